What follows belongs to an exercise in optimizing a design on an open flow for small area; a production flow would make more cautious choices. At most, simulation tests tie the RTL to the original design; equivalence was not proved. The runs stand in the order in which they began. Some may have run side by side, so a run need not build on the results above it, and the first need not be the original design. Not every run is shown, and edits may drop behaviour that the tests do not exercise. Only the layout flow was run in run 1; the RTL was not checked for function there. The flow treats the clock pin as an ideal source. Dropping or thinning the clock tree relies on that and would not hold on a real chip. Power is estimated from default activity; no workload was simulated.

==> design/flow/design.v <==
`timescale 1ns / 1ps
module seven_seg( output a, b, c, d, e, f, g, input d3, d2, d1, d0 );
    assign a = ~d2 & ~d0 | ~d3 & d1 | ~d3 & d2 & d0 | d3 & ~d2;
    assign b = ~d2 | ~d1 & ~d0 | ~d3 & d1 & d0;
    assign c = ~d1 | ~d3 & d0 | ~d3 & d2;
    assign d = ~d2 & ~d0 | ~d2 & d1 | d1 & ~d0 | d2 & ~d1 & d0;
    assign e = ~d2 & ~d0 | d1 & ~d0;
    assign f = ~d1 & ~d0 | d2 & ~d1 | d2 & ~d0 | d3 & ~d2;
    assign g = ~d2 & d1 | d2 & ~d1 | d2 & ~d0 | d3 & ~d2;
endmodule
`timescale 1ns / 1ps
module seg_multiplexer( digit, clk, enable, A, B, C, D, select );
    output  reg [3:0]digit;
    input   clk;
    input   enable;
    input   [3:0]A;
    input   [3:0]B;
    input   [3:0]C;
    input   [3:0]D;
    input   [3:0]select;
    always @( posedge clk )
    if( enable )
    begin
        case( select )
            4'h1:  digit <= A;
            4'h2:  digit <= B;
            4'h4:  digit <= C;
            4'h8:  digit <= D;
        endcase
    end
    else
    begin
        digit <= 4'hF;
    end
endmodule
`timescale 1ns / 1ps
module timer #(parameter size = 24)( tmr_count, flag, wrap, clk, ce, rst, tmr_period, tmr_compare );
    output  reg [size-1:0]tmr_count;
    output  flag;
    output  wrap;
    input   clk, ce, rst;
    input   [size-1:0]tmr_period;
    input   [size-1:0]tmr_compare;
    reg     [size-1:0]tmr_load;
    reg     [size-1:0]tmr_cmp;
    always@( posedge clk or negedge rst )
    begin
        if( rst == 0 )
        begin
            tmr_count <= 0;
            tmr_load  <= 0;
            tmr_cmp   <= 0;
        end
        else if( ce )
        begin
            if( wrap )
            begin
                tmr_count <= 0;
                tmr_load  <= tmr_period;
                tmr_cmp   <= tmr_compare;
            end
            else
            begin
                tmr_count <= tmr_count + 1;
            end
        end
    end
    assign flag = tmr_cmp > tmr_count;
    assign wrap = tmr_count == tmr_load;
endmodule
`timescale 1ns / 1ps
module rotate #(parameter size = 4)(
    output  reg[size-1:0] out,
    input   clk,
    input   rst,
    input   en,
    input   direction,
    input   [size-1:0] load
    );
    always @( posedge clk or negedge rst )
    begin
        if( rst == 0 )
            out <= load;
        else if( en )
        begin
            if( direction )
                out <= {out[size-2:0],out[size-1]};
            else
                out <= {out[0],out[size-1:1]};
        end
    end
endmodule
`timescale 1ns / 1ps
module divide10( quotient, remainder, ready, clk, rst, start, value );
    output  reg [9:0]   quotient;
    output      [3:0]   remainder;
    output              ready;
    input               clk, rst, start;
    input   [13:0]      value;
    reg     [13:0]  dividend;
    reg     [13:0]  divisor;
    reg             run;
    wire            fit;
    assign ready = divisor[0];
    assign fit   = dividend >= divisor;
    assign remainder = dividend[3:0];
    always @( posedge clk or negedge rst ) begin
        if( ~rst ) begin
            quotient <= 0;
            dividend <= 0;
            divisor <= 0;
            run <= 0;
        end
        else if( run ) begin
            if( ~ready ) begin
                quotient <= {quotient[8:0], fit};
                divisor <= divisor >> 1;
                if( fit ) begin
                    dividend <= dividend - divisor;
                end
            end
            else begin
                run <= 0;
            end
        end
        else if( start ) begin
            quotient <= 0;
            dividend <= value;
            divisor <= 14'h2800;
            run <= 1;
        end
    end
endmodule
`timescale 1ns / 1ps
module bcd4digit( ready, A, B, C, D, clk, rst, value, start );
    parameter   S_IDLE      = 2'b00,
                S_LOAD_V    = 2'b01,
                S_DIVIDE    = 2'b11,
                S_LOAD_Q    = 2'b10;
    output          ready;
    output  [3:0]   A;
    output  [3:0]   B;
    output  [3:0]   C;
    output  [3:0]   D;
    input           clk;
    input           rst;
    input   [13:0]  value;
    input           start;
    reg     [1:0]   state;
    reg     [3:0]   digits [0:3];
    reg     [1:0]   dig_sel;
    reg             start_div;
    wire    [9:0]   quotient;
    wire    [3:0]   remainder;
    wire            div_ready;
    wire    [13:0]  div_value;
    wire            done;
    assign ready = state == S_IDLE;
    assign A = digits[0];
    assign B = digits[1];
    assign C = digits[2];
    assign D = digits[3];
    assign div_value = ~state[1] ? value : {4'h0, quotient};
    divide10 M1(quotient, remainder, div_ready, clk, rst, start_div, div_value);
    assign done = quotient == 10'h0 && div_ready;
    always @( posedge clk or negedge rst ) begin
        if( ~rst ) begin
            state <= S_IDLE;
            digits[0] <= 4'hF;
            digits[1] <= 4'hF;
            digits[2] <= 4'hF;
            digits[3] <= 4'hF;
            dig_sel <= 0;
            start_div <= 0;
        end
        else begin
            case( state )
                S_IDLE:
                    if( start ) begin
                        state <= S_LOAD_V;
                        start_div <= 1;
                    end
                S_LOAD_V:
                    if( 1 ) begin
                        state <= S_DIVIDE;
                        start_div <= 0;
                    end
                S_LOAD_Q:
                    if( 1 ) begin
                        state <= S_DIVIDE;
                        start_div <= 0;
                    end
                S_DIVIDE:
                    if( div_ready ) begin
                        digits[dig_sel] <= remainder;
                        dig_sel <= dig_sel + 1;
                        if( done ) begin
                            state <= S_IDLE;
                            dig_sel <= 0;
                        end
                        else begin
                            state <= S_LOAD_Q;
                            start_div <= 1;
                        end
                    end
            endcase
        end
    end
endmodule
`timescale 1ns / 1ps
module display_driver( 
    a_l, b_l, c_l, d_l, e_l, f_l, g_l, dp_l, dig1, dig2, dig3, dig4, led,
    clk, rst, en
    );
    output  a_l, b_l, c_l, d_l, e_l, f_l, g_l, dp_l, dig1, dig2, dig3, dig4;
    output  [3:0] led;
    input   clk, rst, en;
    wire    dp = 1'b0;
    wire    a, b, c, d, e, f, g;
    wire    d1, d2, d3, d4;
    not(a_l, a);
    not(b_l, b);
    not(c_l, c);
    not(d_l, d);
    not(e_l, e);
    not(f_l, f);
    not(g_l, g);
    not(dp_l, dp);
    not(dig1, d1);
    not(dig2, d2);
    not(dig3, d3);
    not(dig4, d4);
    wire [3:0] digit;
    seven_seg M1(a, b, c, d, e, f, g, digit[3], digit[2], digit[1], digit[0]);
    wire [3:0] A;
    wire [3:0] B;
    wire [3:0] C;
    wire [3:0] D;
    seg_multiplexer M2(digit, clk, en, A, B, C, D, {d1,d2,d3,d4});
    wire [13:0] value;
    not(led[3], value[3]);
    not(led[2], value[2]);
    not(led[1], value[1]);
    not(led[0], value[0]);
    wire plse, plse_rise;
    wire [15:0] nc1;
    timer #(16) M3(nc1, plse, plse_rise, clk, 1'b1, rst, 16'h7CF, 16'h3E8);
    rotate M4({d1,d2,d3,d4}, clk, rst, en & plse_rise, 1'b1, 4'b1);
    wire rdy, incr, incr_rise, tick, nc3;
    bcd4digit M5(rdy, A, B, C, D, clk, rst, value, incr);
    wire [19:0] nc2;
    timer #(20) M6(nc2, incr, incr_rise, clk, 1'b1, rst, 20'd99, 20'd1);
    timer #(14) M7(value, tick, nc3, clk, incr_rise, rst, 14'd9999, 14'd1);
endmodule
==> design/flow/run.sh <==
#!/bin/bash
# synth_recipe.tcl (not shown) runs the flow's synth.tcl, then flattens the netlist and writes it again
# the make line also repeats each setting of config.mk as NAME=value (left out here)
make -C /OpenROAD-flow-scripts/flow DESIGN_CONFIG=/design/flow/config.mk WORK_HOME=/design/flow/orfs CLKGATE_MAP_FILE= SYNTH_SCRIPT=/design/flow/synth_recipe.tcl finish
==> design/flow/config.mk <==
export PLATFORM = sky130hd
export DESIGN_NAME = display_driver
export DESIGN_NICKNAME = display_driver
export VERILOG_FILES = /design/flow/design.v
export SDC_FILE = /design/flow/constraint.sdc
export NUM_CORES = 4
export LEC_CHECK = 0
export CAP_MARGIN = 20
export CORE_MARGIN = 2
export CORE_UTILIZATION = 40
export SLEW_MARGIN = 20
==> design/flow/constraint.sdc <==
create_clock -name core_clock -period 10.0 [get_ports {clk}]
set_input_delay 2.0000 -clock core_clock [delete_from_list [all_inputs] [get_ports {clk}]]
set_output_delay 2.0000 -clock core_clock [all_outputs]
set_load 0.01 [all_outputs]
==> run summary, run 1 <==
- Outcome: no timing/DRC/antenna violations
- Post-detailed-routing wire length: ~14000 um
- Chip height: approximately 130 um
- Unrepaired setup endpoints after global routing: no
- IO Count: 19
- Largest net degree at the start of global routing: between 70 and 80
- Slew @ Worst Pin: ~1.1 ns
- R2R Setup Slk: 6.68 ns
- Hold_buf cts: 0
- Cell seen most often among critical-path stages: inv_1
- DRC: 0
- Post-cts resize count: 0
- CTS Buf Count: 17
- Row cnt: 46
- Setup Viol. Count Final: 0
- TritonRoute pass-1 iters: 4
- Global route overflow: 0
- Yosys top cell area share: 0.3829
- Max clock buf depth: 2
- Share of layout cells above drive strength 1: 0.1264
- Cell count after synthesis: about 670
- Final worst path period need: between 4 and 5 ns
- Pre-CTS setup slack: 6.384 ns
- Syn avg cell area: 9.812 um^2
- First-pass GRT wire length: approximately 24000 um
- Final setup TNS: 0 ns
- Worst Hold Class: flop to flop
- CTS root buffer: clkbuf_16
- Area grow syn2layout: 14.74%
- H-tree levels: 4
- CP peak stage delay: ~0.57 ns
- WL met3: a little under 400 um
- Crit start category: flop
- Met1 WL: 6419 um
- Synth unique cells: 74
- Die X-Extent: about 130 um
- Setup WS post-layout: 5.951 ns
- DP Wirelength: 9407 um
- Ys Warns: 9
- Sequential share of the synthesized area: 0.4635
- Dpl cell area: just under 7000 um^2
- Max Cap Violations: 0
- 1st-iter DRT viols: about 290
- # port buffers: 17
- Crit-path cells: inv_1 > ha_1 > inv_1 > a211oi_1 > clkdlybuf4s50_1
- Synth async-reset ratio: 0.9669
- Drt wl/cell: between 10 and 15 um
- Metal2 WL: approximately 6600 um
- Clock insertion delay at the later pin of the skew report: approximately 0.42 ns
- FF-to-FF End: M5.M1.dividend[8]
- Final GP Congestion: a little over 0.8
- WHS: 0.4776 ns
- Post-synth top area cell: dfrtp_1
- Critical path class: flop to output pin
- CP max-delay cell: clkdlybuf4s50_1
- Via Count: approximately 4900
- Crit path to: g_l
- Ys flop type: dfrtp_1
- CP Max Fanout: 7
- Hold Fails Final Rpt: 0
- Worst Setup SP: M2.digit[1]
- Count of pins over their slew limit: 0
- Final #Nets: about 720
- Core area: roughly 16000 um^2
- Highest routing layer actually used: met4
- Req. time, crit path: 8.00 ns
- RR Startpoint: M5.M1.divisor[0]
- Routed vias/inst: roughly 5.3
- Fmax: 0.2470 GHz
- Vias in the first global route: roughly 5000
- Skew final: roughly 0.008 ns
- CTS tree: built
- FF+latch count, synth: approximately 120
- Die area: around 17000 um^2
- Clock sinks: between 100 and 150
- Synth area leaders: dfrtp_1 38%, dfstp_2 6.8%, ha_1 5.4%
- Most common cell in the netlist: dfrtp_1
- ANT cells: 0
- CTS clk-pin slew, worst paths: approximately 0.06 ns
- CP Data Arrival Time: between 2 and 2.5 ns
- GRT Overall Usage: 0.1694
- Reg2Reg Depth: 8
- Fin crit share: 0.4049
- Critical path endpoint category: output pin
- Max_slew headroom: 0.2829
- Finished Cell Area: about 7500 um^2
- List of most frequent post-synthesis cells: 100 x dfrtp_1, 73 x nand2_1, 55 x nor2_1
- Mapped Nets: approximately 700
- Final antenna-violating net count: 0
- Setup bufs post-CTS: 0
- Number of synthesized flops with an enable pin: 0
- Starting density of the core: 0.4099
- Initial antenna violation count: 0
- Cell Area, Synth: approximately 6500 um^2
[sequential cells by signal, summed over array words and instances, names as in the netlist, 2 cells and up]
signal / count
M6.tmr_count: 20
M5.M1.dividend: 14
M5.digits: 16
M2.digit: 4
M5.M1.divisor: 14
M4.out: 4
M5.dig_sel: 2
M5.state: 2
M3.tmr_count: 16
M7.tmr_count: 14
M5.M1.quotient: 10
[cells in the final DEF, fill, tap and decap left out, drive strengths merged, types with 5 or more instances in the layout]
cell           synthesis  final
dfstp                 17     17
mux2i                 11     11
clkbuf                12     20
mux2                  15     15
inv                   42     43
a22o                   9      9
a21oi                 26     26
nor3                   9      9
o211ai                10     10
and4                   7      7
nand3                 20     20
dfrtp                100    100
o21ai                 43     43
ha                    28     28
nor4                  13     13
nand4                 10     10
nand2                 73     73
and2                   8      8
clkdlybuf4s50          0     16
and3                   9      9
nand2b                10     10
nor2b                  7      7
nor2                  55     55
a31oi                  5      5
a21o                   6      6
clkinv                 0      6
xor2                  17     17
a211oi                 9      9
xnor2                 29     29
[logic make-up (layout without fill, tap and decap cells)]
family	Yosys count	in the layout	synth area share
AOI/OAI and AO/OA	142	142	0.1507
xor gates and xnor gates	46	46	0.06165
adders and majority gates	29	29	0.05667
buffers and inverters	63	93	0.03944
DFF	121	121	0.4635
muxes	26	26	0.04270
other	1	1	0.0005738
and+or+nand+nor	238	238	0.1848
[per-stage QoR]
step,cells,utilization
after detailed placement,880,0.4320
final,912,0.4703
after global placement,880,0.4320
after floorplan,666,-
after CTS,912,0.4703
after global routing,912,0.4703
[worst max-delay path: cells and delay by family (launching register included)]
family | cells | cell delay (ns)
buffers and inverters | 3 | 0.72
adders and majority gates | 1 | 0.29
AOI/OAI and AO/OA | 1 | 0.19
DFF | 1 | 0.43
[worst min path at each step]
stage	from	endpoint	slack, ns	depth (start not counted)
after global placement	M6.tmr_count[19]	M6.tmr_count[19]	0.46	1
after global routing	M5.digits[3][1]	M5.digits[3][1]	0.50	2
after floorplan	M6.tmr_count[19]	M6.tmr_count[19]	0.44	1
after detailed placement	M6.tmr_count[19]	M6.tmr_count[19]	0.47	1
final	M6.tmr_count[19]	M6.tmr_count[19]	0.48	1
after CTS	M6.tmr_count[19]	M6.tmr_count[19]	0.48	1
[cell type report]
type	instances	area, um^2
Sequential cell	121	3029
Tap cell	216	270.3
Fill cell	1543	8444
Clock buffer	20	436.7
Clock inverter	12	173.9
Inverter	42	157.7
Timing Repair Buffer	19	182.7
Multi-Input combinational cell	482	3248
[metal layers]
layer	GRT usage	vias up
met5	0	-
met1	0.2208	2384
met2	0.2760	73
met3	0.04268	14
li1	-	2396
met4	0.05737	0
Power of run 1 is not shown: the default activity estimate is doubtful for this run.
==> run 2, diff against run 1 <==
==> design/flow/design.v (replaced) <==
module seven_seg( output a, b, c, d, e, f, g, input d3, d2, d1, d0 );
    wire e9 = d3 & d2 & d1 & ~d0;
    wire x3 = d3, x2 = d2 & ~e9, x1 = d1 & ~e9, x0 = d0 | e9;
    assign a = ~x2 & ~x0 | ~x3 & x1 | ~x3 & x2 & x0 | x3 & ~x2;
    assign b = ~x2 | ~x1 & ~x0 | ~x3 & x1 & x0;
    assign c = ~x1 | ~x3 & x0 | ~x3 & x2;
    assign d = ~x2 & ~x0 | ~x2 & x1 | x1 & ~x0 | x2 & ~x1 & x0;
    assign e = ~x2 & ~x0 | x1 & ~x0;
    assign f = ~x1 & ~x0 | x2 & ~x1 | x2 & ~x0 | x3 & ~x2;
    assign g = ~x2 & x1 | x2 & ~x1 | x2 & ~x0 | x3 & ~x2;
endmodule
module display_driver(
    a_l, b_l, c_l, d_l, e_l, f_l, g_l, dp_l, dig1, dig2, dig3, dig4, led,
    clk, rst, en
    );
    output  a_l, b_l, c_l, d_l, e_l, f_l, g_l, dp_l, dig1, dig2, dig3, dig4;
    output  [3:0] led;
    input   clk, rst, en;
    reg [6:0] p;
    reg [3:0] d0, d1, d2, d3;
    reg [3:0] cnt;
    reg [1:0] s;
    reg [3:0] digit;
    wire wrap  = p == 7'd0;
    wire first = d0 == 4'hF;
    wire z0 = d0 == 4'd0;
    wire z1 = d1 == 4'd0;
    wire z2 = d2 == 4'd0;
    wire lead1 = d1[3] & d1[2] & d1[1];
    wire lead2 = d2[3] & d2[2] & d2[1];
    wire lead3 = d3[3] & d3[2] & d3[1];
    wire all9 = d1 == 4'd9 && d2 == 4'd9 && d3 == 4'd9;
    function [3:0] inc;
        input [3:0] d;
        inc = (d == 4'd9) ? 4'd0 : d + 4'd1;
    endfunction
    always @(posedge clk or negedge rst)
        if (!rst) p <= 7'd0;
        else p <= (p == 7'd99) ? 7'd0 : p + 7'd1;
    always @(posedge clk or negedge rst)
        if (!rst) begin
            d0 <= 4'hF; d1 <= 4'hF; d2 <= 4'hF; d3 <= 4'hF;
        end else begin
            if (p == 7'd14)
                d0 <= (d0 == 4'd9 || first) ? 4'd0 : d0 + 4'd1;
            if (p == 7'd27 && z0) begin
                if (all9) begin
                    d1 <= 4'hE; d2 <= 4'hE; d3 <= 4'hE;
                end else if (!lead1)
                    d1 <= inc(d1);
                else if (cnt[1])
                    d1 <= 4'd1;
            end
            if (p == 7'd40 && z0 && z1)
                d2 <= lead2 ? 4'd1 : inc(d2);
            if (p == 7'd53 && z0 && z1 && z2)
                d3 <= lead3 ? 4'd1 : inc(d3);
        end
    always @(posedge clk or negedge rst)
        if (!rst) cnt <= 4'd0;
        else if (wrap && !first) cnt <= cnt + 4'd1;
    wire d1odd = d1[0] & ~(d1[3] & d1[2]);
    always @(posedge clk or negedge rst)
        if (!rst) s <= 2'd0;
        else if (wrap && en && (first || (d0 == 4'd9 && d1odd))) s <= s + 2'd1;
    always @(posedge clk)
        if (en)
            case (s)
                2'd0: digit <= d0;
                2'd1: digit <= d1;
                2'd2: digit <= d2;
                default: digit <= d3;
            endcase
        else
            digit <= 4'hF;
    wire a, b, c, d, e, f, g;
    seven_seg M1(a, b, c, d, e, f, g, digit[3], digit[2], digit[1], digit[0]);
    assign {a_l, b_l, c_l, d_l, e_l, f_l, g_l} = ~{a, b, c, d, e, f, g};
    assign dp_l = 1'b1;
    assign dig4 = s != 2'd0;
    assign dig3 = s != 2'd1;
    assign dig2 = s != 2'd2;
    assign dig1 = s != 2'd3;
    assign led = ~cnt;
endmodule
==> run summary, run 2 <==
- Post-synth top area cell: dfstp_2
- Hold Path Depth: 1 (unchanged)
- Sequential fraction of design power: 0.540
- Mux contribution to synthesized area: 0.04917 (+0.006476)
- Clk network pwr share: 0.410
- Yosys top cell area share: 0.1856 (-0.1973)
- FF-to-FF End: d3[0]
- GRT Overall Usage: 0.1483 (-0.02114)
- Final #Nets: 284 (-60%)
- Synth Area in Adders: 0.1160 (+0.05935)
- Pwr per Cell Area: 98.84 nW/um^2
- WHS: 0.4768 ns (-0.0008000 ns)
- Post-synthesis compound-gate area fraction: 0.1436 (-0.007033)
- DRC: 0 (unchanged)
- Comb pwr share: 0.051
- Crit-path cells: nand2b_1 > a21o_1 > a21boi_0 > clkdlybuf4s50_1
- DP Wirelength: 3217 um (-66%)
- Setup WS post-layout: 6.298 ns (+0.3473 ns)
- Setup Viol. Count Final: 0 (unchanged)
- Crit path to: d_l
- Pwr Total: roughly 250 uW
- Max Cap Violations: 0 (unchanged)
- Starting density of the core: 0.4138 (+0.003905)
- First-pass GRT wire length: 7348 um (-69%)
- Syn avg cell area: 9.095 um^2 (-7.3%)
- Synth unique cells: 54 (-27%)
- Crit start category: flop
- Fin crit share: 0.3702 (-0.03473)
- # placed instances: 325 (-63%)
- Row cnt: 27 (-41%)
- CP max-delay cell: clkdlybuf4s50_1
- Ys Warns: 1 (-8)
- Final worst path period need: 3.702 ns (-0.3473 ns)
- Largest net degree at the start of global routing: 30 (-58%)
- List of most frequent post-synthesis cells: 27 x nand2_1, 25 x inv_1, 21 x ha_1
- Worst Setup SP: digit[3]
- Most common cell after layout, fill and taps aside: nand2_1
- Post-layout util: 0.4650 (-0.005313)
- Skew final: 0.007146 ns (-0.001048 ns)
- Final antenna-violating net count: 0 (unchanged)
- IO Count: 19 (unchanged)
- Synth Area in Simple Gates: 0.2182 (+0.03347)
- CP Depth: 4 (-1)
- Core area: 5473 um^2 (-66%)
- Most frequent cells in the layout: 27 x nand2_1, 25 x inv_1, 21 x ha_1
- Family with the most delay on the worst path: buffers and inverters
- CTS tree: built
- TritonRoute pass-1 iters: 4 (unchanged)
- Worst Hold Class: flop to flop
- Most flops, register: p
- Die area: 6280 um^2 (-64%)
- FF+latch count, synth: 33 (-73%)
- # port buffers: 17 (unchanged)
- Layout fillers: 539 (-65%)
- Outcome: no timing/DRC/antenna violations
- Sequential share of the synthesized area: 0.3646 (-0.09889)
- Cell Area, Synth: 2265 um^2 (-65%)
- Vias in the first global route: 1621 (-68%)
- Sw frac: 0.2173
- Finished Cell Area: 2545 um^2 (-66%)
- Unrepaired setup endpoints after global routing: no
- Req. time, crit path: 8.00 ns (about the same)
- Share of layout cells above drive strength 1: 0.1456 (+0.01916)
- Die X-Extent: 79.25 um (-40%)
- Pre-CTS setup slack: 6.561 ns (+0.1770 ns)
- Final std cells w/o fill: 333 (-63%)
- Switch Pwr: around 55 uW
- Flip-flop count of the largest register after layout: 7 (-65%)
- Number of synthesized flops with an enable pin: 0 (unchanged)
- Leak Pwr: between 1 and 1.5 nW
- Mapped Nets: 273 (-61%)
- Dpl cell area: 2455 um^2 (-64%)
- Hold_buf cts: 0 (unchanged)
- Critical path endpoint category: output pin
- Cell count after synthesis: 249 (-63%)
- Ys flop type: dfstp_2
- CTS root buffer: clkbuf_8
- Post-detailed-routing wire length: 4387 um (-68%)
- R2R Setup Slk: 7.97 ns (+1.29 ns)
- Synth async-reset ratio: 0.8788 (-0.08815)
- Chip height: 79.25 um (-40%)
- H-tree levels: 2 (-2)
- 1st-iter DRT viols: 114 (-61%)
- Hold Fails Final Rpt: 0 (unchanged)
- Initial antenna violation count: 0 (unchanged)
- Synth area leaders: dfstp_2 19%, dfrtp_1 14%, ha_1 12%
- Reg2Reg Depth: 5 (-3)
- CP Data Arrival Time: 1.70 ns (-0.35 ns)
- Post-cts resize count: 0 (unchanged)
- Internal: about 200 uW
- Peak VDD IR: about 0.05 mV
- Clock insertion delay at the later pin of the skew report: 0.28 ns (-0.14 ns)
- Global route overflow: 0 (unchanged)
- CTS clk-pin slew, worst paths: 0.07 ns (about the same)
- Final GP Congestion: 0.8716 (+6.6%)
- Routed vias/inst: 5.282 (-1.0%)
- RR Startpoint: d1[0]
- Drt wl/cell: 13.17 um (-11%)
- Critical path class: flop to output pin
- Max clock buf depth: 2 (unchanged)
- Count of pins over their slew limit: 0 (unchanged)
- CP peak stage delay: 0.56 ns (about the same)
- CTS Buf Count: 5 (-12)
- Final setup TNS: 0 ns (unchanged)
- ANT cells: 0 (unchanged)
- Largest family of logic cells by synthesized area: simple AND/OR/NAND/NOR gates
- Setup bufs post-CTS: 0 (unchanged)
- Via Count: 1759 (-64%)
- CP Max Fanout: 5 (-2)
- Fmax: 0.2701 GHz (+9.4%)
- Buffers & Inverters on Critical Path: 1 (-2)
- Synth Area in XOR/XNOR: 0.03094 (-0.03071)
- Clock sinks: 33 (-73%)
- Most common cell in the netlist: nand2_1
- Area grow syn2layout: 12.38%
-- run 2: changes by cell type in the layout (fill, tap and decap cells not counted), moves of 17 or more --
cell / delta
clkbuf_16: -17
dfrtp_1: -87
inv_1: -17
xnor2_1: -21
nor2_1: -45
xor2_1: -17
o21ai_0: -30
nand2_1: -46
-- run 2: worst min-delay path by stage --
stage	start	end	slack (ns)
3_5_place_dp	cnt[3]	cnt[3]	0.47
5_1_grt	cnt[3]	cnt[3]	0.51
2_1_floorplan	cnt[3]	cnt[3]	0.45
4_1_cts	cnt[3]	cnt[3]	0.48
3_3_place_gp	cnt[3]	cnt[3]	0.46
6_report	cnt[3]	cnt[3]	0.48
-- run 2: power by group through the flow --
stage | combinational, mW | sequential (mW) | clock [mW]
finish | 0.0128 | 0.136 | 0.103
global placement | 0.0129 | 0.138 | 0
global route | 0.0143 | 0.136 | 0.113
CTS | 0.0131 | 0.136 | 0.106
floorplan | 0.00594 | 0.137 | 0
detailed placement | 0.0130 | 0.138 | 0
-- run 2: logic make-up after synthesis --
family                     Yosys count
other                                1
xor gates and xnor gates             8
and+or+nand+nor                     87
muxes                               10
DFF                                 33
AOI/OAI and AO/OA                   50
adders and majority gates           21
buffers and inverters               39
-- run 2: layer usage --
layer,vias up,global-route usage,share of wire,routed length [um]
met1,831,0.1938,0.49,2159
met5,-,0,0,0
met3,5,0.03750,0.039,171
met2,31,0.2458,0.46,2022
li1,892,-,-,-
met4,0,0.03621,0.0078,34
-- run 2: layout make-up --
cell class / count / area [um^2] / area share
inverters: 25 / 93.84 / 0.03687
flip-flops and latches: 33 / 825.8 / 0.3245
clock buffers: 8 / 90.09 / 0.03540
multi-input cells: 177 / 1267 / 0.4980
well taps: 72 / 90.09 / 0.03540
repair buffers: 18 / 177.7 / 0.06981
==> run 3, diff against run 2 <==
--- a/design/flow/config.mk
+++ b/design/flow/config.mk
@@ -5,6 +5,7 @@
 export SDC_FILE = /design/flow/constraint.sdc
 export NUM_CORES = 4
 export LEC_CHECK = 0
+export ABC_AREA = 1
 export CAP_MARGIN = 20
 export CORE_MARGIN = 2
 export CORE_UTILIZATION = 40
==> run summary, run 3 <==
- Req. time, crit path: 8.00 ns (about the same)
- First-pass GRT wire length: 8666 um (+18%)
- Ys flop type: dfstp_2
- Pwr per Cell Area: 90.51 nW/um^2 (-8.4%)
- CTS tree: built
- Final std cells w/o fill: 400 (+20%)
- Max clock buf depth: 2 (unchanged)
- Initial antenna violation count: 0 (unchanged)
- # placed instances: 392 (+21%)
- Clk network pwr share: 0.399 (-0.011)
- Cell count after synthesis: 302 (+21%)
- Pre-CTS setup slack: 6.484 ns (-0.07709 ns)
- Clock sinks: 33 (unchanged)
- Die area: 6569 um^2 (+4.6%)
- GRT Overall Usage: 0.1700 (+0.02177)
- 1st-iter DRT viols: 78 (-32%)
- Post-synth top area cell: dfstp_2
- Sequential share of the synthesized area: 0.3477 (-0.01691)
- Via Count: 1919 (+9.1%)
- Peak VDD IR: 0.05752 mV (+13%)
- Sequential fraction of design power: 0.551 (+0.011)
- Max Cap Violations: 0 (unchanged)
- Routed vias/inst: 4.798 (-9.2%)
- Most common cell in the netlist: nand2_1
- Setup WS post-layout: 6.176 ns (-0.1227 ns)
- Post-cts resize count: 0 (unchanged)
- FF+latch count, synth: 33 (unchanged)
- Outcome: no timing/DRC/antenna violations
- Crit start category: flop
- Most frequent cells in the layout: 52 x nand2_1, 47 x inv_1, 32 x nand3_1
- Setup bufs post-CTS: 0 (unchanged)
- HP Start: p[0]
- WHS: 0.5146 ns (+0.03785 ns)
- Area grow syn2layout: 13.91%
- CTS clk-pin slew, worst paths: 0.07 ns (about the same)
- Drt wl/cell: 12.09 um (-8.3%)
- Synth area leaders: dfstp_2 18%, dfrtp_1 14%, ha_1 11%
- DRC: 0 (unchanged)
- H-tree levels: 2 (unchanged)
- Mapped Nets: 326 (+19%)
- Fmax: 0.2615 GHz (-3.2%)
- Critical path class: flop to output pin
- Final #Nets: 348 (+23%)
- Chip height: 81.05 um (+2.3%)
- CTS root buffer: clkbuf_8
- CP Data Arrival Time: 1.82 ns (+0.12 ns)
- Worst Setup SP: digit[2]
- Worst Hold Class: flop to flop
- Die X-Extent: 81.05 um (+2.3%)
- Global route overflow: 0 (unchanged)
- Synth unique cells: 44 (-19%)
- Final setup TNS: 0 ns (unchanged)
- Final worst path period need: 3.824 ns (+0.1227 ns)
- Starting density of the core: 0.4083 (-0.005461)
- Largest net degree at the start of global routing: 30 (unchanged)
- CTS Buf Count: 5 (unchanged)
- Hold_buf cts: 0 (unchanged)
- Cell Area, Synth: 2375 um^2 (+4.9%)
- Pwr Total: 244.8 uW (-2.7%)
- Sw frac: 0.2326 (+0.01533)
- Post-detailed-routing wire length: 4834 um (+10%)
- Row cnt: 28 (+3.7%)
- Vias in the first global route: 1925 (+19%)
- Dpl cell area: 2623 um^2 (+6.8%)
- Most flops, register: p
- Unrepaired setup endpoints after global routing: no
- Setup Viol. Count Final: 0 (unchanged)
- IO Count: 19 (unchanged)
- Hold Fails Final Rpt: 0 (unchanged)
- Core area: 5816 um^2 (+6.3%)
- Flip-flop count of the largest register after layout: 7 (unchanged)
- Ys Warns: 1 (unchanged)
- Yosys top cell area share: 0.1770 (-0.008607)
- Finished Cell Area: 2705 um^2 (+6.3%)
- TritonRoute pass-1 iters: 4 (unchanged)
- Comb pwr share: 0.050 (about the same)
- Syn avg cell area: 7.864 um^2 (-14%)
- DP Wirelength: 3755 um (+17%)
- Post-layout util: 0.4651 (about the same)
- ANT cells: 0 (unchanged)
- Most common cell after layout, fill and taps aside: nand2_1
- Share of layout cells above drive strength 1: 0.1569 (+0.01133)
- Internal: 187.9 uW (-4.6%)
- Final antenna-violating net count: 0 (unchanged)
- Clock insertion delay at the later pin of the skew report: 0.28 ns (about the same)
- Switch Pwr: 56.95 uW (+4.2%)
- Final GP Congestion: 0.8426 (-3.3%)
- Count of pins over their slew limit: 0 (unchanged)
- Skew final: 0.005357 ns (-0.001789 ns)
- Number of synthesized flops with an enable pin: 0 (unchanged)
- # port buffers: 17 (unchanged)
- List of most frequent post-synthesis cells: 52 x nand2_1, 47 x inv_1, 32 x nand3_1
- Critical path endpoint category: output pin
- Leak Pwr: 1.226 nW (+23%)
- Fin crit share: 0.3824 (+0.01227)
- Synth async-reset ratio: 0.8788 (unchanged)
- CP Max Fanout: 4 (-1)
- RR Startpoint: d3[0]
run 3: power groups by stage:
stage	registers [mW]	clock network [mW]	logic [mW]
floorplan	0.137	0	0.00476
global placement	0.137	0	0.0123
detailed placement	0.137	0	0.0123
CTS	0.135	0.101	0.0124
global route	0.135	0.106	0.0140
finish	0.135	0.0976	0.0122
run 3: final cells by class:
| class | count | area (um^2) |
|---|---|---|
| clock inverters | 2 | 10.01 |
| repair buffers | 18 | 177.7 |
| well taps | 75 | 93.84 |
| multi-input cells | 215 | 1333 |
| clock buffers | 6 | 72.57 |
| flip-flops and latches | 33 | 825.8 |
| inverters | 51 | 192.7 |
| fillers | 596 | 3110 |
run 3: kinds of logic (layout without fill, tap and decap cells):
kind of cell	count (synthesis)	in the layout	synth area share
AND/OR/NAND/NOR	140	140	0.3051
buffers and inverters	54	77	0.09115
AO/OA/AOI/OAI	44	44	0.1107
flip-flops	33	33	0.3477
adder cells (fa/ha/maj)	21	21	0.1106
XOR/XNOR	9	9	0.03319
other	1	1	0.001579
run 3: path summary, 6_finish.rpt:
kind	endpoint	slack, ns	cells past startpoint
worst max-delay path	g_l	6.18	6
worst min-delay path	p[0]	0.51	1
worst max register to register	d3[1]	8.34	9
worst min register to register	p[0]	0.51	1
max in group asynchronous	d1[3]	7.58	2
min in group asynchronous	p[0]	2.10	2
run 3: worst max-delay path, stage by stage (launching register included):
cell and delay [ns]:
dfxtp_1 0.36, inv_1 0.08, nor2_1 0.23, a21oi_1 0.13, a21o_1 0.18, inv_1 0.05, clkdlybuf4s50_1 0.52
run 3: layer usage:
metal	track usage	part of all wire
met1	0.2114	0.46
met2	0.2942	0.49
met3	0.03222	0.029
met4	0.05932	0.015
met5	0	0
==> run 4, diff against run 3 <==
--- a/design/flow/config.mk
+++ b/design/flow/config.mk
@@ -5,8 +5,10 @@
 export SDC_FILE = /design/flow/constraint.sdc
 export NUM_CORES = 4
 export LEC_CHECK = 0
-export ABC_AREA = 1
 export CAP_MARGIN = 20
 export CORE_MARGIN = 2
 export CORE_UTILIZATION = 40
+export CTS_BUF_LIST = sky130_fd_sc_hd__clkbuf_4 sky130_fd_sc_hd__clkbuf_8
+export CTS_CLUSTER_DIAMETER = 200
+export CTS_CLUSTER_SIZE = 40
 export SLEW_MARGIN = 20
==> run summary, run 4 <==
- HP Start: cnt[3]
- Skew final: 0.005370 ns (+0.00001337 ns)
- Most common cell in the netlist: nand2_1
- 1st-iter DRT viols: 110 (+41%)
- Outcome: no timing/DRC/antenna violations
- Post-detailed-routing wire length: 4408 um (-8.8%)
- CTS clk-pin slew, worst paths: 0.07 ns (about the same)
- Via Count: 1764 (-8.1%)
- Die area: 6280 um^2 (-4.4%)
- Clk network pwr share: 0.421 (+0.022)
- Max clock buf depth: 2 (unchanged)
- Reg2Reg Depth: 5 (-4)
- WHS: 0.4765 ns (-0.03814 ns)
- Yosys top cell area share: 0.1856 (+0.008607)
- Post-cts resize count: 0 (unchanged)
- Layout fillers: 538 (-9.7%)
- Sequential fraction of design power: 0.529 (-0.022)
- Setup Viol. Count Final: 0 (unchanged)
- Fin crit share: 0.3700 (-0.01240)
- Area grow syn2layout: 12.71%
- # port buffers: 17 (unchanged)
- R2R Setup Slk: 7.97 ns (-0.37 ns)
- IO Count: 19 (unchanged)
- Initial antenna violation count: 0 (unchanged)
- FF-to-FF End: d3[0]
- Cell count after synthesis: 249 (-18%)
- CP Max Fanout: 5 (+1)
- Share of layout cells above drive strength 1: 0.1533 (-0.003666)
- Leak Pwr: 1.007 nW (-18%)
- Clock insertion delay at the later pin of the skew report: 0.28 ns (about the same)
- Sequential share of the synthesized area: 0.3646 (+0.01691)
- Metal2 WL: 2039 um (-14%)
- Post-synth top area cell: dfstp_2
- Met1 WL: 2173 um (-2.9%)
- Multi-input logic area: 1267 um^2 (-4.9%)
- Switch Pwr: 54.23 uW (-4.8%)
- Most flops, register: p
- Synth unique cells: 54 (+23%)
- Family with the most delay on the worst path: buffers and inverters
- Highest routing layer actually used: met4
- Drt wl/cell: 13.24 um (+9.5%)
- WL met3: 171 um (+21%)
- Register area: 825.8 um^2 (unchanged)
- Row cnt: 27 (-3.6%)
- First-pass GRT wire length: 7348 um (-15%)
- Hold Path Sink: cnt[3]
- Final worst path period need: 3.700 ns (-0.1240 ns)
- Sw frac: 0.2114 (-0.02123)
- ANT cells: 0 (unchanged)
- Die X-Extent: 79.25 um (-2.2%)
- Number of synthesized flops with an enable pin: 0 (unchanged)
- Crit-path cells: nand2b_1 > a21o_1 > a21boi_0 > clkdlybuf4s50_1
- Critical path endpoint category: output pin
- DRC: 0 (unchanged)
- Crit start category: flop
- Starting density of the core: 0.4138 (+0.005461)
- Count of pins over their slew limit: 0 (unchanged)
- Internal: 202.3 uW (+7.7%)
- Comb pwr share: 0.050 (about the same)
- Synth async-reset ratio: 0.8788 (unchanged)
- Pwr per Cell Area: 100.5 nW/um^2 (+11%)
- Largest net degree at the start of global routing: 30 (unchanged)
- Synth area leaders: dfstp_2 19%, dfrtp_1 14%, ha_1 12%
- Cell Area, Synth: 2265 um^2 (-4.6%)
- DP Wirelength: 3217 um (-14%)
- Fmax: 0.2702 GHz (+3.4%)
- CTS tree: built
- TritonRoute pass-1 iters: 6 (+2)
- Mapped Nets: 273 (-16%)
- CTS Buf Count: 5 (unchanged)
- Most common cell after layout, fill and taps aside: nand2_1
- CP peak stage delay: 0.56 ns (+0.04 ns)
- Vias in the first global route: 1621 (-16%)
- Hold_buf cts: 0 (unchanged)
- Peak VDD IR: 0.05096 mV (-11%)
- Critical path class: flop to output pin
- GRT Overall Usage: 0.1483 (-0.02177)
- Worst Hold Class: flop to flop
- CP max-delay cell: clkdlybuf4s50_1
- Req. time, crit path: 8.00 ns (about the same)
- Core area: 5473 um^2 (-5.9%)
- Ys Warns: 1 (unchanged)
- Flip-flop count of the largest register after layout: 7 (unchanged)
- Final #Nets: 284 (-18%)
- Most frequent cells in the layout: 27 x nand2_1, 25 x inv_1, 21 x ha_1
- Setup bufs post-CTS: 0 (unchanged)
- CP Data Arrival Time: 1.70 ns (-0.12 ns)
- H-tree levels: 2 (unchanged)
- Routed vias/inst: 5.297 (+10%)
- Syn avg cell area: 9.095 um^2 (+16%)
- Global route overflow: 0 (unchanged)
- FF+latch count, synth: 33 (unchanged)
- CTS root buffer: clkbuf_8
- Hold Fails Final Rpt: 0 (unchanged)
- Chip height: 79.25 um (-2.2%)
- Clock sinks: 33 (unchanged)
- Unrepaired setup endpoints after global routing: no
- Ys flop type: dfstp_2
- Hold Path Depth: 1 (unchanged)
- List of most frequent post-synthesis cells: 27 x nand2_1, 25 x inv_1, 21 x ha_1
- Buffers & Inverters on Critical Path: 1 (-2)
- RR Startpoint: d1[0]
- Final antenna-violating net count: 0 (unchanged)
- Final GP Congestion: 0.8716 (+3.4%)
- Max Cap Violations: 0 (unchanged)
- Final setup TNS: 0 ns (unchanged)
-- run 4: cell types whose count changed after synthesis, sizes merged, moves of 8 or more --
cell / before / now
mux2: 0 / 9
clkbuf: 0 / 8
o21ai: 20 / 10
nor2: 33 / 11
nand3: 35 / 11
nand2: 58 / 27
inv: 50 / 25
-- run 4: final cells by class --
cell class	instances	share of cell area
flip-flops and latches	33	0.3235
well taps	72	0.03529
repair buffers	18	0.06961
clock buffers	8	0.03824
inverters	25	0.03676
multi-input cells	177	0.4966
-- run 4: cells by family (layout without fill, tap and decap cells) --
group,after synthesis,after routing,synth area share
DFF,33,33,0.3646
AOI/OAI and AO/OA,50,50,0.1437
and+or+nand+nor,87,87,0.2182
other,1,1,0.001656
xor gates and xnor gates,8,8,0.03094
buffers and inverters,39,51,0.07569
muxes,10,10,0.04917
adders and majority gates,21,21,0.1160
-- run 4: stage by stage --
| stage | area [um^2] | worst slack (ns) | utilization | power (mW) | instances |
|---|---|---|---|---|---|
| after floorplan | 2265 | 6.947 | - | 0.1431 | 249 |
| after global placement | 2455 | 6.585 | 0.4486 | 0.1510 | 325 |
| after global routing | 2552 | 6.167 | 0.4664 | 0.2683 | 333 |
| final | 2552 | 6.300 | 0.4664 | 0.2566 | 333 |
| after CTS | 2552 | 6.294 | 0.4664 | 0.2608 | 333 |
| after detailed placement | 2455 | 6.561 | 0.4486 | 0.1511 | 325 |
-- run 4: layer usage --
layer / track usage / vias up
met5: 0 / -
met3: 0.03750 / 2
met4: 0.03621 / 0
li1: - / 895
met2: 0.2458 / 38
met1: 0.1938 / 829
-- run 4: power by group through the flow --
stage,clock network (mW),registers [mW],logic [mW]
final,0.108,0.136,0.0128
after global routing,0.118,0.136,0.0143
after CTS,0.112,0.136,0.0131
after detailed placement,0,0.138,0.0130
after global placement,0,0.138,0.0129
after floorplan,0,0.137,0.00594
-- run 4: worst max path at each step --
stage,from,depth (start not counted),slack (ns),endpoint
final,digit[3],4,6.30,d_l
after global placement,en,4,6.59,s[1]
after floorplan,digit[2],3,6.95,d_l
after CTS,digit[3],4,6.29,d_l
after global routing,digit[3],4,6.17,d_l
after detailed placement,en,4,6.56,s[1]
==> run 5, diff against run 4 <==
==> design/flow/design.v (replaced) <==
module seven_seg( output a, b, c, d, e, f, g, input d3, d2, d1, d0 );
    assign a = ~d2 & ~d0 | d3 & ~d1 | d2 & ~d1 & d0 | ~d3 & d1;
    assign b = ~d2 | ~d3 & d1 & d0 | ~d1 & ~d0;
    assign c = ~(d3 & d1 | ~d2 & d1 & ~d0);
    assign d = ~d2 & ~d0 | ~d3 & d1 & ~d0 | ~d2 & d1 | d2 & ~d1 & d0;
    assign e = ~d3 & d1 & ~d0 | ~d2 & ~d0;
    assign f = ~d3 & d2 & ~d0 | d3 & ~d1 | d2 & ~d1 | ~d1 & ~d0;
    assign g = ~(d3 & d1 | d2 & d1 & d0 | ~d3 & ~d2 & ~d1);
endmodule
module display_driver(
    a_l, b_l, c_l, d_l, e_l, f_l, g_l, dp_l, dig1, dig2, dig3, dig4, led,
    clk, rst, en
    );
    output  a_l, b_l, c_l, d_l, e_l, f_l, g_l, dp_l, dig1, dig2, dig3, dig4;
    output  [3:0] led;
    input   clk, rst, en;
    reg [6:0] p;
    reg [3:0] d0, d1, d2, d3;
    reg [3:0] cnt;
    reg [1:0] s;
    reg [3:0] digit;
    wire wrap = ~p[1] &  p[2] & ~p[4] & p[5] & ~p[6];
    wire t14  = ~p[0] & ~p[2] & ~p[4] & ~p[5] & ~p[6];
    wire t27  = ~p[0] &  p[2] & ~p[3] & p[5] & ~p[6];
    wire t40  = ~p[0] &  p[1] & ~p[2] & p[3] & p[5] & ~p[6];
    wire t53  =  p[2] & ~p[3] & ~p[4] & p[5] & ~p[6];
    wire fb   = p[0] ^ p[1] ^ p[2] ^ p[6] ^ (p[1] & ~p[2] & ~p[3] & p[4] & ~p[5]);
    always @(posedge clk or negedge rst)
        if (!rst) p <= 7'b0101100;
        else p <= {p[5:0], fb};
    wire first = d0[3] & d0[1];              
    wire z0 = d0 == 4'd0;
    wire z1 = d1 == 4'd0;
    wire z2 = d2 == 4'd0;
    wire lead1 = d1[3] & d1[2];              
    wire nine1 = d1[3] & d1[0];
    wire nine2 = d2[3] & d2[0];
    wire nine3 = d3[3] & d3[0];
    function [3:0] tog;
        input [3:0] d;
        tog = {d[2] & d[1] & d[0] | d[3] & (d[2] | d[1] | d[0]),
               d[1] & d[0] | d[3] & d[2],
               d[3] ? d[1] : d[0],
               1'b1};
    endfunction
    wire w1  = t27 & z0;
    wire wr  = w1 & nine1 & nine2 & nine3;   
    wire e0  = t14;
    wire e1  = w1 & ~wr & (cnt[1] | ~lead1);
    wire e2  = t40 & z0 & z1;
    wire e3  = t53 & z0 & z1 & z2;
    always @(posedge clk or negedge rst)
        if (!rst) begin
            d0 <= 4'hF; d1 <= 4'hE; d2 <= 4'hE; d3 <= 4'hE;
        end else begin
            d0 <= d0 ^ ({4{e0}} & tog(d0));
            d1 <= d1 ^ ({4{e1}} & tog(d1)) ^ {1'b0, wr, 1'b0, wr};
            d2 <= d2 ^ ({4{e2}} & tog(d2)) ^ {1'b0, wr, 1'b0, wr};
            d3 <= d3 ^ ({4{e3}} & tog(d3)) ^ {1'b0, wr, 1'b0, wr};
        end
    wire ci = wrap & ~first;
    always @(posedge clk or negedge rst)
        if (!rst) cnt <= 4'd0;
        else cnt <= cnt ^ {ci & cnt[2] & cnt[1] & cnt[0], ci & cnt[1] & cnt[0], ci & cnt[0], ci};
    wire rot = wrap & en & d0[3] & d0[0] & (d0[1] | d1[0]);
    always @(posedge clk or negedge rst)
        if (!rst) s <= 2'd0;
        else s <= s ^ {rot & s[0], rot};
    always @(posedge clk)
        if (en)
            case (s)
                2'd0: digit <= d0;
                2'd1: digit <= d1;
                2'd2: digit <= d2;
                default: digit <= d3;
            endcase
        else
            digit <= 4'hF;
    wire a, b, c, d, e, f, g;
    seven_seg M1(a, b, c, d, e, f, g, digit[3], digit[2], digit[1], digit[0]);
    assign {a_l, b_l, c_l, d_l, e_l, f_l, g_l} = ~{a, b, c, d, e, f, g};
    assign dp_l = 1'b1;
    assign dig4 = s != 2'd0;
    assign dig3 = s != 2'd1;
    assign dig2 = s != 2'd2;
    assign dig1 = s != 2'd3;
    assign led = ~cnt;
endmodule
--- a/design/flow/config.mk
+++ b/design/flow/config.mk
@@ -8,7 +8,4 @@
 export CAP_MARGIN = 20
 export CORE_MARGIN = 2
 export CORE_UTILIZATION = 40
-export CTS_BUF_LIST = sky130_fd_sc_hd__clkbuf_4 sky130_fd_sc_hd__clkbuf_8
-export CTS_CLUSTER_DIAMETER = 200
-export CTS_CLUSTER_SIZE = 40
 export SLEW_MARGIN = 20
==> run summary, run 5 <==
- Synth Area in XOR/XNOR: 0.04208 (+0.01114)
- First-pass GRT wire length: 6727 um (-8.5%)
- Multi-input logic area: 957.2 um^2 (-24%)
- HP Start: p[2]
- Reg2Reg Depth: 4 (-1)
- Global route overflow: 0 (unchanged)
- Hold_buf cts: 0 (unchanged)
- Crit start category: flop
- Final setup TNS: 0 ns (unchanged)
- Yosys top cell area share: 0.2244 (+0.03881)
- GRT Overall Usage: 0.1665 (+0.01826)
- Hold Fails Final Rpt: 0 (unchanged)
- Peak VDD IR: 0.05180 mV (+1.6%)
- Max Cap Violations: 0 (unchanged)
- CTS tree: built
- Register area: 825.8 um^2 (unchanged)
- CP Data Arrival Time: 1.66 ns (-0.04 ns)
- Final GP Congestion: 0.7638 (-12%)
- Slew @ Worst Pin: just over 0.5 ns
- Final #Nets: 207 (-27%)
- Fin crit share: 0.3660 (-0.004075)
- Final std cells w/o fill: 254 (-24%)
- 1st-iter DRT viols: 53 (-52%)
- Skew final: 0.008473 ns (+0.003103 ns)
- Post-cts resize count: 0 (unchanged)
- Hold Path Sink: p[3]
- Final antenna-violating net count: 0 (unchanged)
- FF-to-FF End: d3[3]
- Initial antenna violation count: 0 (unchanged)
- Clock sinks: 33 (unchanged)
- Largest family of logic cells by synthesized area: simple AND/OR/NAND/NOR gates
- Unrepaired setup endpoints after global routing: no
- Largest net degree at the start of global routing: 30 (unchanged)
- Ys flop type: dfstp_2
- Setup Viol. Count Final: 0 (unchanged)
- Mux contribution to synthesized area: 0.06079 (+0.01162)
- Max_slew headroom: 0.6578
- RR Startpoint: p[5]
- Switch Pwr: 55.99 uW (+3.2%)
- Post-detailed-routing wire length: 3816 um (-13%)
- Sequential fraction of design power: 0.526 (-0.003)
- Most common cell in the netlist: dfstp_2
- Worst Hold Class: flop to flop
- Outcome: no timing/DRC/antenna violations
- DP Wirelength: 2710 um (-16%)
- Most frequent cells in the layout: 17 x clkdlybuf4s50_1, 16 x dfstp_2, 15 x o21ai_0
- Ys Warns: 1 (unchanged)
- Leak Pwr: 0.8142 nW (-19%)
- Die X-Extent: 72.43 um (-8.6%)
- Core area: 4444 um^2 (-19%)
- Internal: 201.3 uW (-0.50%)
- Routed vias/inst: 5.606 (+5.8%)
- # placed instances: 246 (-24%)
- TritonRoute pass-1 iters: 4 (-2)
- ANT cells: 0 (unchanged)
- Die area: 5246 um^2 (-16%)
- Share of layout cells above drive strength 1: 0.1980 (+0.04476)
- Critical path class: flop to output pin
- IO Count: 19 (unchanged)
- CTS Buf Count: 5 (unchanged)
- Sw frac: 0.2176 (+0.006239)
- Syn avg cell area: 9.910 um^2 (+9.0%)
- Setup bufs post-CTS: 0 (unchanged)
- Sequential share of the synthesized area: 0.4409 (+0.07624)
- FF+latch count, synth: 33 (unchanged)
- Chip height: 72.43 um (-8.6%)
- Synth unique cells: 52 (-3.7%)
- Post-synthesis compound-gate area fraction: 0.1750 (+0.03137)
- CP Max Fanout: 7 (+2)
- Synth async-reset ratio: 0.8788 (unchanged)
- Row cnt: 24 (-11%)
- Max clock buf depth: 2 (unchanged)
- Mapped Nets: 195 (-29%)
- Final worst path period need: 3.660 ns (-0.04075 ns)
- Flip-flop count of the largest register after layout: 7 (unchanged)
- R2R Setup Slk: 7.83 ns (-0.14 ns)
- Number of synthesized flops with an enable pin: 0 (unchanged)
- Starting density of the core: 0.4215 (+0.007644)
- DRC: 0 (unchanged)
- Via Count: 1424 (-19%)
- Post-synth top area cell: dfstp_2
- Hold Path Depth: 0 (-1)
- Most common cell after layout, fill and taps aside: clkdlybuf4s50_1
- Pwr per Cell Area: 119.1 nW/um^2 (+18%)
- Comb pwr share: 0.041 (-0.009)
- Synth Area in Adders: 0.02004 (-0.09598)
- Fmax: 0.2732 GHz (+1.1%)
- CTS clk-pin slew, worst paths: 0.07 ns (about the same)
- Cell Area, Synth: 1873 um^2 (-17%)
- Clk network pwr share: 0.433 (+0.012)
- Most flops, register: p
- Layout fillers: 428 (-20%)
- Req. time, crit path: 8.00 ns (about the same)
- List of most frequent post-synthesis cells: 16 x dfstp_2, 15 x o21ai_0, 14 x nor2_1
- H-tree levels: 2 (unchanged)
- CTS root buffer: clkbuf_8
- Clock insertion delay at the later pin of the skew report: 0.29 ns (about the same)
- Cell count after synthesis: 189 (-24%)
- # port buffers: 17 (unchanged)
- Synth area leaders: dfstp_2 22%, dfrtp_1 17%, dfxtp_1 4.3%
- Count of pins over their slew limit: 0 (unchanged)
- Critical path endpoint category: output pin
- Drt wl/cell: 15.02 um (+13%)
- Synth Area in Simple Gates: 0.2111 (-0.007143)
- Area grow syn2layout: 15.36%
- Vias in the first global route: 1403 (-13%)
## run 5: logic make-up (layout without fill, tap and decap cells)
logic type	after synthesis	count (layout)
fa+ha+maj	3	3
flops	33	33
mux	6	6
simple gates	68	68
other cells	1	1
xor+xnor	9	9
compound gates	47	47
buf+inv	22	35
## run 5: stage by stage
step	worst slack [ns]	power [mW]	hold WS, ns	area [um^2]	util
after global routing	6.182	0.2680	0.4285	2161	0.4862
after floorplan	7.071	0.1410	0.3830	1873	-
after CTS	6.329	0.2616	0.4159	2161	0.4862
after global placement	6.698	0.1479	0.4072	2059	0.4634
final	6.340	0.2573	0.4127	2161	0.4862
after detailed placement	6.645	0.1484	0.4043	2059	0.4634
## run 5: worst max-delay path, cell delays in order, from the launching register on
cell and delay, ns:
dfxtp_1 0.43, o21ai_0 0.14, a211oi_1 0.24, clkdlybuf4s50_1 0.57
## run 5: area by class of cell
cell class | count | share of cell area
multi-input cells | 134 | 0.4430
clock buffers | 7 | 0.04459
repair buffers | 18 | 0.08222
well taps | 52 | 0.03011
flip-flops and latches | 33 | 0.3822
clock inverters | 1 | 0.002316
inverters | 9 | 0.01563
## run 5: how the worst max path moves through the flow
stage / start / to / slack [ns]
2_1_floorplan: digit[1] / d_l / 7.07
3_3_place_gp: digit[3] / d_l / 6.70
3_5_place_dp: digit[3] / d_l / 6.64
4_1_cts: digit[3] / d_l / 6.33
5_1_grt: digit[2] / a_l / 6.18
6_report: digit[3] / d_l / 6.34
## run 5: power groups by stage
stage	clock (mW)	sequential, mW	combinational, mW
floorplan	0	0.137	0.00398
global placement	0	0.137	0.0105
detailed placement	0	0.138	0.0108
CTS	0.116	0.135	0.0108
global route	0.121	0.135	0.0118
finish	0.111	0.135	0.0106
## run 5: layer usage
metal / up-vias / track usage / share of wire
met3: 6 / 0.04167 / 0.040
met5: - / 0 / 0
li1: 702 / - / -
met2: 30 / 0.2671 / 0.48
met1: 686 / 0.2184 / 0.47
met4: 0 / 0.06173 / 0.018
==> run 6, diff against run 5 <==
==> design/flow/design.v (replaced) <==
module seven_seg( output a, b, c, d, e, f, g, input d3, d2, d1, d0 );
    assign a = ~d2 & ~d0 | d3 & ~d1 | d2 & ~d1 & d0 | ~d3 & d1;
    assign b = ~d2 | ~d3 & d1 & d0 | ~d1 & ~d0;
    assign c = ~(d3 & d1 | ~d2 & d1 & ~d0);
    assign d = ~d2 & ~d0 | ~d3 & d1 & ~d0 | ~d2 & d1 | d2 & ~d1 & d0;
    assign e = ~d3 & d1 & ~d0 | ~d2 & ~d0;
    assign f = ~d3 & d2 & ~d0 | d3 & ~d1 | d2 & ~d1 | ~d1 & ~d0;
    assign g = ~(d3 & d1 | d2 & d1 & d0 | ~d3 & ~d2 & ~d1);
endmodule
module display_driver(
    a_l, b_l, c_l, d_l, e_l, f_l, g_l, dp_l, dig1, dig2, dig3, dig4, led,
    clk, rst, en
    );
    output  a_l, b_l, c_l, d_l, e_l, f_l, g_l, dp_l, dig1, dig2, dig3, dig4;
    output  [3:0] led;
    input   clk, rst, en;
    reg [1:0] q;
    reg [4:0] m;
    reg [3:0] r0, r1, r2, r3;
    reg [3:0] cnt;
    reg [1:0] s;
    reg [3:0] digit;
    wire q0 = ~q[1] & ~q[0];
    wire q1 = ~q[1] &  q[0];
    wire q2 =  q[1] &  q[0];
    wire q3 =  q[1] & ~q[0];
    wire wrap = q2 & m[0] & m[1] & m[4];     
    wire w0   = q0 & m[0] & m[1] & m[3];     
    wire w1   = q1 & m[0] & m[2] & m[3];     
    wire w2   = q2 & m[1] & m[2] & m[4];     
    wire w3   = q3 & m[1] & m[3] & m[4];     
    wire fb   = m[0] ^ m[2] ^ m[3] ^ m[4] ^ (m[0] & m[2] & m[3]);
    always @(posedge clk or negedge rst)
        if (!rst) begin
            q <= 2'b11;
            m <= 5'b10011;
        end else begin
            q <= {q[0], ~q[1]};
            m <= {m[3:0], fb};
        end
    function lead;                           
        input [3:0] d;
        lead = d[3] & d[2];
    endfunction
    function nine;
        input [3:0] d;
        nine = d[3] & d[0];
    endfunction
    function [3:0] tog;
        input [3:0] d;
        tog = {d[2] & d[1] & d[0] | d[3] & (d[2] | d[1] | d[0]),
               d[1] & d[0] | d[3] & d[2],
               d[3] ? d[1] : d[0],
               1'b1};
    endfunction
    wire za = r0 == 4'd0;
    wire zb = r1 == 4'd0;
    wire zc = r2 == 4'd0;
    wire carry = w0 | za & (w1 | zb & (w2 | zc & w3));
    wire wr   = w1 & za & nine(r3) & nine(r1) & nine(r2);
    wire blk  = w1 & lead(r3) & ~cnt[1];
    wire prop = ~q0 & lead(r0) & ~lead(r3);
    wire inc  = carry & ~wr & ~blk;
    always @(posedge clk or negedge rst)
        if (!rst) begin
            r0 <= 4'hE; r1 <= 4'hF; r2 <= 4'hE; r3 <= 4'hE;
        end else begin
            r0 <= (wr | prop) ? 4'hC : r3 ^ ({4{inc}} & tog(r3));
            r1 <= r0;
            r2 <= r1;
            r3 <= r2;
        end
    wire first = r1[3] & r1[1];
    wire ci = wrap & ~first;
    always @(posedge clk or negedge rst)
        if (!rst) cnt <= 4'd0;
        else cnt <= cnt ^ {ci & cnt[2] & cnt[1] & cnt[0], ci & cnt[1] & cnt[0], ci & cnt[0], ci};
    wire rot = wrap & en & r1[3] & r1[0] & (r1[1] | r0[0]);
    always @(posedge clk or negedge rst)
        if (!rst) s <= 2'd0;
        else s <= s ^ {rot & s[0], rot};
    wire [1:0] qn = {q[1], q[1] ^ q[0]};
    wire [1:0] sel = qn - 2'd1 - s;
    always @(posedge clk)
        if (en)
            case (sel)
                2'd0: digit <= r0;
                2'd1: digit <= r1;
                2'd2: digit <= r2;
                default: digit <= r3;
            endcase
        else
            digit <= 4'hF;
    wire a, b, c, d, e, f, g;
    seven_seg M1(a, b, c, d, e, f, g, digit[3], digit[2], digit[1], digit[0]);
    assign {a_l, b_l, c_l, d_l, e_l, f_l, g_l} = ~{a, b, c, d, e, f, g};
    assign dp_l = 1'b1;
    assign dig4 = s != 2'd0;
    assign dig3 = s != 2'd1;
    assign dig2 = s != 2'd2;
    assign dig1 = s != 2'd3;
    assign led = ~cnt;
endmodule
==> run summary, run 6 <==
- DP Wirelength: 2161 um (-20%)
- Slew @ Worst Pin: 0.6043 ns (+0.09496 ns)
- Final #Nets: 170 (-18%)
- Flip-flop count of the largest register after layout: 5 (-2)
- Hold_buf cts: 0 (unchanged)
- Multi-input logic area: 695.7 um^2 (-27%)
- FF-to-FF End: digit[1]
- CTS tree: built
- Cell Area, Synth: 1574 um^2 (-16%)
- Routed vias/inst: 5.135 (-8.4%)
- Syn avg cell area: 11.49 um^2 (+16%)
- Row cnt: 22 (-8.3%)
- GRT Overall Usage: 0.1555 (-0.01107)
- Post-detailed-routing wire length: 2897 um (-24%)
- Ys Warns: 1 (unchanged)
- WHS: 0.3802 ns (-0.03249 ns)
- Cell count after synthesis: 137 (-28%)
- Buffers & Inverters on Critical Path: 1 (unchanged)
- Register area: 828.3 um^2 (+0.30%)
- Max_slew headroom: 0.5942 (-0.06359)
- R2R Setup Slk: 7.42 ns (-0.41 ns)
- Sw frac: 0.2067 (-0.01096)
- Peak VDD IR: 0.06799 mV (+31%)
- Synth unique cells: 40 (-23%)
- Crit start category: flop
- Via Count: 1068 (-25%)
- Most common cell after layout, fill and taps aside: dfstp_2
- Unrepaired setup endpoints after global routing: no
- Reg2Reg Depth: 7 (+3)
- Chip height: 66.73 um (-7.9%)
- CP peak stage delay: 0.58 ns (about the same)
- Final worst path period need: 3.660 ns (+0.00003000 ns)
- 1st-iter DRT viols: 42 (-21%)
- Synth area leaders: dfstp_2 30%, dfrtp_1 17%, ha_1 6.4%
- CTS clk-pin slew, worst paths: 0.07 ns (about the same)
- Die area: 4453 um^2 (-15%)
- Global route overflow: 0 (unchanged)
- Clock sinks: 33 (unchanged)
- Setup bufs post-CTS: 0 (unchanged)
- Internal: 196.6 uW (-2.3%)
- Drt wl/cell: 13.93 um (-7.3%)
- Core area: 3716 um^2 (-16%)
- Yosys top cell area share: 0.3005 (+0.07603)
- CP max-delay cell: clkdlybuf4s50_1
- Leak Pwr: 0.7961 nW (-2.2%)
- Starting density of the core: 0.4236 (+0.002116)
- Crit path to: d_l
- CP Depth: 3 (unchanged)
- CTS Buf Count: 5 (unchanged)
- CTS root buffer: clkbuf_8
- List of most frequent post-synthesis cells: 18 x dfstp_2, 11 x dfrtp_1, 11 x nand2_1, 11 x nor2_1, 9 x inv_1
- Post-synth top area cell: dfstp_2
- Final setup TNS: 0 ns (unchanged)
- H-tree levels: 2 (unchanged)
- Pwr Total: 247.8 uW (-3.7%)
- First-pass GRT wire length: 4954 um (-26%)
- TritonRoute pass-1 iters: 4 (unchanged)
- Finished Cell Area: 1886 um^2 (-13%)
- Most common cell in the netlist: dfstp_2
- Most flops, register: m
- HP Start: r2[1]
- Switch Pwr: 51.22 uW (-8.5%)
- Final GP Congestion: 0.8152 (+6.7%)
- # port buffers: 17 (unchanged)
- Die X-Extent: 66.73 um (-7.9%)
- ANT cells: 0 (unchanged)
- Hold Fails Final Rpt: 0 (unchanged)
- Ys flop type: dfstp_2
- Most frequent cells in the layout: 18 x dfstp_2, 17 x clkdlybuf4s50_1, 11 x nand2_1, 11 x nor2_1, 11 x dfrtp_1
- Clock insertion delay at the later pin of the skew report: 0.28 ns (about the same)
- RR Startpoint: q[1]
- Pwr per Cell Area: 131.4 nW/um^2 (+10%)
- Fin crit share: 0.3660 (about the same)
- Area grow syn2layout: 19.79%
- Crit-path cells: o21ai_0 > a211oi_1 > clkdlybuf4s50_1
- Skew final: 0.007392 ns (-0.001081 ns)
- Initial antenna violation count: 0 (unchanged)
- Outcome: no timing/DRC/antenna violations
- Synth async-reset ratio: 0.8788 (unchanged)
- Mapped Nets: 148 (-24%)
- Comb pwr share: 0.050 (+0.009)
- Sequential fraction of design power: 0.549 (+0.023)
- Clk network pwr share: 0.402 (-0.031)
- Count of pins over their slew limit: 0 (unchanged)
- Layout fillers: 334 (-22%)
- Critical path endpoint category: output pin
- Max clock buf depth: 2 (unchanged)
- IO Count: 19 (unchanged)
- Fmax: 0.2732 GHz (about the same)
- Dpl cell area: 1795 um^2 (-13%)
- CP Max Fanout: 7 (unchanged)
- Post-cts resize count: 0 (unchanged)
- Req. time, crit path: 8.00 ns (about the same)
- # placed instances: 200 (-19%)
- Number of synthesized flops with an enable pin: 0 (unchanged)
- Share of layout cells above drive strength 1: 0.2188 (+0.02073)
- Setup Viol. Count Final: 0 (unchanged)
- Critical path class: flop to output pin
- DRC: 0 (unchanged)
- Max Cap Violations: 0 (unchanged)
- CP Data Arrival Time: 1.66 ns (about the same)
- Final antenna-violating net count: 0 (unchanged)
- Largest net degree at the start of global routing: 30 (unchanged)
- Sequential share of the synthesized area: 0.5262 (+0.08535)
- Worst Setup SP: digit[3]
- Vias in the first global route: 1041 (-26%)
- Worst Hold Class: flop to flop
- FF+latch count, synth: 33 (unchanged)
- Family with the most delay on the worst path: buffers and inverters
- Final std cells w/o fill: 208 (-18%)
==> run 6: cell types whose count changed after synthesis, sizes merged, moves of 3 or more <==
cell / previous run / this run
o31ai: 6 / 1
or3b: 3 / 0
clkbuf: 9 / 2
a21oi: 10 / 5
nor2: 14 / 11
ha: 3 / 8
o21ai: 15 / 5
a22oi: 3 / 0
buf: 4 / 1
nor3: 5 / 1
==> run 6: worst min-delay path by stage <==
stage                        to  depth (start not counted)
after global routing      r2[2]                          0
final                     r3[1]                          0
after floorplan           r2[2]                          0
after global placement    r2[2]                          0
after detailed placement  r3[1]                          0
after CTS                 r2[2]                          0
==> run 6: power by group through the flow <==
stage | Clock, mW | Sequential (mW) | Combinational [mW]
final | 0.0995 | 0.136 | 0.0124
after global routing | 0.111 | 0.136 | 0.0139
after CTS | 0.103 | 0.136 | 0.0127
after detailed placement | 0 | 0.138 | 0.0126
after global placement | 0 | 0.138 | 0.0123
after floorplan | 0 | 0.138 | 0.00508
==> run 6: final cells by class <==
| cell class | count | share of cell area |
|---|---|---|
| Tap cell | 48 | 0.03185 |
| Timing Repair Buffer | 18 | 0.09423 |
| Multi-Input combinational cell | 92 | 0.3689 |
| Clock buffer | 8 | 0.04778 |
| Sequential cell | 33 | 0.4393 |
| Inverter | 9 | 0.01792 |
==> run 6: metal layers <==
metal  GRT usage  up-vias  wire (um)  part of all wire
met3     0.05068        5        124             0.043
met5           0        -          0                 0
met1      0.1993      524       1403              0.48
met4     0.06888        0         44             0.015
met2      0.2388       19       1325              0.46
li1            -      520          -                 -
==> run 6: worst reg2reg max path: stages, from the launching register on <==
cell and delay (ns):
dfstp_2 0.56, inv_1 0.08, ha_1 0.28, ha_1 0.19, xor2_1 0.15, xnor2_1 0.50, mux4_2 0.58, nand2b_1 0.15
==> run 6: kinds of logic after synthesis <==
logic type	count (synthesis)	share of synthesized area
compound gates	21	0.09221
xor+xnor	9	0.05008
fa+ha+maj	8	0.06360
buf+inv	12	0.03179
flops	33	0.5262
mux	4	0.05962
other cells	1	0.002382
simple gates	49	0.1741
==> run 6: metrics by stage <==
stage               worst slack, ns    util
floorplan                     7.071       -
detailed placement            6.645  0.4832
global placement              6.707  0.4832
global route                  6.208  0.5074
finish                        6.340  0.5074
CTS                           6.322  0.5074
==> run 7, diff against run 6 <==
==> design/flow/flow/run.sh (new file) <==
#!/bin/bash
# Standard ORFS flow with smaller port buffers and a smaller clock tree.
export BUFFER_PORTS_ARGS="-buffer_cell sky130_fd_sc_hd__buf_1"
export CTS_ARGS="-sink_clustering_enable -repair_clock_nets -sink_clustering_size 40 -sink_clustering_max_diameter 500 -buf_list sky130_fd_sc_hd__clkbuf_8 -dont_use_dummy_load"
bash standard.sh > standard.log 2>&1
==> design/flow/standard.sh (new file) <==
#!/bin/bash
# synth_recipe.tcl (not shown) runs the flow's synth.tcl, then flattens the netlist and writes it again
# the make line also repeats each setting of config.mk as NAME=value (left out here)
make -C /OpenROAD-flow-scripts/flow DESIGN_CONFIG=/design/flow/config.mk WORK_HOME=/design/flow/orfs CLKGATE_MAP_FILE= SYNTH_SCRIPT=/design/flow/synth_recipe.tcl "${@:-finish}"
removed: design/flow/run.sh
==> run summary, run 7 <==
- Outcome: no timing/DRC/antenna violations
- Synth area leaders: dfstp_2 30%, dfrtp_1 17%, ha_1 6.4%
- GRT Overall Usage: 0.1533 (-0.002104)
- Unrepaired setup endpoints after global routing: no
- Mapped Nets: 148 (unchanged)
- H-tree levels: 2 (unchanged)
- Worst Hold Class: flop to flop
- Post-cts resize count: 0 (unchanged)
- Hold_buf cts: 0 (unchanged)
- CP Data Arrival Time: 1.24 ns (-0.42 ns)
- Flip-flop count of the largest register after layout: 5 (unchanged)
- Setup Viol. Count Final: 0 (unchanged)
- Finished Cell Area: 1758 um^2 (-6.8%)
- ANT cells: 0 (unchanged)
- Leak Pwr: 0.7373 nW (-7.4%)
- Sw frac: 0.2106 (+0.003956)
- Pwr per Cell Area: 131.2 nW/um^2 (-0.18%)
- Pwr Total: 230.6 uW (-6.9%)
- Global route overflow: 0 (unchanged)
- Starting density of the core: 0.4236 (unchanged)
- Most common cell in the netlist: dfstp_2
- First-pass GRT wire length: 4885 um (-1.4%)
- Via Count: 1085 (+1.6%)
- CTS tree: built
- Critical path endpoint category: output pin
- Cell count after synthesis: 137 (unchanged)
- CTS root buffer: clkbuf_8
- IO Count: 19 (unchanged)
- Setup WS post-layout: 6.755 ns (+0.4151 ns)
- DRC: 0 (unchanged)
- Yosys top cell area share: 0.3005 (unchanged)
- # port buffers: 17 (unchanged)
- FF+latch count, synth: 33 (unchanged)
- DP Wirelength: 2097 um (-3.0%)
- Most common cell after layout, fill and taps aside: dfstp_2
- Switch Pwr: 48.58 uW (-5.2%)
- Max Cap Violations: 0 (unchanged)
- CP Max Fanout: 7 (unchanged)
- Post-synth top area cell: dfstp_2
- 1st-iter DRT viols: 35 (-17%)
- Peak VDD IR: 0.07216 mV (+6.1%)
- Syn avg cell area: 11.49 um^2 (unchanged)
- Fmax: 0.3082 GHz (+13%)
- Slew @ Worst Pin: 0.5439 ns (-0.06046 ns)
- TritonRoute pass-1 iters: 4 (unchanged)
- Clock sinks: 33 (unchanged)
- Count of pins over their slew limit: 0 (unchanged)
- Ys Warns: 1 (unchanged)
- Number of synthesized flops with an enable pin: 0 (unchanged)
- Largest net degree at the start of global routing: 30 (unchanged)
- Vias in the first global route: 1028 (-1.2%)
- Row cnt: 22 (unchanged)
- Max clock buf depth: 2 (unchanged)
- Share of layout cells above drive strength 1: 0.2166 (-0.002189)
- Dpl cell area: 1689 um^2 (-5.9%)
- Skew final: 0.007492 ns (+0.0001004 ns)
- Sequential share of the synthesized area: 0.5262 (unchanged)
- Critical path class: flop to output pin
- Clk network pwr share: 0.370 (-0.032)
- Final worst path period need: 3.245 ns (-0.4151 ns)
- Max_slew headroom: 0.6348 (+0.04060)
- Die area: 4453 um^2 (unchanged)
- CTS clk-pin slew, worst paths: 0.06 ns (about the same)
- Sequential fraction of design power: 0.590 (+0.041)
- Req. time, crit path: 8.00 ns (about the same)
- Routed vias/inst: 5.293 (+3.1%)
- Chip height: 66.73 um (unchanged)
- Comb pwr share: 0.041 (-0.009)
- Clock insertion delay at the later pin of the skew report: 0.28 ns (about the same)
- Drt wl/cell: 14.19 um (+1.8%)
- Internal: 182.1 uW (-7.4%)
- Most frequent cells in the layout: 18 x dfstp_2, 17 x buf_1, 11 x nand2_1, 11 x nor2_1, 11 x dfrtp_1
- Setup bufs post-CTS: 0 (unchanged)
- Die X-Extent: 66.73 um (unchanged)
- Synth async-reset ratio: 0.8788 (unchanged)
- Final setup TNS: 0 ns (unchanged)
- Crit start category: flop
- List of most frequent post-synthesis cells: 18 x dfstp_2, 11 x dfrtp_1, 11 x nand2_1, 11 x nor2_1, 9 x inv_1
- Final GP Congestion: 0.8195 (+0.53%)
- Core area: 3716 um^2 (unchanged)
- Final antenna-violating net count: 0 (unchanged)
- Pre-CTS setup slack: 7.039 ns (+0.3945 ns)
- Synth unique cells: 40 (unchanged)
- Ys flop type: dfstp_2
- Final #Nets: 170 (unchanged)
- Area grow syn2layout: 11.69%
- Most flops, register: m
- Post-detailed-routing wire length: 2908 um (+0.38%)
- CTS Buf Count: 5 (unchanged)
- Hold Fails Final Rpt: 0 (unchanged)
- WHS: 0.3776 ns (-0.002630 ns)
- Fin crit share: 0.3245 (-0.04151)
- Initial antenna violation count: 0 (unchanged)
- Cell Area, Synth: 1574 um^2 (unchanged)
run 7: power by group through the flow:
stage	clock network, mW	logic (mW)	registers (mW)
after floorplan	0	0.00508	0.138
after global placement	0	0.00899	0.138
after detailed placement	0	0.00949	0.138
after CTS	0.0893	0.00949	0.136
after global routing	0.0947	0.0106	0.136
final	0.0853	0.00935	0.136
run 7: area by class of cell:
class	instances	area, um^2
clock buffers	5	68.82
repair buffers	18	71.32
inverters	9	33.78
fillers	347	1958
well taps	48	60.06
flip-flops and latches	33	828.3
multi-input cells	92	695.7
run 7: critical path, stage by stage, from the launching register on:
cell      delay [ns]
dfxtp_1         0.42
o21ai_0         0.13
a211oi_1        0.25
buf_1           0.17
run 7: stage by stage:
stage,instances,utilization
floorplan,137,-
global placement,200,0.4545
detailed placement,200,0.4545
CTS,205,0.4731
global route,205,0.4731
finish,205,0.4731
run 7: kinds of logic after synthesis:
family | Yosys count | share of synthesized area
and+or+nand+nor | 49 | 0.1741
DFF | 33 | 0.5262
AOI/OAI and AO/OA | 21 | 0.09221
buffers and inverters | 12 | 0.03179
xor gates and xnor gates | 9 | 0.05008
adders and majority gates | 8 | 0.06360
muxes | 4 | 0.05962
other | 1 | 0.002382
run 7: final timing paths:
kind / start / end / slack, ns / cells past startpoint
worst max-delay path: digit[3] / d_l / 6.76 / 3
worst min-delay path: r2[1] / r3[1] / 0.38 / 0
worst max register to register: q[1] / digit[1] / 7.46 / 7
worst min register to register: r2[1] / r3[1] / 0.38 / 0
max in group asynchronous: rst / r3[3] / 7.98 / 2
min in group asynchronous: rst / cnt[0] / 1.71 / 2
run 7: routing by layer:
| layer | share of wire | track usage | wire [um] |
|---|---|---|---|
| met4 | 0.0055 | 0.05357 | 16 |
| met2 | 0.44 | 0.2300 | 1273 |
| met1 | 0.48 | 0.1974 | 1408 |
| met5 | 0 | 0 | 0 |
| met3 | 0.072 | 0.06588 | 210 |
==> run 8, diff against run 7 <==
==> design/flow/flow/run.sh (replaced) <==
#!/bin/bash
# Standard ORFS flow (standard.sh) with buf_1 port buffers; after CTS
# the clock tree is collapsed into one root buffer driving every register.
export BUFFER_PORTS_ARGS="-buffer_cell sky130_fd_sc_hd__buf_1"
export CTS_ARGS="-sink_clustering_enable -repair_clock_nets -buf_list sky130_fd_sc_hd__clkbuf_4 -root_buf sky130_fd_sc_hd__clkbuf_16 -dont_use_dummy_load"
export POST_CTS_TCL="$(pwd)/flow/post_cts.tcl"
export CLK_ROOT_CELL=sky130_fd_sc_hd__clkbuf_16
bash standard.sh > standard.log 2>&1
==> design/flow/flow/collapse.tcl (new file) <==
# Collapse the clock tree built by CTS into its root buffer, which then drives
# every clock sink directly.
set block [ord::get_db_block]
set root [$block findInst clkbuf_0_clk]
set rootnet [[$root findITerm X] getNet]
foreach inst [$block getInsts] {
  if {$inst == $root} { continue }
  set m [[$inst getMaster] getName]
  if {![string match sky130_fd_sc_hd__clkbuf_* $m]} { continue }
  set a [$inst findITerm A]
  if {[$a getNet] != $rootnet} { continue }
  set onet [[$inst findITerm X] getNet]
  foreach it [$onet getITerms] {
    if {[$it getInst] == $inst} { continue }
    $it disconnect
    $it connect $rootnet
  }
  $a disconnect
  [$inst findITerm X] disconnect
  odb::dbInst_destroy $inst
  odb::dbNet_destroy $onet
}
if {[info exists ::env(CLK_ROOT_CELL)]} {
  replace_cell [$root getName] $::env(CLK_ROOT_CELL)
}
==> design/flow/flow/post_cts.tcl (new file) <==
source [file join [file dirname [info script]] collapse.tcl]
detailed_placement
check_placement -verbose
estimate_parasitics -placement
--- a/design/flow/config.mk
+++ b/design/flow/config.mk
@@ -7,5 +7,5 @@
 export LEC_CHECK = 0
 export CAP_MARGIN = 20
 export CORE_MARGIN = 2
-export CORE_UTILIZATION = 40
+export CORE_UTILIZATION = 70
 export SLEW_MARGIN = 20
==> run summary, run 8 <==
- CP Max Fanout: 7 (unchanged)
- Final antenna-violating net count: 0 (unchanged)
- WHS: 0.3899 ns (+0.01232 ns)
- TritonRoute pass-1 iters: 6 (+2)
- Yosys top cell area share: 0.3005 (unchanged)
- GRT Overall Usage: 0.3137 (+0.1603)
- RR Startpoint: q[0]
- Cell Area, Synth: 1574 um^2 (unchanged)
- HP Start: r1[2]
- Syn avg cell area: 11.49 um^2 (unchanged)
- Crit start category: flop
- Setup Viol. Count Final: 0 (unchanged)
- Hold Path Sink: r2[2]
- Pwr per Cell Area: 116.7 nW/um^2 (-11%)
- Mux contribution to synthesized area: 0.05962 (unchanged)
- Unrepaired setup endpoints after global routing: no
- Layout fillers: 132 (-62%)
- CP max-delay cell: dfxtp_1
- CP peak stage delay: 0.49 ns (+0.07 ns)
- FF+latch count, synth: 33 (unchanged)
- Count of pins over their slew limit: 0 (unchanged)
- Req. time, crit path: 8.00 ns (about the same)
- Ys flop type: dfstp_2
- Reg2Reg Depth: 7 (unchanged)
- Crit-path cells: o21ai_0 > a211oi_1 > buf_1
- List of most frequent post-synthesis cells: 18 x dfstp_2, 11 x dfrtp_1, 11 x nand2_1, 11 x nor2_1, 9 x inv_1
- Largest net degree at the start of global routing: 34 (+13%)
- Peak VDD IR: 0.1063 mV (+47%)
- Die X-Extent: 51.42 um (-23%)
- Area grow syn2layout: 7.313%
- Hold Fails Final Rpt: 0 (unchanged)
- Critical path endpoint category: output pin
- Sequential fraction of design power: 0.690 (+0.100)
- Final GP Congestion: 0.8690 (+6.0%)
- Chip height: 51.42 um (-23%)
- Slew @ Worst Pin: 0.5356 ns (-0.008273 ns)
- Synth Area in Simple Gates: 0.1741 (unchanged)
- Synth async-reset ratio: 0.8788 (unchanged)
- Pwr Total: 197.1 uW (-15%)
- Internal: 156.1 uW (-14%)
- Via Count: 1201 (+11%)
- Comb pwr share: 0.049 (+0.008)
- Outcome: no timing/DRC/antenna violations
- Synth Area in XOR/XNOR: 0.05008 (unchanged)
- Drt wl/cell: 18.26 um (+29%)
- Core area: 2170 um^2 (-42%)
- Max Cap Violations: 0 (unchanged)
- Max_slew headroom: 0.6404 (+0.005555)
- Starting density of the core: 0.7255 (+0.3019)
- Die area: 2644 um^2 (-41%)
- Routed vias/inst: 6.635 (+25%)
- Setup WS post-layout: 6.779 ns (+0.02380 ns)
- Buffers & Inverters on Critical Path: 1 (unchanged)
- Switch Pwr: 41.00 uW (-16%)
- Final #Nets: 166 (-2.4%)
- Dpl cell area: 1664 um^2 (-1.5%)
- Final setup TNS: 0 ns (unchanged)
- Leak Pwr: 0.7137 nW (-3.2%)
- Sequential share of the synthesized area: 0.5262 (unchanged)
- Share of layout cells above drive strength 1: 0.1961 (-0.02048)
- Sw frac: 0.2081 (-0.002541)
- Number of synthesized flops with an enable pin: 0 (unchanged)
- Synth unique cells: 40 (unchanged)
- Most common cell in the netlist: dfstp_2
- Largest family of logic cells by synthesized area: simple AND/OR/NAND/NOR gates
- Finished Cell Area: 1689 um^2 (-3.9%)
- ANT cells: 0 (unchanged)
- Clk network pwr share: 0.261 (-0.109)
- Global route overflow: 0 (unchanged)
- Clock sinks: 33 (unchanged)
- CP Data Arrival Time: 1.22 ns (-0.02 ns)
- Initial antenna violation count: 0 (unchanged)
- Most frequent cells in the layout: 18 x dfstp_2, 17 x buf_1, 11 x nand2_1, 11 x nor2_1, 11 x dfrtp_1
- # port buffers: 17 (unchanged)
- DP Wirelength: 2205 um (+5.2%)
- Post-synth top area cell: dfstp_2
- Most flops, register: m
- Pre-CTS setup slack: 7.052 ns (+0.01283 ns)
- Most common cell after layout, fill and taps aside: dfstp_2
- DRC: 0 (unchanged)
- CTS clk-pin slew, worst paths: 0.12 ns (+0.06 ns)
- IO Count: 19 (unchanged)
- Mapped Nets: 148 (unchanged)
- Synth Area in Adders: 0.06359 (unchanged)
- Skew final: 0.008000 ns (+0.0005072 ns)
- 1st-iter DRT viols: 68 (+94%)
- Post-detailed-routing wire length: 3305 um (+14%)
- R2R Setup Slk: 7.40 ns (-0.06 ns)
- Synth area leaders: dfstp_2 30%, dfrtp_1 17%, ha_1 6.4%
- Flip-flop count of the largest register after layout: 5 (unchanged)
- Critical path class: flop to output pin
- Fin crit share: 0.3221 (-0.002380)
- Cell count after synthesis: 137 (unchanged)
- Family with the most delay on the worst path: flip-flops
- Final worst path period need: 3.221 ns (-0.02380 ns)
- FF-to-FF End: digit[1]
- First-pass GRT wire length: 5354 um (+9.6%)
- Ys Warns: 1 (unchanged)
- Clock insertion delay at the later pin of the skew report: 0.18 ns (-0.10 ns)
- Post-synthesis compound-gate area fraction: 0.09221 (unchanged)
- Vias in the first global route: 1074 (+4.5%)
- Fmax: 0.3105 GHz (+0.74%)
- Hold Path Depth: 0 (unchanged)
- Worst Hold Class: flop to flop
- Row cnt: 17 (-23%)
-- run 8: cell types whose count changed in the layout (fill, tap and decap cells not counted), sizes merged --
cell    change
clkbuf      -4
-- run 8: kinds of logic after synthesis --
family | after synthesis
AOI/OAI and AO/OA | 21
xor gates and xnor gates | 9
adders and majority gates | 8
buffers and inverters | 12
DFF | 33
muxes | 4
other | 1
and+or+nand+nor | 49
-- run 8: per-stage QoR --
step                        util  cells
after floorplan                -    137
after global placement    0.7670    180
after detailed placement  0.7670    180
after global routing      0.7785    181
final                     0.7785    181
-- run 8: per-layer routing --
metal  GRT usage  vias up  part of all wire
met2      0.5043       98              0.46
met3     0.04678       30             0.099
met4      0.1184        0             0.064
li1            -      511                 -
met1      0.4337      562              0.37
met5           0        -                 0
-- run 8: power groups by stage --
stage	combinational [mW]	clock [mW]	sequential, mW
after detailed placement	0.00943	0	0.138
after global placement	0.00888	0	0.138
final	0.00961	0.0514	0.136
after floorplan	0.00508	0	0.138
after global routing	0.0108	0.0544	0.136
-- run 8: layout make-up --
cell class,count,area [um^2],share of cell area
multi-input combinational,92,695.7,0.4119
timing repair buffer,18,71.32,0.04222
sequential,33,828.3,0.4904
tap,28,35.03,0.02074
inverter,9,33.78,0.02000
clock buffer,1,25.02,0.01481
-- run 8: worst register-to-register path: cells and delay by family (launching register included) --
kind,cells,cell delay (ns)
DFF,1,0.59
buffers and inverters,1,0.08
xor gates and xnor gates,2,0.59
and+or+nand+nor,1,0.15
adders and majority gates,2,0.49
muxes,1,0.60
-- run 8: how the worst max path moves through the flow --
stage	from	end	slack, ns	depth (start not counted)
final	digit[3]	d_l	6.78	3
after global routing	digit[3]	f_l	6.71	4
after detailed placement	digit[2]	a_l	7.05	4
after floorplan	digit[1]	d_l	7.07	3
after global placement	digit[3]	d_l	7.11	3
==> run 9, diff against run 8 <==
==> design/flow/flow/run.sh (replaced) <==
#!/bin/bash
# The standard ORFS flow (standard.sh) with these changes:
#  - synthesis: the standard flow's synthesis script, but without Yosys's half/full-adder
#    extraction (ADDER_MAP_FILE empty) and with ABC mapping by an
#    area-oriented script (flow/abc.script); registers are mapped exactly as
#    in the standard synthesis;
#  - port buffers are buf_1 instead of clkdlybuf4s50_1;
#  - after CTS the clock tree is two clkbuf_8 fed by the clock port, each
#    driving half of the registers (flow/clock_tree.tcl).
# make's output goes to standard.log; each tool writes its own log under
# orfs/logs/.
set -e
here=$(pwd)
{ head -n 1 synth_recipe.tcl
  cat <<'EOT'
proc abc {args} {
  set i [lsearch $args -script]
  if {$i >= 0} { lset args [expr {$i + 1}] $::env(FLOW_ABC_SCRIPT) }
  yosys abc {*}$args
}
EOT
  tail -n +2 synth_recipe.tcl; } > flow_synth.tcl
export FLOW_ABC_SCRIPT="$here/flow/abc.script"
export BUFFER_PORTS_ARGS="-buffer_cell sky130_fd_sc_hd__buf_1"
export CTS_ARGS="-sink_clustering_enable -repair_clock_nets -buf_list sky130_fd_sc_hd__clkbuf_4 -dont_use_dummy_load"
export POST_CTS_TCL="$here/flow/post_cts.tcl"
export CLK_LEAF_CELL=sky130_fd_sc_hd__clkbuf_8
bash standard.sh SYNTH_SCRIPT="$here/flow_synth.tcl" ADDER_MAP_FILE= finish > standard.log 2>&1
==> design/flow/flow/abc.script (new file) <==
strash
ifraig
dc2
&get -n
&st
&dch -f
&nf -R 2000 -E 100
&put
topo
dnsize -c
==> design/flow/flow/clock_tree.tcl (new file) <==
# Rebuild the clock tree that CTS made (one root buffer feeding four leaf
# buffers) as two leaf buffers fed straight from the clock port, each
# driving the registers of two of the former leaves.
set block [ord::get_db_block]
set root [$block findInst clkbuf_0_clk]
set clknet [[$root findITerm A] getNet]
set rootnet [[$root findITerm X] getNet]
set leaves {}
foreach it [$rootnet getITerms] {
  set inst [$it getInst]
  if {$inst == $root} { continue }
  lappend leaves [list [lindex [$inst getLocation] 1] $inst]
}
set leaves [lsort -integer -index 0 $leaves]
if {[llength $leaves] != 4} { error "expected 4 leaf clock buffers, found [llength $leaves]" }
foreach {pa pb} {0 1 2 3} {
  set a [lindex $leaves $pa 1]
  set b [lindex $leaves $pb 1]
  set anet [[$a findITerm X] getNet]
  set bnet [[$b findITerm X] getNet]
  foreach it [$bnet getITerms] {
    if {[$it getInst] == $b} { continue }
    $it disconnect
    $it connect $anet
  }
  [$b findITerm A] disconnect
  [$b findITerm X] disconnect
  odb::dbInst_destroy $b
  odb::dbNet_destroy $bnet
  [$a findITerm A] disconnect
  [$a findITerm A] connect $clknet
  replace_cell [$a getName] $::env(CLK_LEAF_CELL)
}
[$root findITerm A] disconnect
[$root findITerm X] disconnect
odb::dbInst_destroy $root
odb::dbNet_destroy $rootnet
==> design/flow/flow/post_cts.tcl (replaced) <==
# Replace the clock tree that CTS built by two leaf buffers fed from the
# clock port, then re-legalise the placement.
source [file join [file dirname [info script]] clock_tree.tcl]
detailed_placement
check_placement -verbose
estimate_parasitics -placement
--- a/design/flow/config.mk
+++ b/design/flow/config.mk
@@ -7,5 +7,5 @@
 export LEC_CHECK = 0
 export CAP_MARGIN = 20
 export CORE_MARGIN = 2
-export CORE_UTILIZATION = 70
+export CORE_UTILIZATION = 40
 export SLEW_MARGIN = 20
removed: design/flow/flow/collapse.tcl
==> run summary, run 9 <==
- Share of layout cells above drive strength 1: 0.1346 (-0.06146)
- Layout fillers: 327 (+150%)
- Area grow syn2layout: 10.43%
- Fin crit share: 0.3356 (+0.01353)
- Largest net degree at the start of global routing: 30 (-12%)
- Routed vias/inst: 5.376 (-19%)
- Outcome: no timing/DRC/antenna violations
- Ys flop type: dfstp_2
- R2R Setup Slk: 7.29 ns (-0.11 ns)
- Flip-flop count of the largest register after layout: 5 (unchanged)
- Starting density of the core: 0.4212 (-0.3043)
- Setup Viol. Count Final: 0 (unchanged)
- Vias in the first global route: 1110 (+3.4%)
- Clock insertion delay at the later pin of the skew report: 0.16 ns (-0.02 ns)
- Cell count after synthesis: 137 (unchanged)
- List of most frequent post-synthesis cells: 18 x dfstp_2, 17 x nor2_1, 12 x nand2_1
- CP Data Arrival Time: 1.36 ns (+0.14 ns)
- DP Wirelength: 2079 um (-5.7%)
- Fmax: 0.2980 GHz (-4.0%)
- Final std cells w/o fill: 202 (+12%)
- Synth async-reset ratio: 0.8788 (unchanged)
- Most common cell in the netlist: dfstp_2
- Cell Area, Synth: 1428 um^2 (-9.3%)
- Hold Fails Final Rpt: 0 (unchanged)
- 1st-iter DRT viols: 61 (-10%)
- Yosys top cell area share: 0.3313 (+0.03081)
- Synth unique cells: 34 (-15%)
- Reg2Reg Depth: 10 (+3)
- Via Count: 1086 (-9.6%)
- CP Max Fanout: 8 (+1)
- Critical path class: flop to output pin
- Drt wl/cell: 14.03 um (-23%)
- Post-synth top area cell: dfstp_2
- Hold Path Depth: 0 (unchanged)
- Crit start category: flop
- Number of synthesized flops with an enable pin: 0 (unchanged)
- Final antenna-violating net count: 0 (unchanged)
- ANT cells: 0 (unchanged)
- Hold Path Sink: r2[2]
- Final #Nets: 161 (-3.0%)
- Final worst path period need: 3.356 ns (+0.1353 ns)
- Die area: 4063 um^2 (+54%)
- DRC: 0 (unchanged)
- IO Count: 19 (unchanged)
- Final GP Congestion: 0.7982 (-8.1%)
- Critical path endpoint category: output pin
- HP Start: r1[2]
- FF-to-FF End: r0[3]
- Worst Hold Class: flop to flop
- Synth area leaders: dfstp_2 33%, dfrtp_1 19%, dfxtp_1 5.6%
- CTS clk-pin slew, worst paths: 0.10 ns (-0.02 ns)
- Sequential share of the synthesized area: 0.5802 (+0.05396)
- Most frequent cells in the layout: 18 x dfstp_2, 17 x nor2_1, 17 x buf_1
- Most flops, register: m
- Max Cap Violations: 0 (unchanged)
- Clock sinks: 33 (unchanged)
- RR Startpoint: r2[2]
- Skew final: 0.009904 ns (+0.001905 ns)
- # port buffers: 17 (unchanged)
- GRT Overall Usage: 0.1592 (-0.1545)
- Most common cell after layout, fill and taps aside: dfstp_2
- Post-detailed-routing wire length: 2834 um (-14%)
- Initial antenna violation count: 0 (unchanged)
- Count of pins over their slew limit: 0 (unchanged)
- Met1 WL: 1302 um (+5.3%)
- Req. time, crit path: 8.00 ns (about the same)
- Ys Warns: 1 (unchanged)
- Metal2 WL: 1371 um (-10%)
- Core area: 3390 um^2 (+56%)
- Syn avg cell area: 10.42 um^2 (-9.3%)
- Final setup TNS: 0 ns (unchanged)
- First-pass GRT wire length: 5175 um (-3.3%)
- Highest routing layer actually used: met4
- Leak Pwr: 0.6127 nW (-14%)
- Die X-Extent: 63.74 um (+24%)
- Peak VDD IR: 0.07094 mV (-33%)
- Global route overflow: 0 (unchanged)
- Pwr per Cell Area: 124.5 nW/um^2 (+6.7%)
- TritonRoute pass-1 iters: 4 (-2)
- WL met3: 131 um (-60%)
- Unrepaired setup endpoints after global routing: no
- Row cnt: 21 (+4)
- # placed instances: 200 (+11%)
- FF+latch count, synth: 33 (unchanged)
- Chip height: 63.74 um (+24%)
- Mapped Nets: 140 (-5.4%)
## run 9: changes by cell type after synthesis, moves of 3 or more
cell and change:
inv_1 -9, ha_1 -8, clkinv_1 +7, nor2_1 +6, a222oi_1 +4, nand2b_1 -4
nor3_1 +4, and2_0 +3, and3_1 +3, mux4_2 -3, nand3_1 +3, nand4_1 -3
## run 9: worst max-delay path by stage
stage / start / endpoint / slack, ns / cells past startpoint
floorplan: digit[1] / d_l / 6.82 / 4
global placement: digit[1] / d_l / 6.95 / 5
detailed placement: digit[1] / d_l / 6.84 / 5
global route: digit[1] / d_l / 6.53 / 5
finish: digit[1] / d_l / 6.64 / 5
## run 9: where the power goes
part	total [mW]	leakage (nW)	switching (mW)	internal, mW
Clock	0.0511	0.0144	0.0325	0.0186
Combinational	0.00978	0.224	0.00689	0.00289
Sequential	0.135	0.374	0.00104	0.134
Total	0.196	0.613	0.0404	0.156
## run 9: cell families after synthesis
family,share of synthesized area
multiplexers,0.007012
AND/OR/NAND/NOR,0.2007
buffers and inverters,0.02367
XOR/XNOR,0.06748
flip-flops,0.5802
other,0.002627
AO/OA/AOI/OAI,0.1183
## run 9: layout make-up
class                           instances  area (um^2)  share of cell area
Multi-Input combinational cell         96        565.5              0.3587
Tap cell                               46        57.56             0.03651
Sequential cell                        33        828.3              0.5254
Timing Repair Buffer                   18        71.32             0.04524
Clock buffer                            2        27.53             0.01746
Inverter                                7        26.28             0.01667
## run 9: critical path, cell delays in order (launching register included)
cell and delay (ns):
dfxtp_1 0.39, nor2b_1 0.18, o21ai_0 0.22, o31ai_1 0.12, a21oi_1 0.13, buf_1 0.16
## run 9: routing by layer
| metal | global-route usage | up-vias |
|---|---|---|
| met1 | 0.2103 | 531 |
| met4 | 0.03261 | 0 |
| li1 | - | 522 |
| met3 | 0.02993 | 3 |
| met2 | 0.2737 | 30 |
| met5 | 0 | - |
## run 9: metrics by stage
step	setup WS, ns	hold WS, ns	area [um^2]	power [mW]	util
5_1_grt	6.533	0.3842	1577	0.2048	0.4651
3_3_place_gp	6.946	0.3711	1549	0.1472	0.4570
3_5_place_dp	6.843	0.3706	1549	0.1477	0.4570
2_1_floorplan	6.815	0.3575	1428	0.1425	-
6_report	6.644	0.3764	1577	0.1963	0.4651
==> run 10, diff against run 9 <==
--- a/design/flow/design.v
+++ b/design/flow/design.v
@@ -17,13 +17,13 @@
     reg [1:0] q;
     reg [4:0] m;
     reg [3:0] r0, r1, r2, r3;
-    reg [3:0] cnt;
+    reg [3:0] led;                           
     reg [1:0] s;
     reg [3:0] digit;
     wire q0 = ~q[1] & ~q[0];
     wire q1 = ~q[1] &  q[0];
-    wire q2 =  q[1] &  q[0];
-    wire q3 =  q[1] & ~q[0];
+    wire q2 =  q[1] & ~q[0];
+    wire q3 =  q[1] &  q[0];
     wire wrap = q2 & m[0] & m[1] & m[4];     
     wire w0   = q0 & m[0] & m[1] & m[3];     
     wire w1   = q1 & m[0] & m[2] & m[3];     
@@ -32,10 +32,10 @@
     wire fb   = m[0] ^ m[2] ^ m[3] ^ m[4] ^ (m[0] & m[2] & m[3]);
     always @(posedge clk or negedge rst)
         if (!rst) begin
-            q <= 2'b11;
+            q <= 2'b10;
             m <= 5'b10011;
         end else begin
-            q <= {q[0], ~q[1]};
+            q <= q + 2'd1;
             m <= {m[3:0], fb};
         end
     function lead;                           
@@ -58,7 +58,7 @@
     wire zc = r2 == 4'd0;
     wire carry = w0 | za & (w1 | zb & (w2 | zc & w3));
     wire wr   = w1 & za & nine(r3) & nine(r1) & nine(r2);
-    wire blk  = w1 & lead(r3) & ~cnt[1];
+    wire blk  = w1 & lead(r3) & led[1];
     wire prop = ~q0 & lead(r0) & ~lead(r3);
     wire inc  = carry & ~wr & ~blk;
     always @(posedge clk or negedge rst)
@@ -73,14 +73,13 @@
     wire first = r1[3] & r1[1];
     wire ci = wrap & ~first;
     always @(posedge clk or negedge rst)
-        if (!rst) cnt <= 4'd0;
-        else cnt <= cnt ^ {ci & cnt[2] & cnt[1] & cnt[0], ci & cnt[1] & cnt[0], ci & cnt[0], ci};
+        if (!rst) led <= 4'hF;
+        else led <= led ^ {ci & ~led[2] & ~led[1] & ~led[0], ci & ~led[1] & ~led[0], ci & ~led[0], ci};
     wire rot = wrap & en & r1[3] & r1[0] & (r1[1] | r0[0]);
     always @(posedge clk or negedge rst)
         if (!rst) s <= 2'd0;
         else s <= s ^ {rot & s[0], rot};
-    wire [1:0] qn = {q[1], q[1] ^ q[0]};
-    wire [1:0] sel = qn - 2'd1 - s;
+    wire [1:0] sel = q + ~s;
     always @(posedge clk)
         if (en)
             case (sel)
@@ -99,5 +98,4 @@
     assign dig3 = s != 2'd1;
     assign dig2 = s != 2'd2;
     assign dig1 = s != 2'd3;
-    assign led = ~cnt;
 endmodule
==> design/flow/flow/post_cts.tcl (replaced) <==
# Replace the clock tree that CTS built by two leaf buffers fed from the
# clock port; make every buffer that drives an output port a buf_1 (the
# tie cell of the constant output dp_l gets a buf_4 from synthesis); then
# re-legalise the placement.
source [file join [file dirname [info script]] clock_tree.tcl]
foreach bt [[ord::get_db_block] getBTerms] {
  if {[$bt getIoType] ne "OUTPUT"} { continue }
  foreach it [[$bt getNet] getITerms] {
    set inst [$it getInst]
    set m [[$inst getMaster] getName]
    if {[$it isOutputSignal] && [regexp {^sky130_fd_sc_hd__buf_[0-9]+$} $m] && $m ne "sky130_fd_sc_hd__buf_1"} {
      replace_cell [$inst getName] sky130_fd_sc_hd__buf_1
    }
  }
}
detailed_placement
check_placement -verbose
estimate_parasitics -placement
==> run summary, run 10 <==
- Setup Viol. Count Final: 0 (unchanged)
- Initial antenna violation count: 0 (unchanged)
- Count of pins over their slew limit: 0 (unchanged)
- Routed vias/inst: 5.355 (-0.40%)
- Ys Warns: 1 (unchanged)
- Unrepaired setup endpoints after global routing: no
- Final std cells w/o fill: 200 (-0.99%)
- Final worst path period need: 3.357 ns (+0.001230 ns)
- Final setup TNS: 0 ns (unchanged)
- CP Data Arrival Time: 1.36 ns (about the same)
- Most common cell in the netlist: dfstp_2
- Vias in the first global route: 1057 (-4.8%)
- Outcome: no timing/DRC/antenna violations
- Leak Pwr: 0.5941 nW (-3.0%)
- Sequential share of the synthesized area: 0.5875 (+0.007263)
- Starting density of the core: 0.4211 (about the same)
- Most frequent cells in the layout: 21 x dfstp_2, 17 x buf_1, 15 x nor2_1
- Most flops, register: m
- Die X-Extent: 63.51 um (-0.37%)
- Global route overflow: 0 (unchanged)
- # placed instances: 198 (-1.0%)
- Clock insertion delay at the later pin of the skew report: 0.16 ns (about the same)
- Final #Nets: 159 (-1.2%)
- CP peak stage delay: 0.38 ns (about the same)
- Synth async-reset ratio: 0.8788 (unchanged)
- Critical path class: flop to output pin
- FF-to-FF End: r0[3]
- Flip-flop count of the largest register after layout: 5 (unchanged)
- Dpl cell area: 1538 um^2 (-0.73%)
- RR Startpoint: q[0]
- Post-detailed-routing wire length: 2766 um (-2.4%)
- Req. time, crit path: 8.00 ns (about the same)
- Hold Path Depth: 0 (unchanged)
- # port buffers: 17 (unchanged)
- R2R Setup Slk: 7.82 ns (+0.53 ns)
- Fmax: 0.2978 GHz (about the same)
- Max Cap Violations: 0 (unchanged)
- Crit start category: flop
- Chip height: 63.51 um (-0.37%)
- Drt wl/cell: 13.83 um (-1.4%)
- Clock sinks: 33 (unchanged)
- Post-synth top area cell: dfstp_2
- Internal: 156.3 uW (+0.27%)
- Fin crit share: 0.3357 (about the same)
- Synth unique cells: 32 (-5.9%)
- Clk network pwr share: 0.255 (-0.005)
- Crit-path cells: nor2b_1 > o21ai_0 > o31ai_1 > a21oi_1 > buf_1
- IO Count: 19 (unchanged)
- Final antenna-violating net count: 0 (unchanged)
- Die area: 4033 um^2 (-0.74%)
- Mapped Nets: 138 (-1.4%)
- Switch Pwr: 39.12 uW (-3.3%)
- Skew final: 0.01510 ns (+0.005198 ns)
- FF+latch count, synth: 33 (unchanged)
- Register area: 832.0 um^2 (+0.45%)
- DP Wirelength: 2088 um (+0.42%)
- Sequential fraction of design power: 0.693 (+0.003)
- Multi-input logic area: 561.8 um^2 (-0.66%)
- 1st-iter DRT viols: 46 (-25%)
- Core area: 3363 um^2 (-0.78%)
- Syn avg cell area: 10.49 um^2 (+0.68%)
- Comb pwr share: 0.052 (+0.002)
- Number of synthesized flops with an enable pin: 0 (unchanged)
- Critical path endpoint category: output pin
- HP Start: r2[1]
- Finished Cell Area: 1565 um^2 (-0.71%)
- Yosys top cell area share: 0.3896 (+0.05829)
- Via Count: 1071 (-1.4%)
- Area grow syn2layout: 10.51% (about the same)
- Hold Fails Final Rpt: 0 (unchanged)
- Setup WS post-layout: 6.643 ns (-0.001230 ns)
- Row cnt: 21 (unchanged)
- Hold Path Sink: r3[1]
- List of most frequent post-synthesis cells: 21 x dfstp_2, 15 x nor2_1, 14 x nand2_1
- Largest net degree at the start of global routing: 30 (unchanged)
- Reg2Reg Depth: 9 (-1)
- DRC: 0 (unchanged)
- Ys flop type: dfstp_2
- First-pass GRT wire length: 4933 um (-4.7%)
- Sw frac: 0.2002 (-0.005807)
- Pwr per Cell Area: 124.9 nW/um^2 (+0.26%)
- Cell Area, Synth: 1416 um^2 (-0.79%)
- ANT cells: 0 (unchanged)
- Most common cell after layout, fill and taps aside: dfstp_2
- Worst Hold Class: flop to flop
- Share of layout cells above drive strength 1: 0.1558 (+0.02123)
- CTS clk-pin slew, worst paths: 0.10 ns (about the same)
- Final GP Congestion: 0.8070 (+1.1%)
- Synth area leaders: dfstp_2 39%, dfrtp_1 14%, dfxtp_1 5.7%
- Pre-CTS setup slack: 6.830 ns (-0.01244 ns)
- Peak VDD IR: 0.07241 mV (+2.1%)
- CP max-delay cell: dfxtp_1
- Post-layout util: 0.4654 (about the same)
- Layout fillers: 346 (+5.8%)
- TritonRoute pass-1 iters: 4 (unchanged)
- GRT Overall Usage: 0.1514 (-0.007766)
- CP Max Fanout: 8 (unchanged)
- Cell count after synthesis: 135 (-1.5%)
==> run 10: layout make-up <==
cell class | count | area share
well taps | 46 | 0.03677
inverters | 4 | 0.009592
repair buffers | 18 | 0.04556
flip-flops and latches | 33 | 0.5316
multi-input cells | 97 | 0.3589
clock buffers | 2 | 0.01759
==> run 10: logic make-up (layout without fill, tap and decap cells) <==
family,count (synthesis),count (layout),share of synthesized area
other cells,1,1,0.002648
simple gates,59,59,0.2041
buf+inv,5,24,0.01590
compound gates,27,27,0.1281
xor+xnor,10,10,0.06184
flops,33,33,0.5875
==> run 10: metal layers <==
metal | vias to the layer above | GRT usage | share of wire
li1 | 518 | - | -
met1 | 523 | 0.2074 | 0.47
met2 | 28 | 0.2539 | 0.49
met3 | 2 | 0.01250 | 0.037
met4 | 0 | 0.04891 | 0.0076
met5 | - | 0 | 0
==> run 10: power groups by stage <==
stage	clock network, mW	logic (mW)	registers [mW]
after global routing	0.0574	0.0118	0.136
after detailed placement	0	0.0104	0.138
after floorplan	0	0.00547	0.138
after global placement	0	0.00982	0.138
final	0.0498	0.0102	0.135
==> run 10: per-stage QoR <==
stage / hold WS [ns] / power [mW]
6_report: 0.3843 / 0.1954
5_1_grt: 0.3904 / 0.2049
3_5_place_dp: 0.3705 / 0.1482
3_3_place_gp: 0.3724 / 0.1475
2_1_floorplan: 0.3581 / 0.1430
==> run 10: how the worst max path moves through the flow <==
stage,slack (ns),startpoint,cells past startpoint,to
after detailed placement,6.83,digit[1],5,d_l
after floorplan,6.82,digit[1],4,d_l
final,6.64,digit[1],5,d_l
after global placement,6.94,digit[1],5,d_l
after global routing,6.45,digit[1],5,d_l
==> run 10: critical path, delay by kind of cell, from the launching register on <==
family	cells	cell delay, ns
AOI/OAI and AO/OA	3	0.47
DFF	1	0.38
and+or+nand+nor	1	0.18
buffers and inverters	1	0.17

## re-timing with driven ports
In the flow no input, the clock included, has a driving cell. The finished layouts below were timed again as built, in two steps.
Step 1 assumes that a clkbuf_16 drives the clock port and a buf_2 every other input.
Step 2, shift: input delay + t, output delay - t, t = (earliest + latest rising clock arrival at the registers) / 2. This alone moves slack from input paths to output paths.
Slacks: ideal ports / drivers / drivers and shift; pairs: ideal ports / drivers.
run | t, ns | setup slack, ns | worst setup path after step 2 | clock arrival spread, ns | worst register clock-pin slew, ns
run 1 | 0.454 | 5.951 / 5.911 / 6.365 | register to output | 0.009 / 0.009 | 0.06 / 0.06
run 2 | 0.303 | 6.298 / 6.271 / 6.544 | input to register | 0.008 / 0.007 | 0.07 / 0.07
run 3 | 0.305 | 6.176 / 6.152 / 6.457 | register to output | 0.005 / 0.005 | 0.07 / 0.07
run 4 | 0.301 | 6.300 / 6.272 / 6.542 | input to register | 0.006 / 0.005 | 0.07 / 0.07
run 5 | 0.311 | 6.340 / 6.313 / 6.625 | register to output | 0.009 / 0.009 | 0.07 / 0.07
run 6 | 0.305 | 6.340 / 6.316 / 6.621 | register to output | 0.007 / 0.008 | 0.07 / 0.07
run 7 | 0.303 | 6.755 / 6.729 / 7.032 | register to output | 0.008 / 0.008 | 0.06 / 0.06
run 8 | 0.201 | 6.779 / 6.751 / 6.952 | register to output | 0.009 / 0.009 | 0.12 / 0.12
run 9 | 0.188 | 6.644 / 6.609 / 6.797 | register to output | 0.010 / 0.010 | 0.10 / 0.10
run 10 | 0.182 | 6.643 / 6.612 / 6.795 | register to output | 0.015 / 0.015 | 0.10 / 0.10
After both steps setup and hold are still met in every run listed.
